Context: an optimization exercise on an open-source flow, tuned for small area. The choices shown serve that exercise and are no tape-out recipe.
The RTL was checked by simulation tests, not by an equivalence proof against the original design.
The runs stand in the order in which they began. Some may have run side by side, so a run need not build on the results above it, and the first need not be the original design.
Some runs may be left out. An edit can pass the tests and still lose a function that they never use.
Power and IR drop assume default switching activity.

**design/flow/config.mk**
```make
export PLATFORM = sky130hd
export DESIGN_NAME = Draw_Waveform
export DESIGN_NICKNAME = Draw_Waveform
export VERILOG_FILES = /design/flow/design.v
export SDC_FILE = /design/flow/constraint.sdc
export NUM_CORES = 8
export LEC_CHECK = 0
export CAP_MARGIN = 10
export CORE_MARGIN = 2
export CORE_UTILIZATION = 65
export CTS_BUF_LIST = sky130_fd_sc_hd__clkbuf_16
export CTS_CLUSTER_DIAMETER = 45
export CTS_CLUSTER_SIZE = 30
export GPL_TIMING_DRIVEN = 0
export SETUP_SLACK_MARGIN = 0.8
export SLEW_MARGIN = 10
export SYNTH_HIERARCHICAL = 1
export SYNTH_MEMORY_MAX_BITS = 100000
```
**design/flow/constraint.sdc**
```tcl
create_clock -name core_clock -period 25.0 [get_ports {clk_sample}]
set_input_delay 5.0000 -clock core_clock [delete_from_list [all_inputs] [get_ports {clk_sample}]]
set_output_delay 5.0000 -clock core_clock [all_outputs]
set_load 0.01 [all_outputs]
```
**design/flow/design.v**
```verilog
`timescale 1ns / 1ps
module aoi222(input a1, input a2, input b1, input b2, input c1, input c2, output y);
    assign y = ~((a1 & a2) | (b1 & b2) | (c1 & c2));
endmodule
module sel_nor(input a_n, input b_n, output y);
    assign y = ~(a_n | b_n);
endmodule
module Draw_Waveform(
    input clk_sample,  
    input rst,         
    input waveform_sw,
    input freeze_sw,
    input advanced_sw,
    input [9:0] wave_sample,
    input [11:0] VGA_HORZ_COORD,
    input [11:0] VGA_VERT_COORD,
    input [2:0] colour_select,
    output reg [3:0] VGA_Red_waveform,
    output reg [3:0] VGA_Green_waveform,
    output reg [3:0] VGA_Blue_waveform
    );
    reg [10:0] n;
    reg [7:0]  ng;
    reg [2:0]  ns;
    reg        fdc;           
    reg [7:0]  jq;
    reg [2:0]  jr;
    reg        lap;           
    reg [1:0]  col;           
    reg [10:0] r;             
    reg [12639:0]     sring;   
    reg [9:0]         lb [0:15];    
    reg [9:0]         bk [0:15];    
    reg [15:0]        bk_v;
    reg [6:0]         bk_st;   
    reg [10:0]        last;    
    reg [2:0]         lidx [1:212];
    reg [212*15-1:0]  ering;   
    reg [7:0]         u;       
    reg [7:0]         hm, hn0, hn1;  
    reg               hx;      
    reg               pv;      
    reg [7:0]         pw;
    reg [14:0]        pd;
    wire n_end  = (n == 11'd1279);
    wire ns_end = (ns == 3'd5) || n_end;
    wire step   = (n == 11'd6)   || (n == 11'd165) || (n == 11'd324) || (n == 11'd483) ||
                  (n == 11'd642) || (n == 11'd801) || (n == 11'd960) || (n == 11'd1119) ||
                  (n == 11'd1278);
    wire j_wrap = (jq == 8'd213) && (jr == 3'd1);
    wire rot    = step && (jr == 3'd5);
    wire clear  = step && !j_wrap && !freeze_sw;
    wire fdc_next = freeze_sw && (n_end || fdc);
    wire write_en = !(freeze_sw && fdc_next);
    wire wr     = !rst && write_en;
    wire [10:0] r1    = (r >= 11'd1263) ? 11'd0 : r + 11'd1;
    wire [3:0]  q_due = r1[3:0];
    wire [11:0] xd    = {1'b0, r1} + 12'd16 - {1'b0, n};
    wire [10:0] x     = xd[11] ? xd[10:0] + 11'd1264 : xd[10:0];
    wire [7:0]  xk    = {1'b0, x[10:4]} + (x[3:0] != 4'd0);
    wire [6:0]  st_k  = (xk == 8'd79) ? 7'd0 : xk[6:0];
    wire        w_lb  = (n < 11'd16);
    wire        w_imm = wr && !w_lb && (n[3:0] == q_due);
    wire        w_bk  = wr && !w_lb && (n[3:0] != q_due);
    wire        due   = bk_v[q_due];
    wire        ins   = w_imm || due;
    wire [9:0]  ins_d = w_imm ? wave_sample : bk[q_due];
    wire [6:0]  ins_k = w_imm ? st_k : bk_st;
    reg [12639:0] sring_d;
    integer sp;
    always @(*) begin
        sring_d = {sring[12629:0], sring[12639:12630]};
        for (sp = 0; sp < 79; sp = sp + 1)
            if (ins && ins_k == sp)
                sring_d[sp*160 +: 10] = ins_d;
    end
    always @(posedge clk_sample) begin
        r <= r1;
        sring <= sring_d;
        if (wr && w_lb)
            lb[n[3:0]] <= wave_sample;
        if (w_bk)
            bk[n[3:0]] <= wave_sample;
    end
    integer bi;
    always @(posedge clk_sample) begin
        for (bi = 0; bi < 16; bi = bi + 1)
            if (w_bk && n[3:0] == bi)
                bk_v[bi] <= 1'b1;
            else if (q_due == bi)
                bk_v[bi] <= 1'b0;
        if (w_bk)
            bk_st <= st_k;
        if (wr && !w_lb)
            last <= n;
    end
    wire [7:0] ce = wave_sample / 6 + 8'd1;
    function [14:0] env_enc(input [7:0] fm, input [7:0] fn);
        env_enc = fn[7] ? {fn - 8'd128, fm[6:0] - 7'd44} : {fm, fn[6:0]};
    endfunction
    function [15:0] env_dec(input [14:0] w);
        env_dec = ({1'b0, w[6:0]} > w[14:7]) ? {{1'b0, w[6:0]} + 8'd44, w[14:7] + 8'd128}
                                             : {w[14:7], 1'b0, w[6:0]};
    endfunction
    wire [7:0]  u1   = (u >= 8'd224 || u < 8'd13) ? 8'd13 : u + 8'd1;
    wire [7:0]  wk   = rot ? jq + 8'd1 : jq;           
    wire [7:0]  wk_m = (wk == 8'd212) ? 8'd0 : wk;     
    wire        avail = (u1 == wk_m + 8'd13);          
    wire [15:0] old  = lap ? env_dec(ering[211*15 +: 15]) : 16'd0;
    wire        old_now = !lap || avail;
    reg  [7:0]  bm, bn0, bn1;
    reg         bx;
    always @(*) begin
        if (rot) begin
            bx  = old_now;
            bm  = old_now ? old[15:8] : 8'd0;
            bn0 = old_now ? old[7:0]  : 8'd0;
            bn1 = 8'd255;
        end else if (!hx && avail && lap) begin
            bx  = 1'b1;
            bm  = (old[15:8] > hm) ? old[15:8] : hm;
            bn0 = (old[7:0] == 8'd0) ? hn0 : (old[7:0] < hn1) ? old[7:0] : hn1;
            bn1 = hn1;
        end else begin
            bx  = hx;
            bm  = hm;
            bn0 = hn0;
            bn1 = hn1;
        end
    end
    wire [7:0]  mc  = clear ? 8'd0 : bm;
    wire [7:0]  nc  = clear ? 8'd0 : bn0;
    wire [7:0]  new_max = (write_en && ce > mc) ? ce : mc;
    wire [7:0]  new_min = !write_en ? nc :
                          (nc == 8'd0) ? (freeze_sw ? 8'd0 : ce) :
                          (ce <= nc) ? ce : nc;
    wire [7:0]  new_n1  = (write_en && ce < bn1) ? ce : bn1;
    wire        wb = pv && (u1 == ((pw == 8'd212) ? 8'd13 : pw + 8'd13));
    always @(posedge clk_sample) begin
        u <= u1;
        ering <= {ering[211*15-1:0], wb ? pd : ering[211*15 +: 15]};
        if (rst) begin
            pv <= 1'b0;
        end else begin
            hm  <= new_max;
            hn0 <= new_min;
            hn1 <= new_n1;
            hx  <= bx || clear;
            if (rot && jq != 8'd0) begin
                pv <= 1'b1;
                pw <= jq;
                pd <= env_enc(hm, hn0);
            end else if (wb)
                pv <= 1'b0;
        end
    end
    always @(posedge clk_sample) begin
        case (colour_select)
            3'b001:  col <= 2'd1;
            3'b010:  col <= 2'd2;
            3'b011:  col <= 2'd3;
            default: col <= 2'd0;
        endcase
        if (rst) begin
            n   <= 11'd1;
            ng  <= 8'd0;
            ns  <= 3'd1;
            fdc <= 1'b0;
            jq  <= 8'd0;
            jr  <= 3'd0;
            lap <= 1'b0;
        end else begin
            n   <= n_end ? 11'd0 : n + 11'd1;
            ns  <= ns_end ? 3'd0 : ns + 3'd1;
            ng  <= n_end ? 8'd0 : (ns_end ? ng + 8'd1 : ng);
            fdc <= fdc_next;
            if (step) begin
                if (j_wrap) begin
                    jq  <= 8'd0;
                    jr  <= 3'd0;
                    lap <= 1'b1;
                end else if (jr == 3'd5) begin
                    jq <= jq + 8'd1;
                    jr <= 3'd0;
                end else
                    jr <= jr + 3'd1;
            end
        end
    end
    always @(posedge clk_sample) begin
        if (wr && ng >= 8'd1 && ng <= 8'd212)
            lidx[ng] <= ns;
    end
    wire [11:0] H = VGA_HORZ_COORD;
    wire [11:0] V = VGA_VERT_COORD;
    wire [7:0]  g   = H[7:0] - 8'd30;
    wire [7:0]  h   = H[7:0] - 8'd13;
    wire [8:0]  ped = {1'b0, u} - {1'b0, H[7:0]};
    wire [7:0]  pe  = ped[8] ? ped[7:0] + 8'd212 : ped[7:0];
    wire [215:0] gsel, psel;
    wire [15:0] g_hi, g_lo, p_hi, p_lo;
    genvar k, b;
    generate
        for (k = 0; k < 16; k = k + 1) begin : g_pre
            assign g_hi[k] = (H[7:4] == k);    
            assign g_lo[k] = (H[3:0] == k);
            assign p_hi[k] = (pe[7:4] == k);
            assign p_lo[k] = (pe[3:0] == k);
        end
        for (k = 0; k < 216; k = k + 1) begin : g_sel
            if (k >= 1 && k <= 212) begin : g_gs
                sel_nor u(.a_n(~g_hi[(k+30)/16]), .b_n(~g_lo[(k+30)%16]), .y(gsel[k]));
            end else begin : g_gz
                assign gsel[k] = 1'b0;
            end
            if (k <= 211) begin : g_ps
                sel_nor u(.a_n(~p_hi[k/16]), .b_n(~p_lo[k%16]), .y(psel[k]));
            end else begin : g_pz
                assign psel[k] = 1'b0;
            end
        end
    endgenerate
    wire [2:0]  lidx_e [0:215];
    wire [14:0] ring_e [0:215];
    generate
        for (k = 0; k < 216; k = k + 1) begin : g_ent
            if (k >= 1 && k <= 212) begin : g_v
                assign lidx_e[k] = lidx[k];
            end else begin : g_z
                assign lidx_e[k] = 3'd0;
            end
            if (k <= 211) begin : g_ev
                assign ring_e[k] = ering[k*15 +: 15];
            end else begin : g_ez
                assign ring_e[k] = 15'd0;
            end
        end
    endgenerate
    wire [2:0]  gi;
    wire [14:0] ew_ring;
    generate
        for (b = 0; b < 3; b = b + 1) begin : g_lb
            wire [71:0] y;
            for (k = 0; k < 72; k = k + 1) begin : g_a
                aoi222 u(.a1(gsel[3*k]),   .a2(lidx_e[3*k][b]),
                         .b1(gsel[3*k+1]), .b2(lidx_e[3*k+1][b]),
                         .c1(gsel[3*k+2]), .c2(lidx_e[3*k+2][b]), .y(y[k]));
            end
            assign gi[b] = ~&y;
        end
        for (b = 0; b < 15; b = b + 1) begin : g_rb
            wire [71:0] y;
            for (k = 0; k < 72; k = k + 1) begin : g_a
                aoi222 u(.a1(psel[3*k]),   .a2(ring_e[3*k][b]),
                         .b1(psel[3*k+1]), .b2(ring_e[3*k+1][b]),
                         .c1(psel[3*k+2]), .c2(ring_e[3*k+2][b]), .y(y[k]));
            end
            assign ew_ring[b] = ~&y;
        end
    endgenerate
    wire [14:0] ew = (pv && h == pw) ? pd : ew_ring;     
    wire [10:0] g6  = {1'b0, g, 2'b00} + {2'b00, g, 1'b0};
    wire [10:0] sa  = g6 + {8'd0, gi};
    wire [10:0] ra  = advanced_sw ? sa : H[10:0];
    wire [4:0]  fl_d = {1'b0, r[3:0]} - {1'b0, H[3:0]};
    wire [7:0]  fh_d = {1'b0, r[10:4]} + 8'd1 - {1'b0, H[10:4]} - {7'd0, fl_d[4]};
    wire [6:0]  f_ph = fh_d[7] ? fh_d[6:0] + 7'd79 : fh_d[6:0];
    wire [3:0]  f_pl = fl_d[3:0];
    wire [11:0] bd   = {1'b0, r} + 12'd16 - {1'b0, g6};
    wire [10:0] bs   = bd[11] ? bd[10:0] + 11'd1264 : (bd[10:0] >= 11'd1264) ? bd[10:0] - 11'd1264 : bd[10:0];
    wire [6:0]  bh   = bs[10:4];
    wire [3:0]  bl   = bs[3:0];
    wire        s_bw = ({1'b0, bl} < {2'b00, gi});    
    wire [78:0] f_hi, b_hi, r_hi;
    wire [15:0] f_lo, b_lo, r_lo;
    generate
        for (k = 0; k < 79; k = k + 1) begin : r_pre_hi
            assign f_hi[k] = (f_ph == k);
            assign b_hi[k] = (bh == k);
        end
        for (k = 0; k < 16; k = k + 1) begin : r_pre_lo
            assign f_lo[k] = (f_pl == k);
            assign b_lo[k] = (bl == k);
        end
    endgenerate
    wire [78:0] s_hi = s_bw ? {b_hi[0], b_hi[78:1]} : b_hi;
    reg  [15:0] s_lo;
    always @(*) begin
        case (gi)
            3'd0:    s_lo = b_lo;
            3'd1:    s_lo = {b_lo[0],   b_lo[15:1]};
            3'd2:    s_lo = {b_lo[1:0], b_lo[15:2]};
            3'd3:    s_lo = {b_lo[2:0], b_lo[15:3]};
            3'd4:    s_lo = {b_lo[3:0], b_lo[15:4]};
            default: s_lo = {b_lo[4:0], b_lo[15:5]};
        endcase
    end
    assign r_hi = advanced_sw ? s_hi : f_hi;
    assign r_lo = advanced_sw ? s_lo : f_lo;
    wire [1265:0] rsel;
    wire [9:0] s_ring;
    generate
        for (k = 0; k < 1264; k = k + 1) begin : r_sel
            sel_nor u(.a_n(~r_hi[k/16]), .b_n(~r_lo[k%16]), .y(rsel[k]));
        end
        assign rsel[1264] = 1'b0;
        assign rsel[1265] = 1'b0;
        for (b = 0; b < 10; b = b + 1) begin : g_sb
            wire [421:0] y;
            for (k = 0; k < 422; k = k + 1) begin : g_a
                aoi222 u(.a1(rsel[3*k]),   .a2(sring[(3*k)*10 + b]),
                         .b1(rsel[3*k+1]), .b2((3*k+1 < 1264) ? sring[(3*k+1)*10 + b] : 1'b0),
                         .c1(rsel[3*k+2]), .c2((3*k+2 < 1264) ? sring[(3*k+2)*10 + b] : 1'b0), .y(y[k]));
            end
            assign s_ring[b] = ~&y;
        end
    endgenerate
    wire [10:0] ld  = last - ra;
    wire bk_hit     = bk_v[ra[3:0]] && (ra <= last) && (ld < 11'd16);
    wire [9:0]  s   = (ra < 11'd16) ? lb[ra[3:0]] : bk_hit ? bk[ra[3:0]] : s_ring;
    function win(input [9:0] sv, input [11:0] lo, input [11:0] hi);
        begin
            win = (({2'b00, sv[9:3]} == lo[11:3]) && (sv[2:0] >= lo[2:0]) &&
                   ((hi[11:3] != lo[11:3]) || (sv[2:0] <= hi[2:0]))) ||
                  ((hi[11:3] != lo[11:3]) && ({2'b00, sv[9:3]} == hi[11:3]) && (sv[2:0] <= hi[2:0]));
        end
    endfunction
    wire [11:0] cf_lo = (V >= 12'd1022) ? 12'd0 : 12'd1022 - V;
    wire [11:0] cf_hi = 12'd1026 - V;
    wire full_hit   = (H < 12'd1280) && (V <= 12'd1026) && win(s, cf_lo, cf_hi);
    wire [8:0]  t6   = 9'd274 - V[8:0];
    wire [11:0] cs_lo = {t6, 2'b00} + {1'b0, t6, 1'b0};
    wire scl_hit    = (H > 12'd30) && (H < 12'd243) && (V >= 12'd104) && (V <= 12'd274) &&
                      win(s, cs_lo, cs_lo + 12'd5);
    wire [8:0]  t5   = 9'd275 - V[8:0];
    wire [7:0]  ex  = ew[14:7];
    wire [6:0]  ey  = ew[6:0];
    wire        efold = ({1'b0, ey} > ex);
    wire hi_d  = (ex == 8'd0) ? (V >= 12'd1024) : ((V >= 12'd275) || ({1'b0, ex} >= t5));
    wire hi_f  = (V >= 12'd275) || (t5 <= 9'd44) || ({2'b00, ey} >= t5 - 9'd44);
    wire lo_d  = (ey == 7'd0) ? (V <= 12'd1024) : ((V <= 12'd275) && ({2'b00, ey} <= t5));
    wire lo_f  = (V <= 12'd275) && (t5 >= 9'd128) && ({1'b0, ex} <= t5 - 9'd128);
    wire hi_ok = efold ? hi_f : hi_d;
    wire lo_ok = efold ? lo_f : lo_d;
    wire env_hit = (H > 12'd1037) && (H < {4'd0, jq} + 12'd1037) && hi_ok && lo_ok;
    wire lit = !waveform_sw && (advanced_sw ? (scl_hit || env_hit) : full_hit);
    always @(*) begin
        VGA_Red_waveform = 4'h0;
        VGA_Green_waveform = 4'h0;
        VGA_Blue_waveform = 4'h0;
        if (lit) begin
            case (col)
                2'd1: begin VGA_Red_waveform = 4'h9; VGA_Green_waveform = 4'he; VGA_Blue_waveform = 4'h0; end
                2'd2: begin VGA_Red_waveform = 4'h7; VGA_Green_waveform = 4'h5; VGA_Blue_waveform = 4'h3; end
                2'd3: begin VGA_Red_waveform = 4'hf; VGA_Green_waveform = 4'ha; VGA_Blue_waveform = 4'h0; end
                default: begin VGA_Red_waveform = 4'hf; VGA_Green_waveform = 4'hf; VGA_Blue_waveform = 4'hf; end
            endcase
        end
    end
endmodule
```
**design/flow/run.sh**
```bash
#!/bin/bash
# synth_recipe.tcl (not shown) runs the flow's synth.tcl, then flattens the netlist and writes it again
# the make line also repeats each setting of config.mk as NAME=value (left out here)
make -C /OpenROAD-flow-scripts/flow DESIGN_CONFIG=/design/flow/config.mk WORK_HOME=/design/flow/orfs CLKGATE_MAP_FILE= SYNTH_SCRIPT=/design/flow/synth_recipe.tcl finish
```
==> results of run 1 <==
-- per-stage QoR --
step	utilization, %	total power (W)	area [sq um]	setup TNS (ps)
5_1_grt	74.84	0.05139	523200	0
4_1_cts	74.69	0.05017	522200	0
3_3_place_gp	67.05	0.02940	468700	-313000
6_report	74.87	0.05028	523400	0
2_1_floorplan	-	0.02869	456600	0
3_5_place_dp	68.39	0.02965	478100	-40000
-- power breakdown --
part / leakage [nW] / internal (W) / switching [W] / total, W
Sequential: 137 / 0.0272 / 0.0000373 / 0.0273
Combinational: 33.2 / 0.000563 / 0.00138 / 0.00194
Clock: 20.9 / 0.0107 / 0.0104 / 0.0211
-- state kept, by name, indices dropped and copies added, names as in the netlist, 2 cells and up --
register	cells
sring	12640
lb	160
jq	8
ering	3180
r	11
hm	8
ng	8
pd	15
last	11
bk	160
u	8
lidx	636
bk_st	7
bk_v	16
col	2
n	11
jr	3
ns	3
hn0	8
pw	8
hn1	8
-- cells in the final DEF, fill, tap and decap left out, types with 80 or more instances in the layout --
cell	synthesis	final
a21oi_1	216	196
a222oi_1	5516	5516
buf_16	0	105
buf_4	15	159
buf_6	3	110
buf_8	0	124
clkbuf_1	283	192
clkbuf_16	0	1274
clkbuf_2	0	84
clkinv_2	0	80
clkinv_8	0	160
conb_1	1	184
dfxtp_1	15890	15890
edfxtp_1	1022	1022
ha_1	239	236
inv_1	228	264
inv_6	0	150
inv_8	0	116
mux2_2	830	828
nand2_1	602	558
nand3_1	161	149
nand4_1	1474	1474
nor2_1	2237	2064
nor2_2	18	188
nor3_1	110	98
nor4_1	359	235
nor4_2	1	103
o21ai_0	156	153
xnor2_1	142	127
-- what timing repair did --
action | in CTS | in global routing
endpoints found under the hold margin | 0 | 0
pin swaps | 47 | 59
endpoints found under the setup margin | 12 | 12
buffers inserted | 26 | 27
gates cloned | 0 | 0
gates resized for setup | 226 | 67
-- modules after synthesis (local to each module, per instance) --
module         flops+latches  cell area (sq um)
sel_nor                    0              3.754
Draw_Waveform          16920             394400
aoi222                     0              10.01
-- routing by layer --
| layer | wire [um] | vias to the layer above | track usage, % | share of wire (%) |
|---|---|---|---|---|
| li1 | - | 129000 | - | - |
| met1 | 578800 | 154600 | 56.45 | 38 |
| met2 | 642400 | 21350 | 59.65 | 42 |
| met3 | 199100 | 3995 | 11.63 | 13 |
| met4 | 100100 | 62 | 23.39 | 6.6 |
| met5 | 583 | - | 0.1355 | 0.038 |
-- path summary, 6_finish.rpt --
kind | startpoint | endpoint | slack (ps) | cells past startpoint
setup / recovery | VGA_HORZ_COORD[5] | VGA_Red_waveform[3] | 500 | 40
hold / removal | ering[1121]$_DFF_P_ | ering[1136]$_DFF_P_ | 250 | 0
setup reg to reg | r[0]$_DFF_P_ | sring[6727]$_DFF_P_ | 12010 | 32
hold reg to reg | ering[1121]$_DFF_P_ | ering[1136]$_DFF_P_ | 250 | 0
-- final cells by class --
cell class / count / area [sq um]
flip-flops and latches: 16920 / 348900
fillers: 44450 / 175700
multi-input cells: 13530 / 108400
clock buffers: 1273 / 31860
well taps: 9270 / 11600
clock inverters: 910 / 11030
repair buffers: 618 / 8940
plain buffers: 338 / 1546
inverters: 234 / 904.6
diodes: 78 / 195.2
-- cell families (layout without fill, tap and decap cells) --
logic type	count (synthesis)	after routing	synth area share [%]
flops	16920	16920	76.51
compound gates	6544	6544	13.66
simple gates	5388	5388	5.857
mux	935	935	2.330
buf+inv	572	3373	0.4920
fa+ha+maj	249	249	0.6954
xor+xnor	229	229	0.4479
other cells	1	262	0.0008225
==> flow_summary.toml, run 1 <==
[run_status]
status = "finished with violations"
violatedChecks = "capacitance limit, slew limit"

[worst_setup_path]
critPathCaptureType = "output pin"
cp.arrival_ps = 19500
required_ps = 20000
cp_top_family = "simple AND/OR/NAND/NOR gates"
critPathKind = "primary input to output pin"
cp_max_fo = 16
path_buf_inv = 10
startpoint_type = "primary input"
slowest_delay_ps = 1240
worst_path_max_delay_cell = "a222oi_1"

[cts]
path_clk_slew_ps = 80
clkLatencyLatePin_ps = 1310
cts_tree = "built"
cts_sinks = 16920
htreeDepth = 7
cts-root-buf = "clkbuf_16"
cts_made_buffers = 1246
clock_path_buffers = 5
ctsHoldBuffers = 0

[timing]
max-slew-margin-rel_pct = -9.392
max_freq_mhz = 40.82
setup_viol = 0
fin_skew_ps = 110.8
finalHoldViolCount = 0
rsz0062_at_grt = "no"
tightest_slew_ps = 1626
min_period_ps = 24500
final-max-slew-violation-count = 6
fin_crit_sh_pct = 97.99
whs_ps = 246.0
fin_ws_ps = 502.1

[floorplanning]
ios = 54
num_rows = 307
core_sq_um = 699100
dieArea_sq_um = 708200
start_util_pct = 65.22
die_y_um = 841.5
die_w_um = 841.5

[global_route]
grt_max_degree = 72
grt_usage_pct = 41.37
grt_pass1_vias = 290400
antenna_found_initial = 147
grt_pass1_wl_um = 2112000
grt-ovfl-total = 0

[finish]
area_growth_pct = 14.79
final_layout_size_suffix_gt1_share_pct = 12.76
stdcell_count = 43170
num-nets-final = 33170

[logic_synthesis]
synth_common_cells = "dfxtp_1, a222oi_1, nor2_1"
synth.cell_area_sq_um = 455900
yosysSeqAreaShare_pct = 76.51
ys_ff_latch = 16920
synth_area_leaders = "dfxtp_1, a222oi_1, edfxtp_1"
synthFlopType = "dfxtp_1"
yosys.area.top_type = "dfxtp_1"
synth_warnings = 7
synthCells = 30830
postSynthAreaPerCell_sq_um = 14.79
synth_edf_count = 1022
async_flop_share_pct = 0
synth_most_common_cell = "dfxtp_1"
synth_top_cell_area_share_pct = 69.78
synth_cell_types = 123

[placement]
portBuffers = 49
dp_slack_ps = -3422
gp_congestion = 0.9996
dpl.hpwl_um = 1094000
dp.cells = 40820

[detailed_routing]
vias = 309000
drc = 0
vias_per_cell = 7.158
wl_per_cell_um = 35.24
drt-initial-drc-count = 67890
ant_nets = 0
wl_um = 1521000
drtPass1Iterations = 13

[min_path]
hold_class = "flip-flop to flip-flop"

[pwr]
vdd_drop_max_mv = 0.1059
power.density_nw_per_um2 = 96.06
p_leak_nw = 191.4

[job]
max-cap-violations = 3
==> run 2, diff against run 1 <==
==> design/flow/flow/run.sh (new file) <==
#!/bin/bash
# Layout flow: the standard flow (standard.sh) with a leaner clock tree and faster port
# buffers. Synthesis is the standard one, unchanged.
#  - clock tree: clkbuf_16 at the sinks (clusters of up to 30 flip-flops within 50 um),
#    clkbuf_8 in the tree, clkbuf_16 at the root, and no dummy loads;
#  - port buffers: buf_4 instead of the default delay-cell buffer.
# Each step's full output goes to a log file of its own in the folder this runs in; ORFS also
# keeps its per-step logs under orfs/logs.
set -euo pipefail
export CTS_ARGS="-sink_clustering_enable -repair_clock_nets -sink_clustering_size 30 -sink_clustering_max_diameter 50 -buf_list sky130_fd_sc_hd__clkbuf_8 -sink_clustering_buffer sky130_fd_sc_hd__clkbuf_16 -root_buf sky130_fd_sc_hd__clkbuf_16 -dont_use_dummy_load"
export BUFFER_PORTS_ARGS="-buffer_cell sky130_fd_sc_hd__buf_4"
bash standard.sh synth > synth.log 2>&1
bash standard.sh place > place.log 2>&1
bash standard.sh cts > cts.log 2>&1
bash standard.sh finish > route_finish.log 2>&1
==> design/flow/standard.sh (new file) <==
#!/bin/bash
# synth_recipe.tcl (not shown) runs the flow's synth.tcl, then flattens the netlist and writes it again
# the make line also repeats each setting of config.mk as NAME=value (left out here)
make -C /OpenROAD-flow-scripts/flow DESIGN_CONFIG=/design/flow/config.mk WORK_HOME=/design/flow/orfs CLKGATE_MAP_FILE= SYNTH_SCRIPT=/design/flow/synth_recipe.tcl "${@:-finish}"
--- a/design/flow/config.mk
+++ b/design/flow/config.mk
@@ -10,5 +10,2 @@
 export CORE_UTILIZATION = 65
-export CTS_BUF_LIST = sky130_fd_sc_hd__clkbuf_16
-export CTS_CLUSTER_DIAMETER = 45
-export CTS_CLUSTER_SIZE = 30
 export GPL_TIMING_DRIVEN = 0
removed: design/flow/run.sh
==> flow_summary.toml, run 2 <==
[run_status]
status = "finished with violations"
violatedChecks = "capacitance limit, slew limit"

[logic_synthesis]
yosysSeqAreaShare_pct = 76.51
synth_xor_area_share_pct = 0.4479
synth_warnings = 7
ys_ff_latch = 16920
synth_most_common_cell = "dfxtp_1"
synth_area_leaders = "dfxtp_1, a222oi_1, edfxtp_1"
synthAdderAreaFrac_pct = 0.6954
synth.area.mux_share_pct = 2.330
synth_cell_types = 123
yosys.area.top_type = "dfxtp_1"
synthFlopType = "dfxtp_1"
synthSimpleGateAreaFrac_pct = 5.857
synth_edf_count = 1022
postSynthAreaPerCell_sq_um = 14.79
async_flop_share_pct = 0
synth.cell_area_sq_um = 455900
synth_compound_area_share_pct = 13.66
synth_top_cell_area_share_pct = 69.78
synth_common_cells = "dfxtp_1, a222oi_1, nor2_1"
synth_top_family_by_area = "compound AO/OA/AOI/OAI gates"
synthCells = 30830

[pwr]
switching_share_pct = 21.75
p_leak_nw = 180.8
vdd_drop_max_mv = 0.08086
power_switching_w = 0.009363
seqPwrFrac_pct = 63.4
clkPwrFrac_pct = 32.4
power.total_w = 0.04306
comb_power_share_pct = 4.2
internal-power_w = 0.03369
power.density_nw_per_um2 = 85.90

[detailed_routing]
vias_per_cell = 7.216
drc = 0
drtPass1Iterations = 14
drt-initial-drc-count = 67120
vias = 302000
wl_um = 1491000
ant_nets = 0
wl_per_cell_um = 35.62

[floorplanning]
core_sq_um = 699100
start_util_pct = 65.22
ios = 54
die_w_um = 841.5
die_y_um = 841.5
dieArea_sq_um = 708200
num_rows = 307

[finish]
top_regs = "sring: 12640 flops, ering: 3180 flops, lidx: 636 flops"
stdcell_count = 41860
fill_cells = 47410
final_layout_size_suffix_gt1_share_pct = 9.496
largest_reg_flops = 12640
layout_commonest_cell = "dfxtp_1"
layout_common_cells = "dfxtp_1, a222oi_1, nor2_1, nand4_1, edfxtp_1"
final_cell_area_sq_um = 501300
area_growth_pct = 9.943
ff_latch_area_sq_um = 348900
num-nets-final = 32790
top_register = "sring"
multi_input_area_sq_um = 108000

[cts]
path_clk_slew_ps = 100
cts_tree = "built"
clock_path_buffers = 4
clkLatencyLatePin_ps = 1510
cts_made_buffers = 881
htreeDepth = 6
cts_sinks = 16920
cts-root-buf = "clkbuf_16"
ctsHoldBuffers = 0

[timing]
final-max-slew-violation-count = 4
setup_viol = 0
min_period_ps = 24370
fin_ws_ps = 633.8
finalHoldViolCount = 0
fin_crit_sh_pct = 97.46
fin_skew_ps = 218.5
max_freq_mhz = 41.04
tightest_slew_ps = 1649
rsz0062_at_grt = "no"
max-slew-margin-rel_pct = -9.965

[global_route]
grt_max_degree = 82
antenna_found_initial = 129
grt_usage_pct = 40.31
grt_pass1_vias = 284000
grt-ovfl-total = 0
grt_pass1_wl_um = 2070000

[placement]
dp.cells = 40840
portBuffers = 49
placed_area_sq_um = 478300
gp_congestion = 1.022
dpl.hpwl_um = 1091000
dp_slack_ps = -1961

[min_path]
min_to = "ering[1021]$_DFF_P_"
min_delay_path_depth = 0
hold_start = "ering[1006]$_DFF_P_"
hold_class = "flip-flop to flip-flop"

[worst_setup_path]
worst_path_max_delay_cell = "a222oi_1"
critPathCaptureType = "output pin"
startpoint_type = "primary input"
cp.arrival_ps = 19370
r2r-start = "r[0]$_DFF_P_"
rrSetupSlack_ps = 12330
slowest_delay_ps = 1240
r2r-end = "sring[7043]$_DFF_P_"
critPathKind = "primary input to output pin"
required_ps = 20000
cp_max_fo = 13
reg2regPathDepth = 32

[job]
max-cap-violations = 3
## run 2: worst max-delay path by stage
stage / start / to / slack [ps] / depth (start not counted)
2_1_floorplan: VGA_HORZ_COORD[1] / VGA_Blue_waveform[3] / 4060 / 40
4_1_cts: VGA_HORZ_COORD[1] / VGA_Red_waveform[3] / 800 / 44
5_1_grt: VGA_HORZ_COORD[1] / VGA_Blue_waveform[3] / 790 / 48
3_5_place_dp: VGA_HORZ_COORD[1] / VGA_Red_waveform[3] / -1960 / 47
3_3_place_gp: VGA_HORZ_COORD[1] / VGA_Green_waveform[3] / -24540 / 36
6_report: VGA_HORZ_COORD[1] / VGA_Red_waveform[3] / 630 / 44
## run 2: timing repair
action                     in CTS  in global routing
resized for setup             115                 61
buffers inserted                5                 20
setup endpoints to repair      12                 12
pin swaps                      29                 35
## run 2: area by class of cell
class,count,share of cell area (%)
clock buffer,881,4.245
antenna,86,0.04293
sequential,16920,69.60
timing repair buffer,602,1.772
multi-input combinational,13530,21.55
buffer,338,0.2978
tap,9270,2.314
inverter,234,0.1805
## run 2: Yosys stat by module (local to each module, per instance)
module,cells inside,flip-flops and latches,copies in the design,area [sq um]
Draw_Waveform,23630,16920,1,394400
aoi222,1,0,5516,10.01
sel_nor,1,0,1688,3.754
## run 2: logic make-up (layout without fill, tap and decap cells)
family,Yosys count,after routing
flip-flops,16920,16920
buffers and inverters,572,2055
AND/OR/NAND/NOR,5388,5388
adder cells (fa/ha/maj),249,249
other,1,270
multiplexers,935,935
XOR/XNOR,229,229
AO/OA/AOI/OAI,6544,6544
## run 2: critical path: cells and delay by family
kind,cells,cell delay (ps)
AND/OR/NAND/NOR,17,6530
adder cells (fa/ha/maj),1,160
XOR/XNOR,1,170
AO/OA/AOI/OAI,10,4200
multiplexers,1,140
buffers and inverters,14,2980
## run 2: routing by layer
layer,vias to the layer above,global-route usage [%],share of wire [%]
met5,-,0,0.020
met4,48,20.56,6.2
met3,3452,10.72,13
met2,19970,58.29,42
met1,151600,56.22,39
li1,127000,-,-
## run 2: metrics by stage
stage | TNS, ps | hold WS [ps] | utilization (%)
5_1_grt | 0 | 131.4 | 71.67
6_report | 0 | 162.8 | 71.70
3_3_place_gp | -293540 | 330.7 | 67.03
3_5_place_dp | -22290 | 334.5 | 68.42
2_1_floorplan | 0 | 329.8 | -
4_1_cts | 0 | 127.0 | 71.55
## run 2: power groups by stage
stage | logic, W | registers, W | clock network [W]
global placement | 0.00141 | 0.0280 | 0
floorplan | 0.000775 | 0.0279 | 0
detailed placement | 0.00170 | 0.0279 | 0
finish | 0.00182 | 0.0273 | 0.0140
CTS | 0.00172 | 0.0273 | 0.0139
global route | 0.00186 | 0.0273 | 0.0149
==> run 3, diff against run 2 <==
--- a/design/flow/config.mk
+++ b/design/flow/config.mk
@@ -7,3 +7,3 @@
 export LEC_CHECK = 0
-export CAP_MARGIN = 10
+export CAP_MARGIN = 30
 export CORE_MARGIN = 2
@@ -12,3 +12,3 @@
 export SETUP_SLACK_MARGIN = 0.8
-export SLEW_MARGIN = 10
+export SLEW_MARGIN = 30
 export SYNTH_HIERARCHICAL = 1
==> flow_summary.toml, run 3 <==
[cts]
cts_made_buffers = 884
htreeDepth = 6
cts_sinks = 16920
cts-root-buf = "clkbuf_16"
clock_path_buffers = 4
path_clk_slew_ps = 90
clkLatencyLatePin_ps = 1510
cts_tree = "built"

[floorplanning]
dieArea_sq_um = 708200
ios = 54
die_y_um = 841.5
num_rows = 307
start_util_pct = 65.22
die_w_um = 841.5
core_sq_um = 699100

[worst_setup_path]
critPathLaunch = "VGA_HORZ_COORD[6]"
rrSetupSlack_ps = 12450
startpoint_type = "primary input"
cpMostUsedCell = "buf_4"
critPathKind = "primary input to output pin"
critPathCaptureType = "output pin"
cp.arrival_ps = 19340
required_ps = 20000
worst_path_max_delay_cell = "nor4_2"
slowest_delay_ps = 850
r2r-start = "r[0]$_DFF_P_"
cp_max_fo = 16

[logic_synthesis]
synth.cell_area_sq_um = 455900
postSynthAreaPerCell_sq_um = 14.79
synth_warnings = 7
synth_common_cells = "dfxtp_1, a222oi_1, nor2_1"
synthCells = 30830
synth_top_cell_area_share_pct = 69.78
synth_most_common_cell = "dfxtp_1"
yosys.area.top_type = "dfxtp_1"
synth_area_leaders = "dfxtp_1, a222oi_1, edfxtp_1"
synth_edf_count = 1022
yosysSeqAreaShare_pct = 76.51
async_flop_share_pct = 0
ys_ff_latch = 16920
synthFlopType = "dfxtp_1"
synth_cell_types = 123

[finish]
area_growth_pct = 10.52
fill_cells = 46840
largest_reg_flops = 12640
top_register = "sring"
final_layout_size_suffix_gt1_share_pct = 10.46
layout_commonest_cell = "dfxtp_1"
num-nets-final = 32960
stdcell_count = 42010
top_regs = "sring: 12640 flops, ering: 3180 flops, lidx: 636 flops"
layout_common_cells = "dfxtp_1, a222oi_1, nor2_1, nand4_1, edfxtp_1"

[pwr]
vdd_drop_max_mv = 0.08064
internal-power_w = 0.03372
comb_power_share_pct = 4.3
p_leak_nw = 181.9
switching_share_pct = 21.73
power.total_w = 0.04308
power.density_nw_per_um2 = 85.50
clkPwrFrac_pct = 32.4
seqPwrFrac_pct = 63.3
power_switching_w = 0.009364

[timing]
min_period_ps = 24340
max-slew-margin-rel_pct = 10.86
fin_skew_ps = 231.7
tns_ps = 0
whs_ps = 158.7
fin_ws_ps = 657.7
fin_crit_sh_pct = 97.37
max_freq_mhz = 41.08
tightest_slew_ps = 1337
final-max-slew-violation-count = 0
finalHoldViolCount = 0
rsz0062_at_grt = "no"
setup_viol = 0

[detailed_routing]
vias = 303200
drt-initial-drc-count = 66810
ant_nets = 0
wl_um = 1493000
vias_per_cell = 7.218
wl_per_cell_um = 35.54
drc = 0
drtPass1Iterations = 12

[placement]
gp_congestion = 1.022
portBuffers = 49
dp_slack_ps = -1205
dpl.hpwl_um = 1101000
dp.cells = 41020

[global_route]
antenna_found_initial = 148
grt_max_degree = 63
grt_usage_pct = 40.38
grt_pass1_vias = 284700
grt_pass1_wl_um = 2074000
grt-ovfl-total = 0

[min_path]
hold_start = "ering[1022]$_DFF_P_"
hold_class = "flip-flop to flip-flop"

[job]
max-cap-violations = 0

[run_status]
status = "no timing/DRC/antenna violations"
==> run 3: cell types whose count changed in the layout (fill, tap and decap cells not counted), sizes merged <==
cell,before,now
diode,86,68
clkdlybuf4s18,0,7
inv,225,227
buf,650,816
clkbuf,1171,1169
clkinvlp,7,5
==> run 3: kinds of logic after synthesis <==
family	share of synthesized area, %
flip-flops	76.51
AO/OA/AOI/OAI	13.66
AND/OR/NAND/NOR	5.857
multiplexers	2.330
buffers and inverters	0.4920
adder cells (fa/ha/maj)	0.6954
XOR/XNOR	0.4479
other	0.0008225
==> run 3: what timing repair did <==
| action | in CTS | in global routing |
|---|---|---|
| hold buffers | 0 | 0 |
| buffers inserted | 3 | 9 |
| endpoints found under the setup margin | 12 | 12 |
| pin swaps | 31 | 59 |
| gates resized for setup | 82 | 57 |
| hold endpoints to repair | 0 | 0 |
| cloned | 0 | 0 |
==> run 3: stage by stage <==
stage	instance area [sq um]	util, %
final	503900	72.08
after global routing	503700	72.06
after CTS	503100	71.97
after detailed placement	481300	68.85
after global placement	468600	67.03
after floorplan	456600	-
==> run 3: cell type report <==
class / count / area [sq um] / share of cell area [%]
buffer: 338 / 1514 / 0.3005
inverter: 234 / 897.1 / 0.1780
clock buffer: 884 / 21360 / 4.238
sequential: 16920 / 348900 / 69.23
tap: 9270 / 11600 / 2.302
multi-input combinational: 13530 / 108700 / 21.58
timing repair buffer: 770 / 10750 / 2.133
antenna: 68 / 170.2 / 0.03377
==> run 3: critical path, delay by kind of cell <==
kind	cells	cell delay, ps
mux	1	140
buf+inv	9	2160
simple gates	18	7240
fa+ha+maj	1	250
compound gates	11	4260
xor+xnor	1	170
==> run 3: Yosys stat by module, one instance, submodules excluded <==
module,area [sq um],times used,flops+latches,cells inside
sel_nor,3.754,1688,0,1
aoi222,10.01,5516,0,1
Draw_Waveform,394400,1,16920,23630
==> run 3: power by group through the flow <==
stage	combinational [W]	clock, W	sequential [W]
2_1_floorplan	0.000775	0	0.0279
3_3_place_gp	0.00141	0	0.0280
3_5_place_dp	0.00174	0	0.0279
4_1_cts	0.00175	0.0140	0.0273
5_1_grt	0.00188	0.0149	0.0273
6_report	0.00184	0.0140	0.0273
==> run 3: metal layers <==
metal	global-route usage [%]	share of wire [%]
met2	58.37	42
met4	20.81	6.3
met1	56.48	39
met3	10.38	13
met5	0	0.041
==> run 3: path summary, 6_finish.rpt <==
path | end | cells past startpoint
worst max-delay path | VGA_Red_waveform[3] | 41
worst min-delay path | ering[1037]$_DFF_P_ | 0
worst max register to register | sring[6084]$_DFF_P_ | 33
worst min register to register | ering[1037]$_DFF_P_ | 0
==> run 4, diff against run 3 <==
==> design/flow/run.sh (new file) <==
#!/bin/bash
# synth_recipe.tcl (not shown) runs the flow's synth.tcl, then flattens the netlist and writes it again
# the make line also repeats each setting of config.mk as NAME=value (left out here)
make -C /OpenROAD-flow-scripts/flow DESIGN_CONFIG=/design/flow/config.mk WORK_HOME=/design/flow/orfs CLKGATE_MAP_FILE= SYNTH_SCRIPT=/design/flow/synth_recipe.tcl finish
--- a/design/flow/config.mk
+++ b/design/flow/config.mk
@@ -10,2 +10,5 @@
 export CORE_UTILIZATION = 65
+export CTS_BUF_LIST = sky130_fd_sc_hd__clkbuf_16
+export CTS_CLUSTER_DIAMETER = 45
+export CTS_CLUSTER_SIZE = 30
 export GPL_TIMING_DRIVEN = 0
removed: design/flow/flow/run.sh
removed: design/flow/standard.sh
==> flow_summary.toml, run 4 <==
[run_status]
status = "no timing/DRC/antenna violations"

[logic_synthesis]
yosysSeqAreaShare_pct = 76.51
synth_common_cells = "dfxtp_1, a222oi_1, nor2_1"
synth_top_cell_area_share_pct = 69.78
yosys.area.top_type = "dfxtp_1"
synth.cell_area_sq_um = 455900
async_flop_share_pct = 0
synthFlopType = "dfxtp_1"
ys_ff_latch = 16920
synth_cell_types = 123
synth_edf_count = 1022
synthCells = 30830
synth_area_leaders = "dfxtp_1, a222oi_1, edfxtp_1"
synth_most_common_cell = "dfxtp_1"
postSynthAreaPerCell_sq_um = 14.79
synth_warnings = 7

[worst_setup_path]
startpoint_type = "primary input"
critPathLaunch = "VGA_HORZ_COORD[0]"
required_ps = 20000
path_buf_inv = 11
cpMostUsedCell = "buf_16"
rrSetupSlack_ps = 12200
r2r-end = "sring[7364]$_DFF_P_"
cp_max_fo = 13
worst_path_max_delay_cell = "nand4_1"
cp_top_family = "simple AND/OR/NAND/NOR gates"
critPathKind = "primary input to output pin"
crit_cells = 41
worstSetupEndpoint = "VGA_Blue_waveform[3]"
reg2regPathDepth = 32
slowest_delay_ps = 1030
critPathCaptureType = "output pin"
r2r-start = "r[0]$_DFF_P_"
cp.arrival_ps = 19660

[cts]
ctsHoldBuffers = 0
cts_tree = "built"
htreeDepth = 7
cts_sinks = 16920
cts_made_buffers = 1246
clock_path_buffers = 5
cts-root-buf = "clkbuf_16"
clkLatencyLatePin_ps = 1310
path_clk_slew_ps = 80

[global_route]
antenna_found_initial = 120
grt_pass1_wl_um = 2111000
grt_max_degree = 66
grt_usage_pct = 41.32
grt-ovfl-total = 0
grt_pass1_vias = 291300

[detailed_routing]
wl_um = 1518000
drtPass1Iterations = 14
drt-initial-drc-count = 67230
vias_per_cell = 7.118
wl_per_cell_um = 34.99
drc = 0
vias = 308700
ant_nets = 0

[pwr]
vdd_drop_max_mv = 0.1175
comb_power_share_pct = 3.9
power.density_nw_per_um2 = 95.60
clkPwrFrac_pct = 41.9
p_leak_nw = 192.3
seqPwrFrac_pct = 54.2
switching_share_pct = 23.59
internal-power_w = 0.03843
power_switching_w = 0.01186

[finish]
top_regs = "sring: 12640 flops, ering: 3180 flops, lidx: 636 flops"
fill_cells = 43810
stdcell_count = 43370
largest_reg_flops = 12640
layout_common_cells = "dfxtp_1, a222oi_1, nor2_1, nand4_1, clkbuf_16"
top_register = "sring"
layout_commonest_cell = "dfxtp_1"
num-nets-final = 33380
area_growth_pct = 15.38
final_layout_size_suffix_gt1_share_pct = 13.90
final_cell_area_sq_um = 526000

[placement]
gp_congestion = 0.9996
placed_area_sq_um = 481200
dp.cells = 41030
dpl.hpwl_um = 1098000
portBuffers = 49

[floorplanning]
start_util_pct = 65.22
ios = 54
num_rows = 307
dieArea_sq_um = 708200
die_w_um = 841.5
die_y_um = 841.5
core_sq_um = 699100

[timing]
fin_skew_ps = 100.6
fin_crit_sh_pct = 98.64
setup_viol = 0
final-max-slew-violation-count = 0
rsz0062_at_grt = "no"
finalHoldViolCount = 0
tightest_slew_ps = 1207
max_freq_mhz = 40.55
min_period_ps = 24660
tns_ps = 0
max-slew-margin-rel_pct = 18.79

[job]
max-cap-violations = 0

[min_path]
hold_class = "flip-flop to flip-flop"
==> run 4: cell counts after synthesis <==
No cell type changed its count.
==> run 4: layout make-up <==
cell class	count	area (sq um)	area share [%]
antenna	65	162.7	0.03092
buffer	338	1551	0.2949
clock buffer	1278	31980	6.079
clock inverter	915	10920	2.076
inverter	234	904.6	0.1720
multi-input combinational	13530	109400	20.79
sequential	16920	348900	66.32
tap	9270	11600	2.205
timing repair buffer	822	10690	2.033
==> run 4: worst register-to-register path, delay by kind of cell (launching register included) <==
family / cells / cell delay [ps]
buffers and inverters: 4 / 1760
DFF: 1 / 330
muxes: 1 / 450
adders and majority gates: 5 / 1460
xor gates and xnor gates: 3 / 1030
and+or+nand+nor: 13 / 5620
AOI/OAI and AO/OA: 6 / 2060
==> run 4: power groups by stage <==
stage | Sequential, W | Combinational, W | Clock [W]
finish | 0.0273 | 0.00195 | 0.0211
global placement | 0.0280 | 0.00144 | 0
CTS | 0.0273 | 0.00180 | 0.0211
floorplan | 0.0279 | 0.000775 | 0
global route | 0.0273 | 0.00199 | 0.0221
detailed placement | 0.0279 | 0.00177 | 0
==> run 4: worst min-delay path by stage <==
stage / from / slack (ps) / endpoint / depth (start not counted)
floorplan: ering[990]$_DFF_P_ / 330 / ering[1005]$_DFF_P_ / 0
global placement: ering[1327]$_DFF_P_ / 330 / ering[1342]$_DFF_P_ / 0
global route: ering[1121]$_DFF_P_ / 270 / ering[1136]$_DFF_P_ / 0
CTS: ering[1121]$_DFF_P_ / 270 / ering[1136]$_DFF_P_ / 0
detailed placement: sring[12601]$_DFF_P_ / 330 / sring[12611]$_DFF_P_ / 0
finish: ering[1121]$_DFF_P_ / 280 / ering[1136]$_DFF_P_ / 0
==> run 4: modules after synthesis, one instance, submodules excluded <==
| module | cells | times used | area [sq um] |
|---|---|---|---|
| Draw_Waveform | 23630 | 1 | 394400 |
| sel_nor | 1 | 1688 | 3.754 |
| aoi222 | 1 | 5516 | 10.01 |
==> run 4: what timing repair did <==
| item | in CTS | in global routing |
|---|---|---|
| endpoints found under the setup margin | 12 | 12 |
| setup buffers | 20 | 26 |
| gates resized for setup | 148 | 108 |
| endpoints found under the hold margin | 0 | 0 |
| pin swaps | 45 | 53 |
==> run 4: cell families (layout without fill, tap and decap cells) <==
| family | Yosys count | in the layout | share of synthesized area [%] |
|---|---|---|---|
| xor gates and xnor gates | 229 | 229 | 0.4479 |
| AOI/OAI and AO/OA | 6544 | 6544 | 13.66 |
| muxes | 935 | 935 | 2.330 |
| adders and majority gates | 249 | 249 | 0.6954 |
| DFF | 16920 | 16920 | 76.51 |
| and+or+nand+nor | 5388 | 5388 | 5.857 |
| buffers and inverters | 572 | 3587 | 0.4920 |
| other | 1 | 249 | 0.0008225 |
==> run 4: metal layers <==
layer	share of wire [%]	vias up	track usage, %	routed length (um)
met3	13	4027	11.67	194900
met4	6.8	52	23.74	102700
li1	-	129400	-	-
met5	0.036	-	0	553
met1	38	154200	56.32	582400
met2	42	21010	59.43	637000
==> run 4: metrics by stage <==
stage	worst slack (ps)	hold slack, ps	total power, W	utilization, %
6_report	340.7	276.0	0.05029	75.25
5_1_grt	716.1	270.7	0.05140	75.23
4_1_cts	813.8	273.3	0.05017	75.08
3_5_place_dp	-2198	334.5	0.02968	68.83
3_3_place_gp	-26160	331.0	0.02940	67.05
2_1_floorplan	4061	329.8	0.02869	-
==> run 5, diff against run 4 <==
==> design/flow/flow/run.sh (new file) <==
#!/bin/bash
# Layout flow: the standard flow (standard.sh) with a leaner clock tree, faster port
# buffers and timing repair limited to sizing and buffering. Synthesis is the standard one,
# unchanged.
#  - clock tree: clkbuf_16 at the sinks (clusters of up to 30 flip-flops within 50 um),
#    clkbuf_8 in the tree, clkbuf_16 at the root, and no dummy loads;
#  - port buffers: buf_4 instead of the default delay-cell buffer;
#  - repair_timing without pin swapping or gate cloning, so that the layout's netlist keeps
#    the synthesized structure.
# Each step's full output goes to a log file of its own in the folder this runs in; ORFS also
# keeps its per-step logs under orfs/logs.
set -euo pipefail
export CTS_ARGS="-sink_clustering_enable -repair_clock_nets -sink_clustering_size 30 -sink_clustering_max_diameter 50 -buf_list sky130_fd_sc_hd__clkbuf_8 -sink_clustering_buffer sky130_fd_sc_hd__clkbuf_16 -root_buf sky130_fd_sc_hd__clkbuf_16 -dont_use_dummy_load"
export BUFFER_PORTS_ARGS="-buffer_cell sky130_fd_sc_hd__buf_4"
export SKIP_PIN_SWAP=1
export SKIP_GATE_CLONING=1
bash standard.sh synth > synth.log 2>&1
bash standard.sh place > place.log 2>&1
bash standard.sh cts > cts.log 2>&1
bash standard.sh finish > route_finish.log 2>&1
==> design/flow/standard.sh (new file) <==
#!/bin/bash
# synth_recipe.tcl (not shown) runs the flow's synth.tcl, then flattens the netlist and writes it again
# the make line also repeats each setting of config.mk as NAME=value (left out here)
make -C /OpenROAD-flow-scripts/flow DESIGN_CONFIG=/design/flow/config.mk WORK_HOME=/design/flow/orfs CLKGATE_MAP_FILE= SYNTH_SCRIPT=/design/flow/synth_recipe.tcl "${@:-finish}"
--- a/design/flow/config.mk
+++ b/design/flow/config.mk
@@ -10,5 +10,2 @@
 export CORE_UTILIZATION = 65
-export CTS_BUF_LIST = sky130_fd_sc_hd__clkbuf_16
-export CTS_CLUSTER_DIAMETER = 45
-export CTS_CLUSTER_SIZE = 30
 export GPL_TIMING_DRIVEN = 0
removed: design/flow/run.sh
==> flow_summary.toml, run 5 <==
[run_status]
status = "no timing/DRC/antenna violations"

[finish]
num-nets-final = 32970
fill_cells = 46870
final_layout_size_suffix_gt1_share_pct = 10.49
stdcell_count = 42010
final_cell_area_sq_um = 503900
top_regs = "sring: 12640 flops, ering: 3180 flops, lidx: 636 flops"
layout_common_cells = "dfxtp_1, a222oi_1, nor2_1, nand4_1, edfxtp_1"
layout_commonest_cell = "dfxtp_1"
top_register = "sring"
largest_reg_flops = 12640
area_growth_pct = 10.52

[logic_synthesis]
yosys.area.top_type = "dfxtp_1"
synthSimpleGateAreaFrac_pct = 5.857
synth.cell_area_sq_um = 455900
synth.area.mux_share_pct = 2.330
synth_common_cells = "dfxtp_1, a222oi_1, nor2_1"
synth_cell_types = 123
synthAdderAreaFrac_pct = 0.6954
synth_warnings = 7
synth_area_leaders = "dfxtp_1, a222oi_1, edfxtp_1"
postSynthAreaPerCell_sq_um = 14.79
synth_edf_count = 1022
yosysSeqAreaShare_pct = 76.51
synthCells = 30830
ys_ff_latch = 16920
async_flop_share_pct = 0
synth_xor_area_share_pct = 0.4479
synth_most_common_cell = "dfxtp_1"
synth_top_family_by_area = "compound AO/OA/AOI/OAI gates"
synth_top_cell_area_share_pct = 69.78
synthFlopType = "dfxtp_1"
synth_compound_area_share_pct = 13.66

[cts]
cts_made_buffers = 884
cts_sinks = 16920
cts_tree = "built"
clkLatencyLatePin_ps = 1500
cts-root-buf = "clkbuf_16"
ctsHoldBuffers = 0
htreeDepth = 6
path_clk_slew_ps = 90
clock_path_buffers = 4

[floorplanning]
ios = 54
core_sq_um = 699100
start_util_pct = 65.22
num_rows = 307
dieArea_sq_um = 708200
die_y_um = 841.5
die_w_um = 841.5

[global_route]
grt_max_degree = 63
grt_pass1_wl_um = 2074000
grt_usage_pct = 40.37
grt_pass1_vias = 284800
antenna_found_initial = 144
grt-ovfl-total = 0

[timing]
finalHoldViolCount = 0
fin_skew_ps = 214.7
tns_ps = 0
whs_ps = 175.2
fin_crit_sh_pct = 97.81
tightest_slew_ps = 1362
max-slew-margin-rel_pct = 8.329
max_freq_mhz = 40.90
setup_viol = 0
rsz0062_at_grt = "no"
min_period_ps = 24450
final-max-slew-violation-count = 0

[detailed_routing]
drtPass1Iterations = 13
vias = 302900
wl_um = 1493000
drc = 0
wl_per_cell_um = 35.53
ant_nets = 0
drt-initial-drc-count = 66680
vias_per_cell = 7.209

[worst_setup_path]
startpoint_type = "primary input"
critPathCaptureType = "output pin"
worstSetupEndpoint = "VGA_Red_waveform[3]"
path_buf_inv = 14
cp.arrival_ps = 19450
crit_cells = 43
cp_max_fo = 13
critPathKind = "primary input to output pin"
rrSetupSlack_ps = 12420
reg2regPathDepth = 33
critPathLaunch = "VGA_HORZ_COORD[1]"
r2r-end = "sring[6084]$_DFF_P_"
worst_path_max_delay_cell = "nand4_1"
required_ps = 20000
r2r-start = "r[0]$_DFF_P_"
cp_top_family = "simple AND/OR/NAND/NOR gates"
slowest_delay_ps = 1070

[pwr]
power.density_nw_per_um2 = 85.53
vdd_drop_max_mv = 0.08041
p_leak_nw = 181.9
power.total_w = 0.04310

[min_path]
hold_class = "flip-flop to flip-flop"

[placement]
placed_area_sq_um = 481300
dp.cells = 41020
gp_congestion = 1.022
dpl.hpwl_um = 1101000
portBuffers = 49

[job]
max-cap-violations = 0
==> run 5: worst reg2reg max path: cells and delay by family, from the launching register on <==
| kind | cells | cell delay (ps) |
|---|---|---|
| adders and majority gates | 5 | 1520 |
| muxes | 1 | 440 |
| buffers and inverters | 5 | 2330 |
| DFF | 1 | 330 |
| and+or+nand+nor | 13 | 5020 |
| xor gates and xnor gates | 3 | 780 |
| AOI/OAI and AO/OA | 6 | 2060 |
==> run 5: worst min-delay path by stage <==
stage	to	slack, ps	from	cells after the start
after global routing	ering[1037]$_DFF_P_	140	ering[1022]$_DFF_P_	0
final	ering[1037]$_DFF_P_	180	ering[1022]$_DFF_P_	0
after global placement	sring[2383]$_DFF_P_	330	sring[2373]$_DFF_P_	0
after detailed placement	ering[2948]$_DFF_P_	330	ering[2933]$_DFF_P_	0
after floorplan	ering[1005]$_DFF_P_	330	ering[990]$_DFF_P_	0
after CTS	ering[1037]$_DFF_P_	130	ering[1022]$_DFF_P_	0
==> run 5: logic make-up (layout without fill, tap and decap cells) <==
| kind of cell | count (synthesis) | in the layout |
|---|---|---|
| adder cells (fa/ha/maj) | 249 | 249 |
| AND/OR/NAND/NOR | 5388 | 5388 |
| AO/OA/AOI/OAI | 6544 | 6544 |
| XOR/XNOR | 229 | 229 |
| other | 1 | 248 |
| buffers and inverters | 572 | 2234 |
| flip-flops | 16920 | 16920 |
| multiplexers | 935 | 935 |
==> run 5: power by group <==
part           total (W)  switching, W  leakage [nW]  internal, W
sequential        0.0273     0.0000383           137       0.0272
clock             0.0140       0.00803          10.5      0.00594
combinational    0.00185       0.00131          34.1     0.000537
==> run 5: per-module statistics from Yosys, one instance, submodules excluded <==
module | times used | flops+latches | cells inside
aoi222 | 5516 | 0 | 1
sel_nor | 1688 | 0 | 1
Draw_Waveform | 1 | 16920 | 23630
==> run 5: metrics by stage <==
stage / setup slack, ps / util [%]
2_1_floorplan: 4061 / -
3_3_place_gp: -24540 / 67.03
3_5_place_dp: -1205 / 68.85
4_1_cts: 853.2 / 71.97
5_1_grt: 780.0 / 72.06
6_report: 548.4 / 72.08
==> run 5: final cells by class <==
class | instances | area (sq um) | share of cell area [%]
Buffer | 338 | 1514 | 0.3004
Multi-Input combinational cell | 13530 | 108700 | 21.57
Clock buffer | 884 | 21360 | 4.238
Timing Repair Buffer | 778 | 10800 | 2.143
Antenna cell | 64 | 160.2 | 0.03178
Sequential cell | 16920 | 348900 | 69.23
Inverter | 234 | 900.9 | 0.1788
Tap cell | 9270 | 11600 | 2.302
==> run 5: repair_timing <==
item	4_1_cts	5_1_grt
gates resized for setup	82	52
buffers inserted	3	14
endpoints found under the setup margin	12	12
==> run 5: routing by layer <==
metal  routed length [um]  vias up  GRT usage [%]
met5                  484        -              0
met4                94700       74          20.91
met3               192600     3518          10.41
met2               625200    19940          58.29
met1               579800   152000          56.46
li1                     -   127300              -
==> run 6, diff against run 5 <==
--- a/design/flow/config.mk
+++ b/design/flow/config.mk
@@ -9,3 +9,3 @@
 export CORE_MARGIN = 2
-export CORE_UTILIZATION = 65
+export CORE_UTILIZATION = 72
 export GPL_TIMING_DRIVEN = 0
==> flow_summary.toml, run 6 <==
[timing]
tns_ps = 0
min_period_ps = 24610
setup_viol = 0
max-slew-margin-rel_pct = 14.07
tightest_slew_ps = 1289
finalHoldViolCount = 0
fin_crit_sh_pct = 98.46
final-max-slew-violation-count = 0
rsz0062_at_grt = "no"
max_freq_mhz = 40.63
fin_skew_ps = 158.2

[detailed_routing]
ant_nets = 0
drtPass1Iterations = 14
vias_per_cell = 7.486
drt-initial-drc-count = 72530
wl_um = 1483000
drc = 0
vias = 307000
wl_per_cell_um = 36.16

[logic_synthesis]
synth_area_leaders = "dfxtp_1, a222oi_1, edfxtp_1"
synth_common_cells = "dfxtp_1, a222oi_1, nor2_1"
postSynthAreaPerCell_sq_um = 14.79
yosysSeqAreaShare_pct = 76.51
synth_edf_count = 1022
synth_most_common_cell = "dfxtp_1"
async_flop_share_pct = 0
synth.cell_area_sq_um = 455900
synth_warnings = 7
synth_cell_types = 123
synth_top_cell_area_share_pct = 69.78
ys_ff_latch = 16920
synthCells = 30830
synthFlopType = "dfxtp_1"
yosys.area.top_type = "dfxtp_1"

[pwr]
comb_power_share_pct = 4.4
internal-power_w = 0.03322
power_switching_w = 0.009269
power.density_nw_per_um2 = 84.97
vdd_drop_max_mv = 0.08212
p_leak_nw = 180.7
seqPwrFrac_pct = 64.2
clkPwrFrac_pct = 31.4
switching_share_pct = 21.81

[global_route]
grt_pass1_wl_um = 2068000
grt_usage_pct = 44.46
grt_pass1_vias = 290000
grt-ovfl-total = 0
antenna_found_initial = 134
grt_max_degree = 68

[finish]
utilization_pct = 79.16
top_register = "sring"
num-nets-final = 32860
top_regs = "sring: 12640 flops, ering: 3180 flops, lidx: 636 flops"
final_cell_area_sq_um = 500100
layout_commonest_cell = "dfxtp_1"
final_layout_size_suffix_gt1_share_pct = 10.10
ff_latch_area_sq_um = 348900
largest_reg_flops = 12640
layout_common_cells = "dfxtp_1, a222oi_1, nor2_1, nand4_1, edfxtp_1"
stdcell_count = 41020
area_growth_pct = 9.679
fill_cells = 36590
multi_input_area_sq_um = 108600

[worst_setup_path]
worstSetupEndpoint = "VGA_Green_waveform[3]"
cp_max_fo = 16
startpoint_type = "primary input"
rrSetupSlack_ps = 12430
critPathLaunch = "VGA_HORZ_COORD[4]"
cp.arrival_ps = 19610
critPathKind = "primary input to output pin"
required_ps = 20000
path_buf_inv = 8
cpMostUsedCell = "buf_4"
worst_path_max_delay_cell = "nand4_1"
crit_cells = 40
reg2regPathDepth = 33
cp_top_family = "simple AND/OR/NAND/NOR gates"
slowest_delay_ps = 960
r2r-end = "sring[6085]$_DFF_P_"
critPathCaptureType = "output pin"
r2r-start = "r[0]$_DFF_P_"

[floorplanning]
ios = 54
die_y_um = 799.8
start_util_pct = 72.18
die_w_um = 799.8
num_rows = 292
core_sq_um = 631700
dieArea_sq_um = 639600

[job]
max-cap-violations = 0

[cts]
htreeDepth = 6
cts_tree = "built"
cts-root-buf = "clkbuf_16"
clock_path_buffers = 4
path_clk_slew_ps = 80
cts_made_buffers = 808
cts_sinks = 16920
clkLatencyLatePin_ps = 1480

[placement]
gp_congestion = 1.024
placed_area_sq_um = 479100
dp.cells = 40080
portBuffers = 49
dpl.hpwl_um = 1081000

[min_path]
hold_class = "flip-flop to flip-flop"
hold_start = "sring[9152]$_DFF_P_"

[run_status]
status = "no timing/DRC/antenna violations"
run 6: changes by cell type in the layout (fill, tap and decap cells not counted), sizes merged:
| cell | delta |
|---|---|
| clkbuf | -75 |
| buf | -34 |
| diode | +4 |
| clkdlybuf4s18 | -1 |
run 6: routing by layer:
metal / routed length [um] / track usage [%] / vias up
li1: - / - / 127100
met1: 539600 / 59.96 / 152200
met2: 616000 / 63.44 / 23290
met3: 215800 / 13.63 / 4429
met4: 111200 / 26.91 / 72
met5: 500 / 0.1050 / -
run 6: how the worst min path moves through the flow:
stage | end | cells past startpoint
after floorplan | ering[1005]$_DFF_P_ | 0
after global placement | sring[1427]$_DFF_P_ | 0
after detailed placement | sring[1514]$_DFF_P_ | 0
after CTS | ering[1021]$_DFF_P_ | 0
after global routing | sring[9931]$_DFF_P_ | 0
final | sring[9162]$_DFF_P_ | 0
run 6: logic make-up (layout without fill, tap and decap cells):
family                     count (synthesis)  count (layout)  synth area share [%]
DFF                                    16920           16920                 76.51
AOI/OAI and AO/OA                       6544            6544                 13.66
and+or+nand+nor                         5388            5388                 5.857
muxes                                    935             935                 2.330
buffers and inverters                    572            2124                0.4920
adders and majority gates                249             249                0.6954
xor gates and xnor gates                 229             229                0.4479
other                                      1             252             0.0008225
run 6: per-stage QoR:
stage,hold WS [ps],setup WS [ps],power (W)
after floorplan,329.8,4061,0.02869
after global placement,331.1,-23530,0.02935
after detailed placement,334.5,-1336,0.02963
after CTS,212.5,846.9,0.04228
after global routing,229.2,781.3,0.04334
final,241.7,385.2,0.04249
run 6: power groups by stage:
stage	clock (W)	sequential, W	combinational (W)
2_1_floorplan	0	0.0279	0.000775
3_3_place_gp	0	0.0280	0.00140
3_5_place_dp	0	0.0279	0.00172
4_1_cts	0.0133	0.0273	0.00175
5_1_grt	0.0142	0.0273	0.00189
6_report	0.0133	0.0273	0.00187
run 6: timing repair:
item                       4_1_cts  5_1_grt
gates resized for setup         74       61
buffers inserted                12       17
setup endpoints to repair       12       12
hold buffers                     0        0
run 6: area by class of cell:
class                      instances  share of cell area, %
timing repair buffer             744                  2.014
multi-input combinational      13530                  21.72
sequential                     16920                  69.76
clock buffer                     808                  3.890
buffer                           338                 0.3027
tap                             8379                  2.096
inverter                         234                 0.1801
antenna                           68                0.03403
run 6: per-module statistics from Yosys (local to each module, per instance):
| module | area (sq um) | copies in the design |
|---|---|---|
| sel_nor | 3.754 | 1688 |
| Draw_Waveform | 394400 | 1 |
| aoi222 | 10.01 | 5516 |
==> run 7, diff against run 6 <==
--- a/design/flow/config.mk
+++ b/design/flow/config.mk
@@ -9,3 +9,3 @@
 export CORE_MARGIN = 2
-export CORE_UTILIZATION = 72
+export CORE_UTILIZATION = 78
 export GPL_TIMING_DRIVEN = 0
==> flow_summary.toml, run 7 <==
[job]
max-cap-violations = 0

[detailed_routing]
vias_per_cell = 7.965
wl_um = 1595000
vias = 322100
drc = 0
wl_per_cell_um = 39.44
drtPass1Iterations = 15
ant_nets = 0
drt-initial-drc-count = 81910

[pwr]
comb_power_share_pct = 4.3
clkPwrFrac_pct = 31.4
power_switching_w = 0.009377
vdd_drop_max_mv = 0.1012
power.density_nw_per_um2 = 85.20
seqPwrFrac_pct = 64.3
internal-power_w = 0.03310
p_leak_nw = 180.1
switching_share_pct = 22.08

[logic_synthesis]
ys_ff_latch = 16920
postSynthAreaPerCell_sq_um = 14.79
synth_cell_types = 123
synth_top_family_by_area = "compound AO/OA/AOI/OAI gates"
yosysSeqAreaShare_pct = 76.51
synth_compound_area_share_pct = 13.66
synthFlopType = "dfxtp_1"
synth_edf_count = 1022
async_flop_share_pct = 0
synthSimpleGateAreaFrac_pct = 5.857
synthAdderAreaFrac_pct = 0.6954
synth.cell_area_sq_um = 455900
synth_most_common_cell = "dfxtp_1"
yosys.area.top_type = "dfxtp_1"
synth_area_leaders = "dfxtp_1, a222oi_1, edfxtp_1"
synth_top_cell_area_share_pct = 69.78
synth.area.mux_share_pct = 2.330
synthCells = 30830
synth_xor_area_share_pct = 0.4479
synth_warnings = 7
synth_common_cells = "dfxtp_1, a222oi_1, nor2_1"

[cts]
cts_made_buffers = 791
htreeDepth = 6
clock_path_buffers = 4
cts_sinks = 16920
path_clk_slew_ps = 80
clkLatencyLatePin_ps = 1490
ctsHoldBuffers = 0
cts_tree = "built"
cts-root-buf = "clkbuf_16"

[finish]
num-nets-final = 32820
top_register = "sring"
multi_input_area_sq_um = 108700
stdcell_count = 40440
area_growth_pct = 9.341
largest_reg_flops = 12640
fill_cells = 26370
final_layout_size_suffix_gt1_share_pct = 10.08
top_regs = "sring: 12640 flops, ering: 3180 flops, lidx: 636 flops"
layout_common_cells = "dfxtp_1, a222oi_1, nor2_1, nand4_1, edfxtp_1"
layout_commonest_cell = "dfxtp_1"
ff_latch_area_sq_um = 348900

[global_route]
antenna_found_initial = 152
grt_usage_pct = 51.29
grt_pass1_vias = 306200
grt_pass1_wl_um = 2206000
grt-ovfl-total = 0
grt_max_degree = 61

[floorplanning]
ios = 54
core_sq_um = 581900
die_w_um = 768.5
num_rows = 280
start_util_pct = 78.35
die_y_um = 768.5
dieArea_sq_um = 590700

[timing]
final-max-slew-violation-count = 1
fin_crit_sh_pct = 98.53
finalHoldViolCount = 0
max-slew-margin-rel_pct = -21.35
setup_viol = 0
rsz0062_at_grt = "no"
tns_ps = 0
fin_skew_ps = 236.3
tightest_slew_ps = 1820
min_period_ps = 24630
max_freq_mhz = 40.60

[worst_setup_path]
r2r-end = "sring[7364]$_DFF_P_"
cp.arrival_ps = 19630
required_ps = 20000
rrSetupSlack_ps = 12810
cp_max_fo = 16
startpoint_type = "primary input"
worst_path_max_delay_cell = "nand4_1"
worstSetupEndpoint = "VGA_Blue_waveform[3]"
critPathKind = "primary input to output pin"
slowest_delay_ps = 1000
critPathCaptureType = "output pin"
r2r-start = "r[0]$_DFF_P_"
reg2regPathDepth = 32
critPathLaunch = "VGA_HORZ_COORD[4]"

[placement]
gp_congestion = 1.066
dp.cells = 39400
dpl.hpwl_um = 1096000
portBuffers = 49

[min_path]
hold_start = "ering[1079]$_DFF_P_"
hold_class = "flip-flop to flip-flop"

[run_status]
status = "finished with violations"
violatedChecks = "slew limit"
run 7: area by class of cell:
class | count | area share (%)
diodes | 155 | 0.07780
plain buffers | 338 | 0.3054
clock buffers | 791 | 3.817
inverters | 234 | 0.1815
multi-input cells | 13530 | 21.80
flip-flops and latches | 16920 | 69.98
well taps | 7755 | 1.946
repair buffers | 718 | 1.895
run 7: stage by stage:
step | instance area (sq um) | hold WS (ps) | setup WS [ps] | power (W) | util (%)
2_1_floorplan | 456600 | 329.8 | 4061 | 0.02869 | -
3_3_place_gp | 466700 | 330.5 | -21710 | 0.02932 | 80.20
3_5_place_dp | 477400 | 334.5 | -1387 | 0.02958 | 82.05
4_1_cts | 496900 | 222.2 | 810.5 | 0.04209 | 85.39
5_1_grt | 498200 | 214.3 | 753.7 | 0.04318 | 85.61
6_report | 498500 | 231.3 | 366.7 | 0.04248 | 85.67
run 7: power by group through the flow:
stage	clock network, W	registers (W)	logic (W)
2_1_floorplan	0	0.0279	0.000775
5_1_grt	0.0140	0.0273	0.00184
3_3_place_gp	0	0.0280	0.00136
6_report	0.0133	0.0273	0.00184
3_5_place_dp	0	0.0279	0.00167
4_1_cts	0.0131	0.0273	0.00169
run 7: repair_timing:
action,in CTS,in global routing
buffers inserted,5,23
cloned,0,0
gates resized for setup,76,67
endpoints found under the setup margin,12,12
run 7: per-module statistics from Yosys, one instance, submodules excluded:
module,cells,cell area [sq um],flip-flops and latches
sel_nor,1,3.754,0
Draw_Waveform,23630,394400,16920
aoi222,1,10.01,0
run 7: worst max-delay path, delay by kind of cell:
kind / cells / cell delay, ps
buffers and inverters: 8 / 2200
AOI/OAI and AO/OA: 9 / 3830
and+or+nand+nor: 19 / 7940
adders and majority gates: 1 / 310
xor gates and xnor gates: 1 / 220
run 7: how the worst min path moves through the flow:
stage | end | depth (start not counted)
2_1_floorplan | ering[1005]$_DFF_P_ | 0
3_3_place_gp | sring[10271]$_DFF_P_ | 0
3_5_place_dp | sring[10843]$_DFF_P_ | 0
4_1_cts | ering[980]$_DFF_P_ | 0
5_1_grt | ering[1163]$_DFF_P_ | 0
6_report | ering[1094]$_DFF_P_ | 0
run 7: cells by family (layout without fill, tap and decap cells):
family / after synthesis / after routing
adders and majority gates: 249 / 249
buffers and inverters: 572 / 2081
AOI/OAI and AO/OA: 6544 / 6544
DFF: 16920 / 16920
xor gates and xnor gates: 229 / 229
muxes: 935 / 935
other: 1 / 339
and+or+nand+nor: 5388 / 5388
run 7: layer usage:
layer	up-vias	track usage (%)	routed length [um]
met5	-	0.4383	631
met4	74	37.46	154900
met3	7746	19.30	263000
met2	30760	72.85	655500
met1	156400	64.47	520900
li1	127100	-	-
==> run 8, diff against run 7 <==
--- a/design/flow/config.mk
+++ b/design/flow/config.mk
@@ -7,8 +7,8 @@
 export LEC_CHECK = 0
-export CAP_MARGIN = 30
+export CAP_MARGIN = 40
 export CORE_MARGIN = 2
-export CORE_UTILIZATION = 78
+export CORE_UTILIZATION = 76
 export GPL_TIMING_DRIVEN = 0
 export SETUP_SLACK_MARGIN = 0.8
-export SLEW_MARGIN = 30
+export SLEW_MARGIN = 40
 export SYNTH_HIERARCHICAL = 1
==> flow_summary.toml, run 8 <==
[logic_synthesis]
ys_ff_latch = 16920
synthCells = 30830
synth.cell_area_sq_um = 455900
synth_edf_count = 1022
yosysSeqAreaShare_pct = 76.51
synth_warnings = 7
synthFlopType = "dfxtp_1"
yosys.area.top_type = "dfxtp_1"
postSynthAreaPerCell_sq_um = 14.79
synth_top_cell_area_share_pct = 69.78
synth_common_cells = "dfxtp_1, a222oi_1, nor2_1"
async_flop_share_pct = 0
synth_cell_types = 123
synth_most_common_cell = "dfxtp_1"
synth_area_leaders = "dfxtp_1, a222oi_1, edfxtp_1"

[detailed_routing]
vias_per_cell = 7.684
drc = 0
wl_per_cell_um = 37.19
drt-initial-drc-count = 73280
ant_nets = 0
vias = 313800
wl_um = 1519000
drtPass1Iterations = 16

[cts]
clkLatencyLatePin_ps = 1500
htreeDepth = 6
cts_tree = "built"
path_clk_slew_ps = 110
cts_made_buffers = 796
clock_path_buffers = 4
cts_sinks = 16920
cts-root-buf = "clkbuf_16"

[finish]
top_register = "sring"
num-nets-final = 33030
area_growth_pct = 9.745
fill_cells = 30050
layout_common_cells = "dfxtp_1, a222oi_1, nor2_1, nand4_1, edfxtp_1"
final_layout_size_suffix_gt1_share_pct = 11.88
ff_latch_area_sq_um = 348900
largest_reg_flops = 12640
layout_commonest_cell = "dfxtp_1"
top_regs = "sring: 12640 flops, ering: 3180 flops, lidx: 636 flops"
multi_input_area_sq_um = 110300

[pwr]
p_leak_nw = 180.5
vdd_drop_max_mv = 0.08925
power.density_nw_per_um2 = 84.75
power.total_w = 0.04241

[timing]
rsz0062_at_grt = "no"
final-max-slew-violation-count = 0
max-slew-margin-rel_pct = 21.74
min_period_ps = 24600
setup_viol = 0
tightest_slew_ps = 1163
fin_skew_ps = 244.7
fin_crit_sh_pct = 98.39
max_freq_mhz = 40.66
finalHoldViolCount = 0
whs_ps = 197.9

[floorplanning]
die_y_um = 778.5
dieArea_sq_um = 606100
ios = 54
die_w_um = 778.5
start_util_pct = 76.24
num_rows = 284
core_sq_um = 598000

[placement]
gp_congestion = 1.049
portBuffers = 49
dpl.hpwl_um = 1083000

[worst_setup_path]
cp_max_fo = 10
reg2regPathDepth = 33
path_buf_inv = 10
startpoint_type = "primary input"
rrSetupSlack_ps = 12440
required_ps = 20000
crit_cells = 45
critPathCaptureType = "output pin"
cpMostUsedCell = "buf_4"
critPathKind = "primary input to output pin"
slowest_delay_ps = 970
worst_path_max_delay_cell = "nor4_1"
cp_top_family = "simple AND/OR/NAND/NOR gates"
cp.arrival_ps = 19600

[global_route]
grt_max_degree = 54
grt_usage_pct = 48.10
grt_pass1_vias = 298900
antenna_found_initial = 116
grt_pass1_wl_um = 2126000
grt-ovfl-total = 0

[min_path]
min_delay_path_depth = 0
hold_class = "flip-flop to flip-flop"

[run_status]
status = "no timing/DRC/antenna violations"

[job]
max-cap-violations = 0
## run 8: area by class of cell
| cell class | instances | area share [%] |
|---|---|---|
| flip-flops and latches | 16920 | 69.72 |
| multi-input cells | 13530 | 22.04 |
| clock buffers | 796 | 3.828 |
| diodes | 83 | 0.04151 |
| plain buffers | 338 | 0.3068 |
| inverters | 234 | 0.1805 |
| well taps | 8008 | 2.002 |
| repair buffers | 928 | 1.876 |
## run 8: logic make-up after synthesis
logic type               count (synthesis)  share of synthesized area [%]
AO/OA/AOI/OAI                         6544                          13.66
XOR/XNOR                               229                         0.4479
flip-flops                           16920                          76.51
AND/OR/NAND/NOR                       5388                          5.857
other                                    1                      0.0008225
buffers and inverters                  572                         0.4920
adder cells (fa/ha/maj)                249                         0.6954
multiplexers                           935                          2.330
## run 8: path summary, 6_finish.rpt
path	startpoint	endpoint
max reg2reg	r[0]$_DFF_P_	sring[6084]$_DFF_P_
min	sring[7439]$_DFF_P_	sring[7449]$_DFF_P_
max	VGA_HORZ_COORD[5]	VGA_Blue_waveform[3]
min reg2reg	sring[7439]$_DFF_P_	sring[7449]$_DFF_P_
## run 8: Yosys stat by module, one instance, submodules excluded
module | cells | copies in the design | cell area (sq um) | flops+latches
Draw_Waveform | 23630 | 1 | 394400 | 16920
aoi222 | 1 | 5516 | 10.01 | 0
sel_nor | 1 | 1688 | 3.754 | 0
## run 8: through the flow
stage	TNS, ps	util [%]	cells	instance area [sq um]	setup slack [ps]
2_1_floorplan	0	-	31020	456600	4061
3_3_place_gp	-280710	78.09	39070	467000	-23470
3_5_place_dp	-13600	80.10	39870	479000	-1252
4_1_cts	0	83.38	40680	498600	848.6
5_1_grt	0	83.64	40750	500200	690.3
6_report	0	83.67	40830	500400	403.0
## run 8: power by group
group | switching [W] | internal, W
Combinational | 0.00136 | 0.000504
Clock | 0.00790 | 0.00536
Sequential | 0.0000363 | 0.0273
Total | 0.00929 | 0.0331
## run 8: repair_timing
item / 4_1_cts / 5_1_grt
resized for setup: 58 / 52
hold buffers: 0 / 0
endpoints found under the setup margin: 12 / 12
buffers inserted: 16 / 11
## run 8: metal layers
metal / track usage (%) / up-vias / part of all wire, %
met5: 0.1645 / - / 0.054
met4: 32.18 / 88 / 8.4
met3: 16.37 / 5600 / 16
met2: 68.28 / 26480 / 41
met1: 62.95 / 154100 / 35
li1: - / 127500 / -

port drivers added, routing unchanged:
In the flow no input, the clock included, has a driving cell. The finished layouts below were timed again as built, in two steps.
Step 1: set_driving_cell puts a clkbuf_16 on clk_sample and a buf_2 on each other input, an assumption about the parent block.
Step 2 moves the port delays by t, midway between the first and last clock arrival at a register: inputs arrive t later, outputs are due t later. That takes back most of the time a late clock gives input paths.
Slacks: ideal ports / drivers / drivers and shift; pairs: ideal ports / drivers.
run	t (ns)	slack for setup (ns)	clock arrival spread, ns
run 1	1.393	0.502 / 0.330 / 0.330	0.135 / 0.135
run 2	1.565	0.634 / 0.492 / 0.492	0.254 / 0.254
run 3	1.558	0.658 / 0.515 / 0.515	0.258 / 0.259
run 4	1.419	0.341 / 0.178 / 0.178	0.131 / 0.130
run 5	1.548	0.548 / 0.416 / 0.416	0.243 / 0.242
run 6	1.530	0.385 / 0.288 / 0.288	0.199 / 0.198
run 7	1.514	0.367 / 0.338 / 0.338	0.262 / 0.262
run 8	1.528	0.403 / 0.348 / 0.348	0.255 / 0.256
The setup slack of run 1, which loses most, moves by -0.172 ns with the drivers and by -0.172 ns with both steps.
